What follows belongs to an exercise in optimizing a design on an open flow for a short achievable clock period and few clock cycles; a production flow would make more cautious choices.
At most, simulation tests tie the RTL to the original design; equivalence was not proved.
Runs are listed by start time; runs that overlapped did not see each other's results, and the first one shown may already differ from the original design.
Some runs may be left out. An edit can pass the tests and still lose a function that they never use.
Only the layout flow was run in run 1; the RTL was not checked for function there.
Power is estimated from default activity; no workload was simulated.

File: flow/constraint.sdc
create_clock -name core_clock -period 18.0 [get_ports {clk}]
set_input_delay 3.6000 -clock core_clock [delete_from_list [all_inputs] [get_ports {clk}]]
set_output_delay 3.6000 -clock core_clock [all_outputs]
set_load 0.01 [all_outputs]
File: flow/config.mk
export PLATFORM = sky130hd
export DESIGN_NAME = riscv_core
export DESIGN_NICKNAME = riscv_core
export VERILOG_FILES = /design/flow/design.v
export SDC_FILE = /design/flow/constraint.sdc
export NUM_CORES = 4
export LEC_CHECK = 0
export ABC_CLOCK_PERIOD_IN_PS = 4000
export CAP_MARGIN = 20
export CORE_MARGIN = 2
export CORE_UTILIZATION = 30
export SLEW_MARGIN = 20
File: flow/design.v
module riscv_core (
    input clk,
    input reset,
    output [31:0] imem_addr,
    input  [31:0] imem_rdata,
    output [31:0] dmem_addr,
    output [31:0] dmem_wdata,
    output [1:0]  dmem_size,
    output        dmem_we,
    input  [31:0] dmem_rdata
);
    reg  [31:0] pc_f;
    assign imem_addr = pc_f;
    wire [31:0] in = imem_rdata;
    wire [4:0]  op = in[6:2];
    wire d_lui    = (op == 5'b01101);
    wire d_auipc  = (op == 5'b00101);
    wire d_jal    = (op == 5'b11011);
    wire d_jalr   = (op == 5'b11001);
    wire d_branch = (op == 5'b11000);
    wire d_load   = (op == 5'b00000);
    wire d_store  = (op == 5'b01000);
    wire d_opimm  = (op == 5'b00100);
    wire d_op     = (op == 5'b01100);
    wire [2:0] f3 = in[14:12];
    wire d_alu    = d_opimm | d_op;
    wire d_sub    = d_op & (f3 == 3'b000) & in[30];
    wire d_add    = (d_alu & (f3 == 3'b000) & ~d_sub) | d_load | d_store;
    wire d_sll    = d_alu & (f3 == 3'b001);
    wire d_slt    = d_alu & (f3 == 3'b010);
    wire d_sltu   = d_alu & (f3 == 3'b011);
    wire d_xor    = d_alu & (f3 == 3'b100);
    wire d_srl    = d_alu & (f3 == 3'b101) & ~in[30];
    wire d_sra    = d_alu & (f3 == 3'b101) & in[30];
    wire d_or     = d_alu & (f3 == 3'b110);
    wire d_and    = d_alu & (f3 == 3'b111);
    wire d_rdwe   = (d_lui | d_auipc | d_jal | d_jalr | d_load | d_opimm | d_op) & (in[11:7] != 5'd0);
    wire d_use1   = d_jalr | d_branch | d_load | d_store | d_opimm | d_op;
    wire d_use2   = d_branch | d_store | d_op;
    reg [31:0] d_imm;
    always @(*) begin
        if (d_lui | d_auipc)   d_imm = {in[31:12], 12'b0};
        else if (d_jal)        d_imm = {{12{in[31]}}, in[19:12], in[20], in[30:21], 1'b0};
        else if (d_branch)     d_imm = {{20{in[31]}}, in[7], in[30:25], in[11:8], 1'b0};
        else if (d_store)      d_imm = {{21{in[31]}}, in[30:25], in[11:7]};
        else                   d_imm = {{21{in[31]}}, in[30:20]};
    end
    reg        x_valid;
    reg [31:0] x_pc, x_imm;
    reg [4:0]  x_rs1, x_rs2, x_rd;
    reg [2:0]  x_f3;
    reg x_lui, x_auipc, x_jal, x_jalr, x_branch, x_load, x_store, x_bsel;
    reg x_add, x_sub, x_sll, x_slt, x_sltu, x_xor, x_srl, x_sra, x_or, x_and;
    reg x_rdwe, x_use1, x_use2;
    reg        m_we, m_ldwe;
    reg [31:0] m_addr, m_wdata;
    reg [1:0]  m_size;
    reg [4:0]  m_rd;
    reg [2:0]  m_f3;
    assign dmem_addr  = m_addr;
    assign dmem_wdata = m_wdata;
    assign dmem_size  = m_size;
    assign dmem_we    = m_we;
    reg [31:0] rf [1:31];
    wire [31:0] rs1v = (x_rs1 == 5'd0) ? 32'd0 : rf[x_rs1];
    wire [31:0] rs2v = (x_rs2 == 5'd0) ? 32'd0 : rf[x_rs2];
    wire stall = x_valid & m_ldwe &
                 ((x_use1 & (x_rs1 == m_rd)) | (x_use2 & (x_rs2 == m_rd)));
    wire x_go = x_valid & ~stall;
    wire [31:0] opb = x_bsel ? x_imm : rs2v;
    wire [31:0] sum = rs1v + opb;
    wire [31:0] dif = rs1v - rs2v;
    wire        lt  = $signed(rs1v) < $signed(opb);
    wire        ltu = rs1v < opb;
    wire [31:0] sl  = rs1v << opb[4:0];
    wire [31:0] sr  = $signed({x_sra & rs1v[31], rs1v}) >>> opb[4:0];
    wire [31:0] pc_imm = x_pc + x_imm;
    wire [31:0] pc_4   = pc_f;    
    wire [31:0] res =
          ({32{x_add}}  & sum)
        | ({32{x_sub}}  & dif)
        | ({32{x_sll}}  & sl)
        | ({32{x_slt}}  & {31'b0, lt})
        | ({32{x_sltu}} & {31'b0, ltu})
        | ({32{x_xor}}  & (rs1v ^ opb))
        | ({32{x_srl | x_sra}} & sr)
        | ({32{x_or}}   & (rs1v | opb))
        | ({32{x_and}}  & (rs1v & opb))
        | ({32{x_lui}}  & x_imm)
        | ({32{x_auipc}} & pc_imm)
        | ({32{x_jal | x_jalr}} & pc_4);
    wire beq  = (rs1v == rs2v);
    wire blt  = $signed(rs1v) < $signed(rs2v);
    wire bltu = rs1v < rs2v;
    reg  cond;
    always @(*) begin
        case (x_f3)
            3'b000: cond = beq;
            3'b001: cond = ~beq;
            3'b100: cond = blt;
            3'b101: cond = ~blt;
            3'b110: cond = bltu;
            default: cond = ~bltu;
        endcase
    end
    wire redirect = x_go & (x_jal | x_jalr | (x_branch & cond));
    wire [31:0] target = x_jalr ? {sum[31:1], 1'b0} : pc_imm;
    always @(posedge clk or posedge reset) begin
        if (reset) begin
            pc_f    <= 32'd0;
            x_valid <= 1'b0;
            m_we    <= 1'b0;
            m_ldwe  <= 1'b0;
        end else begin
            if (redirect)    pc_f <= target;
            else if (~stall) pc_f <= pc_f + 32'd4;
            if (~stall) x_valid <= ~redirect;
            m_we   <= x_go & x_store;
            m_ldwe <= x_go & x_load & x_rdwe;
        end
    end
    always @(posedge clk) begin
        if (~stall) begin
            x_pc   <= pc_f;
            x_imm  <= d_imm;
            x_rs1  <= in[19:15];
            x_rs2  <= in[24:20];
            x_rd   <= in[11:7];
            x_f3   <= f3;
            x_lui  <= d_lui;  x_auipc <= d_auipc; x_jal <= d_jal; x_jalr <= d_jalr;
            x_branch <= d_branch; x_load <= d_load; x_store <= d_store;
            x_bsel <= ~(d_op | d_branch);
            x_add <= d_add; x_sub <= d_sub; x_sll <= d_sll; x_slt <= d_slt; x_sltu <= d_sltu;
            x_xor <= d_xor; x_srl <= d_srl; x_sra <= d_sra; x_or <= d_or; x_and <= d_and;
            x_rdwe <= d_rdwe; x_use1 <= d_use1; x_use2 <= d_use2;
        end
        m_addr  <= sum;
        m_wdata <= rs2v;
        m_size  <= x_f3[1:0];
        m_rd    <= x_rd;
        m_f3    <= x_f3;
    end
    reg [31:0] ld;
    always @(*) begin
        case (m_f3)
            3'b000: ld = {{24{dmem_rdata[7]}}, dmem_rdata[7:0]};
            3'b001: ld = {{16{dmem_rdata[15]}}, dmem_rdata[15:0]};
            3'b100: ld = {24'b0, dmem_rdata[7:0]};
            3'b101: ld = {16'b0, dmem_rdata[15:0]};
            default: ld = dmem_rdata;
        endcase
    end
    wire x_rfwe = x_go & x_rdwe & ~x_load;
    integer i;
    always @(posedge clk or posedge reset) begin
        if (reset) begin
            for (i = 1; i < 32; i = i + 1) rf[i] <= 32'd0;
        end else begin
            for (i = 1; i < 32; i = i + 1) begin
                if (x_rfwe && x_rd == i) rf[i] <= res;
                else if (m_ldwe && m_rd == i) rf[i] <= ld;
            end
        end
    end
endmodule
File: flow/run.sh
#!/bin/bash
# synth_recipe.tcl (not shown) runs the flow's synth.tcl, then flattens the netlist and writes it again
# the make line also repeats each setting of config.mk as NAME=value (left out here)
make -C /OpenROAD-flow-scripts/flow DESIGN_CONFIG=/design/flow/config.mk WORK_HOME=/design/flow/orfs CLKGATE_MAP_FILE= SYNTH_SCRIPT=/design/flow/synth_recipe.tcl finish
==> run_results.csv, run 1 <==
group,metric,value,unit
run_status,status,"timing/DRC/antenna clean",
die,start_util,30.2,%
die,boundaryPins,165,
final_layout,area_growth,13.9,%
worst_setup_path,reg2reg_to,"rf[26][28]",
power_and_ir_drop,power,10300,µW
sta,final.period_utilization,55.2,%
synth,synth_flop_cell,"dfrtp_1",
global_routing,first_global_vias,84200,
cts,clock_sinks,1202,
sta,max_freq,0.101,GHz
sta,skew,0.0860,ns
worst_setup_path,reg2reg_from,"x_rs1[2]",
synth,synthCells,9677,
cts,cts-hold-fix-buffers,0,
global_routing,grt_max_degree,154,
cts,clock_latency,0.89,ns
routing,ant_nets,0,
routing,wl_per_cell,39.4,µm
run,max-cap-violations,0,
worst_setup_path,crit_arrival,10.61,ns
global_routing,grt_pass1_wl,696000,µm
worst_hold_path,holdCritPathClass,"flip-flop to flip-flop",
synth,yosysUniqueCellTypes,111,
power_and_ir_drop,powerDensity,114,nW/µm²
worst_setup_path,worst_setup_path_end_kind,"flip-flop",
routing,wirelength,515000,µm
global_routing,antenna_found_initial,75,
die,coreArea,263000,µm²
placed_design,dp_hpwl,320000,µm
die,die_w,519,µm
power_and_ir_drop,ir_drop,0.0896,mV
sta,max_slew_margin,10.2,%
worst_setup_path,startpoint,"x_rs1[2]",
cts,postCtsResizedCells,0,
synth,synth-edff-count,103,
final_layout,fill_cells,27200,
placed_design,place.gp.congestion,1.05,
sta,fin_setup_tns,0,ns
routing,vias,93700,
worst_setup_path,max_stage_delay,0.82,ns
synth,ys_seq_elements,1202,
worst_setup_path,crit_type,"flip-flop to flip-flop",
sta,rsz0062_at_grt,"no",
cts,cts_tree,"done",
routing,drt_iter0_markers,21000,
synth,async_flop_share,85.4,%
worst_setup_path,reg2reg_slack,8.07,ns
worst_setup_path,reg2regPathDepth,24,
global_routing,grtUsageTotal,36.5,%
cts,clk_path_buf_depth,3,
die,num_rows,188,
worst_setup_path,crit_slowest_cell,"nor2b_4",
placed_design,portBuffers,162,
routing,dr.pass1.iters,10,
sta,finalCriticalPeriod,9.93,ns
synth,syn_area_per_cell,8.21,µm²
final_layout,nets,9572,
die,die-area,269000,µm²
cts,cts_setup_buffers,0,
worst_setup_path,cpMostUsedCell,"buf_4",
sta,worst_slack,8.07,ns
cts,cts_max_level,4,
placed_design,dp_slack,8.55,ns
cts,root_buffer,"clkbuf_16",
power_and_ir_drop,leakage,0.0339,µW
worst_setup_path,critPathLaunchType,"flip-flop",
worst_setup_path,cp_max_fo,55,
sta,setup_viol,0,
sta,tightest_slew,1.35,ns
worst_setup_path,worstPathCellList,"buf_12 -> nor2b_4 -> buf_4 -> buf_4 -> nand2_1 -> o2111ai_1 -> nor4_1 -> a21oi_2 -> ha_1 -> inv_1 -> fa_1 -> nor2_1 -> o311a_1 -> o22ai_1 -> o21bai_1 -> o2bb2ai_1 -> o22a_1 -> nand2_1 -> o311ai_0 -> xnor2_1 -> a221oi_1 -> and4b_1 -> buf_4 -> o21ai_0",
global_routing,grt_overflow,0,
synth,ys_warn_count,34,
die,die_y,519,µm
routing,viasPerCell,7.17,
synth,syn-cell-area,79400,µm²
synth,synth_seq_area_share,38.1,%
sta,hold_violations,0,
routing,drcViolationCount,0,
worst_setup_path,cp.required,18.68,ns
cts,numCtsBuffers,144,
sta,finalMaxSlewViolations,0,
worst_setup_path,crit_path_end,"rf[26][28]",
cts,clk_pin_slew,0.06,ns
final_layout,drive_above_1_share,9.57,%
-- sequential cells by signal (all words and copies together), names as in the netlist, 3 cells and up --
signal and cells:
rf 992, m_f3 3, x_imm 32, x_pc 32, m_addr 32, pc_f 32
x_rs2 5, x_f3 3, m_rd 5, x_rs1 5, x_rd 5, m_wdata 32
-- how the worst min path moves through the flow --
stage	from	to	slack [ns]	cells after the start
after global routing	x_f3[2]	m_f3[2]	0.50	0
after floorplan	x_f3[2]	m_f3[2]	0.39	0
after detailed placement	x_f3[2]	m_f3[2]	0.45	0
final	x_f3[2]	m_f3[2]	0.47	0
after CTS	x_f3[2]	m_f3[2]	0.47	0
after global placement	x_f3[2]	m_f3[2]	0.45	0
-- routing by layer --
metal / track usage [%] / share of wire (%) / vias to the layer above
met2: 46.5 / 37 / 10100
li1: - / - / 35700
met1: 44.4 / 36 / 44900
met5: 1.51 / 0.13 / -
met4: 29.0 / 10 / 38
met3: 20.1 / 17 / 2930
-- kinds of logic after synthesis --
family                     after synthesis  share of synthesized area, %
AOI/OAI and AO/OA                     3586                          30.2
xor gates and xnor gates               116                          1.28
adders and majority gates              164                          2.61
buffers and inverters                 1208                          6.09
DFF                                   1202                          38.1
muxes                                   96                          1.35
and+or+nand+nor                       3305                          20.4
-- power breakdown --
group	internal, µW	switching, µW
clock	1700	1350
sequential	3330	620
combinational	1200	2120
total	6230	4090
-- Yosys cell counts, types with 32 or more instances --
cell	count	area share (%)
a2111oi_0	70	0.77
a211oi_1	321	3.0
a21boi_0	34	0.32
a21o_1	87	0.82
a21oi_1	580	3.7
a221o_1	36	0.45
a221oi_1	71	0.78
a222oi_1	32	0.40
a22o_1	45	0.50
a22oi_1	401	3.8
and2_1	40	0.32
and3_1	312	2.5
buf_1	47	0.22
buf_2	157	0.99
clkbuf_1	787	3.7
dfrtp_1	1027	32
dfxtp_1	72	1.8
edfxtp_1	103	3.9
ha_1	161	2.5
inv_1	178	0.84
mux2i_1	70	0.88
nand2_1	1165	5.5
nand2b_1	41	0.32
nand3_1	578	3.6
nand4_1	175	1.4
nor2_1	403	1.9
nor2b_1	260	2.0
nor3_1	96	0.60
nor4_1	77	0.61
o2111ai_1	35	0.39
o211ai_1	689	6.5
o21ai_0	795	5.0
o21ai_1	96	0.60
o22ai_1	46	0.36
xnor2_1	74	0.82
xor2_1	42	0.46
-- layout by cell type, fill, tap and decap left out, drive strengths merged, types with 87 or more instances in the layout --
master,netlist,layout
nor2b,260,260
nor3,99,99
nand2,1166,1166
o211ai,690,690
diode,0,103
clkbuf,795,209
buf,228,380
a21o,87,87
o21ai,893,893
nand3,578,578
a22oi,401,401
ha,161,161
inv,183,189
a211oi,323,323
dfrtp,1027,1027
a21oi,581,581
nor2,407,407
nand4,176,176
clkdlybuf4s50,0,160
and3,312,312
edfxtp,103,103
-- layout make-up --
cell class / count / area, µm² / share of cell area (%)
Multi-Input combinational cell: 7267 / 45600 / 50.4
Sequential cell: 1202 / 30200 / 33.4
Timing Repair Buffer: 542 / 4560 / 5.04
Tap cell: 3515 / 4400 / 4.86
Clock buffer: 207 / 4180 / 4.62
Inverter: 185 / 698 / 0.772
Clock inverter: 47 / 573 / 0.633
Antenna cell: 103 / 258 / 0.285
-- stage by stage --
step	hold slack (ns)	utilization, %	instance area [µm²]	std cells
final	0.471	34.4	90500	13100
after global routing	0.499	34.3	90300	13000
after CTS	0.469	34.3	90200	13000
after detailed placement	0.447	32.5	85400	12700
after global placement	0.446	32.5	85400	12700
after floorplan	0.393	-	79400	9677
-- worst max-delay path: cells and delay by family (launching register included) --
kind / cells / cell delay [ns]
AOI/OAI and AO/OA: 10 / 3.65
xor gates and xnor gates: 1 / 0.36
adders and majority gates: 2 / 0.80
buffers and inverters: 5 / 2.17
DFF: 1 / 0.37
and+or+nand+nor: 6 / 2.14
==> inputs of run 2 (changes only) <==
==> flow/design.v (replaced) <==
module riscv_core (
    input clk,
    input reset,
    output [31:0] imem_addr,
    input  [31:0] imem_rdata,
    output [31:0] dmem_addr,
    output [31:0] dmem_wdata,
    output [1:0]  dmem_size,
    output        dmem_we,
    input  [31:0] dmem_rdata
);
    reg  [31:0] pc_f;
    reg        x_valid;
    reg [31:0] x_pc, x_pc4, x_imm;
    reg [31:0] x_c1 [0:3];
    reg [31:0] x_c2 [0:3];
    reg [5:0]  x_s1, x_s2, x_sb;     
    reg [4:0]  x_rd;
    reg [31:1] x_rd_oh;
    reg [2:0]  x_f3;
    reg x_lui, x_auipc, x_jal, x_jalr, x_branch, x_load, x_store, x_bsel, x_predt;
    reg x_add, x_sub, x_sll, x_slt, x_sltu, x_xor, x_srl, x_sra, x_or, x_and;
    reg x_rdwe;
    reg [31:0] last_res, last_ld;
    reg        m_we, m_ldwe;
    reg [31:0] m_addr, m_wdata;
    reg [1:0]  m_size;
    reg [4:0]  m_rd;
    reg [31:1] m_rd_oh;
    reg [2:0]  m_f3;
    reg [31:0] rf [1:31];
    reg [31:1] wr;
    assign imem_addr  = pc_f;
    assign dmem_addr  = m_addr;
    assign dmem_wdata = m_wdata;
    assign dmem_size  = m_size;
    assign dmem_we    = m_we;
    wire [31:0] in = imem_rdata;
    wire [4:0]  op = in[6:2];
    wire d_lui    = (op == 5'b01101);
    wire d_auipc  = (op == 5'b00101);
    wire d_jal    = (op == 5'b11011);
    wire d_jalr   = (op == 5'b11001);
    wire d_branch = (op == 5'b11000);
    wire d_load   = (op == 5'b00000);
    wire d_store  = (op == 5'b01000);
    wire d_opimm  = (op == 5'b00100);
    wire d_op     = (op == 5'b01100);
    wire [2:0] f3 = in[14:12];
    wire d_alu    = d_opimm | d_op;
    wire d_sub    = d_op & (f3 == 3'b000) & in[30];
    wire d_add    = (d_alu & (f3 == 3'b000) & ~d_sub) | d_load | d_store;
    wire d_sll    = d_alu & (f3 == 3'b001);
    wire d_slt    = d_alu & (f3 == 3'b010);
    wire d_sltu   = d_alu & (f3 == 3'b011);
    wire d_xor    = d_alu & (f3 == 3'b100);
    wire d_srl    = d_alu & (f3 == 3'b101) & ~in[30];
    wire d_sra    = d_alu & (f3 == 3'b101) & in[30];
    wire d_or     = d_alu & (f3 == 3'b110);
    wire d_and    = d_alu & (f3 == 3'b111);
    wire d_rdwe   = (d_lui | d_auipc | d_jal | d_jalr | d_load | d_opimm | d_op) & (in[11:7] != 5'd0);
    wire d_use1   = d_jalr | d_branch | d_load | d_store | d_opimm | d_op;
    wire d_use2   = d_branch | d_store | d_op;
    wire d_bsel   = ~(d_op | d_branch);
    wire d_predt  = d_branch & in[31];
    reg [31:0] d_imm;
    always @(*) begin
        if (d_lui | d_auipc)   d_imm = {in[31:12], 12'b0};
        else if (d_jal)        d_imm = {{12{in[31]}}, in[19:12], in[20], in[30:21], 1'b0};
        else if (d_branch)     d_imm = {{20{in[31]}}, in[7], in[30:25], in[11:8], 1'b0};
        else if (d_store)      d_imm = {{21{in[31]}}, in[30:25], in[11:7]};
        else                   d_imm = {{21{in[31]}}, in[30:20]};
    end
    wire [4:0] rs1 = in[19:15];
    wire [4:0] rs2 = in[24:20];
    wire [7:0] lo1 = 8'd1 << rs1[2:0];
    wire [7:0] lo2 = 8'd1 << rs2[2:0];
    wire [31:0] rfm [0:31];
    assign rfm[0] = 32'd0;
    genvar gi;
    generate
        for (gi = 1; gi < 32; gi = gi + 1) begin : rfmask
            assign rfm[gi] = {32{wr[gi]}} & rf[gi];
        end
    endgenerate
    reg [31:0] c1 [0:3];
    reg [31:0] c2 [0:3];
    integer g, j;
    always @(*) begin
        for (g = 0; g < 4; g = g + 1) begin
            c1[g] = 32'd0;
            c2[g] = 32'd0;
            for (j = 0; j < 8; j = j + 1) begin
                c1[g] = c1[g] | ({32{lo1[j]}} & rfm[8*g+j]);
                c2[g] = c2[g] | ({32{lo2[j]}} & rfm[8*g+j]);
            end
        end
    end
    wire x_wres = x_valid & x_rdwe & ~x_load;
    wire f1_res = x_wres & (rs1 == x_rd);
    wire f2_res = x_wres & (rs2 == x_rd);
    wire f1_ld  = m_ldwe & (rs1 == m_rd);
    wire f2_ld  = m_ldwe & (rs2 == m_rd);
    wire [3:0] hi1 = 4'd1 << rs1[4:3];
    wire [3:0] hi2 = 4'd1 << rs2[4:3];
    wire [5:0] s1 = ~d_use1 ? 6'd0 : f1_res ? 6'b100000 : f1_ld ? 6'b010000 : {2'b00, hi1};
    wire [5:0] s2 = ~d_use2 ? 6'd0 : f2_res ? 6'b100000 : f2_ld ? 6'b010000 : {2'b00, hi2};
    wire x_lw = x_valid & x_load & x_rdwe;
    wire stall = x_lw & ((d_use1 & (rs1 == x_rd)) | (d_use2 & (rs2 == x_rd)));
    wire [31:0] pc_f4 = pc_f + 32'd4;
    wire [20:0] j_lo;
    wire        j_c;
    ks_add #(21, 5) add_j (.a(pc_f[20:0]), .b({in[31], in[19:12], in[20], in[30:21], 1'b0}), .ci(1'b0),
                        .s(j_lo), .co(j_c));
    wire [10:0] j_hi0 = pc_f[31:21];
    wire [10:0] j_hip = pc_f[31:21] + 11'd1;
    wire [10:0] j_him = pc_f[31:21] - 11'd1;
    wire [10:0] j_hi  = in[31] ? (j_c ? j_hi0 : j_him) : (j_c ? j_hip : j_hi0);
    wire [31:0] pc_j  = {j_hi, j_lo};
    wire [12:0] b_lo;
    wire        b_c;
    ks_add #(13, 4) add_b (.a(pc_f[12:0]), .b({in[31], in[7], in[30:25], in[11:8], 1'b0}), .ci(1'b0),
                        .s(b_lo), .co(b_c));
    wire [18:0] b_hi0 = pc_f[31:13];
    wire [18:0] b_hip = pc_f[31:13] + 19'd1;
    wire [18:0] b_him = pc_f[31:13] - 19'd1;
    wire [18:0] b_hi  = in[31] ? (b_c ? b_hi0 : b_him) : (b_c ? b_hip : b_hi0);
    wire [31:0] pc_b  = {b_hi, b_lo};
    wire [31:0] pc_pred = d_jal ? pc_j : d_predt ? pc_b : pc_f4;
    wire [31:0] rs1v = ({32{x_s1[5]}} & last_res) | ({32{x_s1[4]}} & last_ld)
                     | ({32{x_s1[3]}} & x_c1[3]) | ({32{x_s1[2]}} & x_c1[2])
                     | ({32{x_s1[1]}} & x_c1[1]) | ({32{x_s1[0]}} & x_c1[0]);
    wire [31:0] rs2v = ({32{x_s2[5]}} & last_res) | ({32{x_s2[4]}} & last_ld)
                     | ({32{x_s2[3]}} & x_c2[3]) | ({32{x_s2[2]}} & x_c2[2])
                     | ({32{x_s2[1]}} & x_c2[1]) | ({32{x_s2[0]}} & x_c2[0]);
    wire [31:0] opb  = ({32{x_sb[5]}} & last_res) | ({32{x_sb[4]}} & last_ld)
                     | ({32{x_sb[3]}} & x_c2[3]) | ({32{x_sb[2]}} & x_c2[2])
                     | ({32{x_sb[1]}} & x_c2[1]) | ({32{x_sb[0]}} & x_c2[0])
                     | ({32{x_bsel}} & x_imm);
    wire [31:0] sum, dif;
    wire        sum_c, dif_c;
    ks_add #(32, 6) add_s (.a(rs1v), .b(opb),  .ci(1'b0), .s(sum), .co(sum_c));
    ks_add #(32, 6) add_d (.a(rs1v), .b(~opb), .ci(1'b1), .s(dif), .co(dif_c));
    wire ltu = ~dif_c;
    wire lt  = (rs1v[31] ^ opb[31]) ? rs1v[31] : ltu;
    wire eq  = (rs1v == opb);
    wire [31:0] sl  = rs1v << opb[4:0];
    wire [31:0] sr  = $signed({x_sra & rs1v[31], rs1v}) >>> opb[4:0];
    wire [31:0] pc_imm = x_pc + x_imm;
    wire [31:0] res =
          ({32{x_add}}  & sum)
        | ({32{x_sub}}  & dif)
        | ({32{x_sll}}  & sl)
        | ({32{x_slt}}  & {31'b0, lt})
        | ({32{x_sltu}} & {31'b0, ltu})
        | ({32{x_xor}}  & (rs1v ^ opb))
        | ({32{x_srl | x_sra}} & sr)
        | ({32{x_or}}   & (rs1v | opb))
        | ({32{x_and}}  & (rs1v & opb))
        | ({32{x_lui}}  & x_imm)
        | ({32{x_auipc}} & pc_imm)
        | ({32{x_jal | x_jalr}} & x_pc4);
    reg  cond;
    always @(*) begin
        case (x_f3)
            3'b000: cond = eq;
            3'b001: cond = ~eq;
            3'b100: cond = lt;
            3'b101: cond = ~lt;
            3'b110: cond = ltu;
            default: cond = ~ltu;
        endcase
    end
    wire redirect = x_valid & (x_jalr | (x_branch & (cond ^ x_predt)));
    wire [31:0] target = x_jalr ? {sum[31:1], 1'b0} : x_predt ? x_pc4 : pc_imm;
    reg [31:0] ld;
    always @(*) begin
        case (m_f3)
            3'b000: ld = {{24{dmem_rdata[7]}}, dmem_rdata[7:0]};
            3'b001: ld = {{16{dmem_rdata[15]}}, dmem_rdata[15:0]};
            3'b100: ld = {24'b0, dmem_rdata[7:0]};
            3'b101: ld = {16'b0, dmem_rdata[15:0]};
            default: ld = dmem_rdata;
        endcase
    end
    always @(posedge clk or posedge reset) begin
        if (reset) begin
            pc_f    <= 32'd0;
            x_valid <= 1'b0;
            m_we    <= 1'b0;
            m_ldwe  <= 1'b0;
        end else begin
            if (redirect)    pc_f <= target;
            else if (~stall) pc_f <= pc_pred;
            x_valid <= ~redirect & ~stall;
            m_we   <= x_valid & x_store;
            m_ldwe <= x_lw;
        end
    end
    integer q;
    always @(posedge clk) begin
        x_pc     <= pc_f;
        x_pc4    <= pc_f4;
        x_imm    <= d_imm;
        for (q = 0; q < 4; q = q + 1) begin
            x_c1[q] <= c1[q];
            x_c2[q] <= c2[q];
        end
        x_s1     <= s1;
        x_s2     <= s2;
        x_sb     <= d_bsel ? 6'd0 : s2;
        x_rd     <= in[11:7];
        x_rd_oh  <= (32'd1 << in[11:7]) >> 1;
        x_f3     <= f3;
        x_lui  <= d_lui;  x_auipc <= d_auipc; x_jal <= d_jal; x_jalr <= d_jalr;
        x_branch <= d_branch; x_load <= d_load; x_store <= d_store;
        x_bsel <= d_bsel;
        x_predt <= d_predt;
        x_add <= d_add; x_sub <= d_sub; x_sll <= d_sll; x_slt <= d_slt; x_sltu <= d_sltu;
        x_xor <= d_xor; x_srl <= d_srl; x_sra <= d_sra; x_or <= d_or; x_and <= d_and;
        x_rdwe <= d_rdwe;
        last_res <= res;
        last_ld  <= ld;
        m_addr  <= sum;
        m_wdata <= rs2v;
        m_size  <= x_f3[1:0];
        m_rd    <= x_rd;
        m_rd_oh <= x_rd_oh;
        m_f3    <= x_f3;
    end
    wire [31:1] we_x = {31{x_wres}} & x_rd_oh;
    wire [31:1] we_m = {31{m_ldwe}} & m_rd_oh;
    integer i;
    always @(posedge clk) begin
        for (i = 1; i < 32; i = i + 1) begin
            if (we_x[i]) rf[i] <= res;
            else if (we_m[i]) rf[i] <= ld;
        end
    end
    always @(posedge clk or posedge reset) begin
        if (reset) wr <= 31'd0;
        else       wr <= wr | we_x | we_m;
    end
endmodule
module ks_add #(parameter W = 32, parameter L = 6) (
    input  [W-1:0] a,
    input  [W-1:0] b,
    input          ci,
    output [W-1:0] s,
    output         co
);
    wire [W:0] g0 = {a & b, ci};
    wire [W:0] p0 = {a ^ b, 1'b0};
    wire [W:0] g [0:L];
    wire [W:0] p [0:L];
    assign g[0] = g0;
    assign p[0] = p0;
    genvar l, j;
    generate
        for (l = 0; l < L; l = l + 1) begin : lvl
            for (j = 0; j <= W; j = j + 1) begin : bit_
                if (j >= (1 << l)) begin : comb
                    assign g[l+1][j] = g[l][j] | (p[l][j] & g[l][j - (1 << l)]);
                    assign p[l+1][j] = p[l][j] & p[l][j - (1 << l)];
                end else begin : pass
                    assign g[l+1][j] = g[l][j];
                    assign p[l+1][j] = p[l][j];
                end
            end
        end
    endgenerate
    assign s  = p0[W:1] ^ g[L][W-1:0];
    assign co = g[L][W];
endmodule
==> flow/flow/run.sh (new file) <==
#!/bin/bash
set -euo pipefail
bash standard.sh SETUP_SLACK_MARGIN=13 "BUFFER_PORTS_ARGS=-buffer_cell sky130_fd_sc_hd__buf_4" finish > flow_make.log 2>&1
==> flow/standard.sh (new file) <==
#!/bin/bash
# synth_recipe.tcl (not shown) runs the flow's synth.tcl, then flattens the netlist and writes it again
# the make line also repeats each setting of config.mk as NAME=value (left out here)
make -C /OpenROAD-flow-scripts/flow DESIGN_CONFIG=/design/flow/config.mk WORK_HOME=/design/flow/orfs CLKGATE_MAP_FILE= SYNTH_SCRIPT=/design/flow/synth_recipe.tcl "${@:-finish}"
--- a/flow/config.mk
+++ b/flow/config.mk
@@ -5,8 +5,9 @@
 export SDC_FILE = /design/flow/constraint.sdc
 export NUM_CORES = 4
 export LEC_CHECK = 0
-export ABC_CLOCK_PERIOD_IN_PS = 4000
+export ABC_CLOCK_PERIOD_IN_PS = 2000
 export CAP_MARGIN = 20
 export CORE_MARGIN = 2
 export CORE_UTILIZATION = 30
+export PLACE_DENSITY = 0.5
 export SLEW_MARGIN = 20
removed: flow/run.sh
==> run_results.csv, run 2 <==
group,metric,value,unit
run_status,status,"timing/DRC/antenna clean",
placed_design,portBuffers,162,
routing,drcViolationCount,0,
routing,dr.pass1.iters,10,
worst_setup_path,worst-path-buf-inv,4,
cts,cts-hold-fix-buffers,0,
worst_setup_path,cp.required,18.76,ns
final_layout,largest_reg_flops,992,
global_routing,grt_overflow,0,
synth,synth_area_leaders,"edfxtp_1, dfxtp_1, a21oi_1",
final_layout,drive_above_1_share,16.2,%
routing,ant_nets,0,
placed_design,place.gp.congestion,0.972,
final_layout,fill_cells,29500,
worst_setup_path,reg2reg_slack,12.79,ns
worst_setup_path,crit_arrival,6.25,ns
sta,max_slew_margin,9.54,%
synth,yosys.area.top_type,"edfxtp_1",
cts,clock_latency,0.93,ns
sta,finalMaxSlewViolations,0,
power_and_ir_drop,pwr-share-seq,38.4,%
routing,vias,90700,
power_and_ir_drop,leakage,0.0388,µW
die,die_y,548,µm
placed_design,dp_hpwl,307000,µm
final_layout,final_cell_mix,"nor2_1, nand2_1, edfxtp_1",
routing,wl_per_cell,38.0,µm
cts,root_buffer,"clkbuf_16",
synth,synth.most_common_cell,"nor2_1",
worst_hold_path,holdCritPathClass,"flip-flop to flip-flop",
power_and_ir_drop,p_int,7670,µW
cts,cts_max_level,4,
global_routing,first_global_vias,81800,
worst_setup_path,worst_setup_path_end_kind,"flip-flop",
synth,yosysUniqueCellTypes,95,
final_layout,largest_register,"rf",
cts,clk_pin_slew,0.06,ns
synth,async_flop_share,4.00,%
worst_setup_path,crit_family,"compound AO/OA/AOI/OAI gates",
worst_setup_path,critPathLaunchType,"input port",
routing,wirelength,532000,µm
worst_setup_path,crit_type,"input port to flip-flop",
die,die_w,548,µm
power_and_ir_drop,pwr-share-clk,33.1,%
cts,clock_sinks,1652,
worst_setup_path,worstPathCellList,"buf_16 -> ha_4 -> inv_2 -> fa_2 -> nor2b_2 -> o31a_1 -> o211ai_1 -> buf_4 -> a31oi_4 -> a311oi_4 -> mux2i_4 -> buf_6 -> o31ai_4 -> mux2_4",
sta,rsz0062_at_grt,"yes",
die,coreArea,294000,µm²
die,start_util,30.2,%
cts,numCtsBuffers,192,
sta,tightest_slew,1.36,ns
power_and_ir_drop,powerDensity,113,nW/µm²
synth,syn_area_per_cell,8.89,µm²
synth,synthCells,10000,
final_layout,layout_commonest_cell,"nor2_1",
final_layout,nets,10100,
power_and_ir_drop,ir_drop,0.0755,mV
global_routing,antenna_found_initial,61,
final_layout,largest_registers,"rf x992, x_c1 x128, x_c2 x128",
die,num_rows,199,
sta,hold_violations,0,
die,boundaryPins,165,
worst_setup_path,max_stage_delay,0.39,ns
synth,synth_seq_area_share,48.7,%
power_and_ir_drop,switching_share,36.6,%
power_and_ir_drop,p_switching,4420,µW
sta,fin_setup_tns,0,ns
global_routing,grt_max_degree,66,
cts,clk_path_buf_depth,4,
sta,final.period_utilization,30.5,%
sta,setup_viol,0,
synth,ys_warn_count,9,
worst_setup_path,cp_max_fo,6,
run,max-cap-violations,0,
sta,skew,0.0622,ns
synth,ys_top_cells_by_count,"nor2_1, nand2_1, a21oi_1",
synth,synth_flop_cell,"edfxtp_1",
synth,synth-edff-count,992,
global_routing,grtUsageTotal,33.1,%
synth,synth_top_area_share,33.5,%
sta,finalCriticalPeriod,5.48,ns
synth,ys_seq_elements,1652,
worst_setup_path,crit_slowest_cell,"a311oi_4",
routing,drt_iter0_markers,16100,
sta,timing.hold.ws,0.328,ns
synth,syn-cell-area,88900,µm²
final_layout,area_growth,20.3,%
cts,cts_tree,"done",
routing,viasPerCell,6.48,
global_routing,grt_pass1_wl,693000,µm
power_and_ir_drop,pwr-share-comb,28.5,%
sta,max_freq,0.182,GHz
die,die-area,301000,µm²
## run 2: cell count changes after synthesis, sizes merged, moves of 257 or more
| cell | before | now |
|---|---|---|
| nand3 | 578 | 321 |
| a21oi | 581 | 1089 |
| dfrtp | 1027 | 66 |
| dfxtp | 72 | 594 |
| nor2 | 407 | 1313 |
| o22ai | 46 | 790 |
| a211oi | 323 | 29 |
| o211ai | 690 | 53 |
| o21ai | 893 | 191 |
| edfxtp | 103 | 992 |
## run 2: worst paths after layout
kind                                      from           to  depth (start not counted)
worst max-delay path            imem_rdata[21]     pc_f[31]                         14
worst min-delay path               x_rd_oh[15]  m_rd_oh[15]                          0
worst max register to register         x_s1[1]    rf[9][28]                         21
worst min register to register     x_rd_oh[15]  m_rd_oh[15]                          0
max in group asynchronous                reset       wr[13]                          4
min in group asynchronous                reset     pc_f[10]                          3
## run 2: final cells by class
| class | instances | area [µm²] | area share, % |
|---|---|---|---|
| Inverter | 169 | 716 | 0.669 |
| Timing Repair Buffer | 713 | 7660 | 7.16 |
| Sequential cell | 1652 | 43400 | 40.6 |
| Antenna cell | 36 | 90.1 | 0.0842 |
| Multi-Input combinational cell | 7154 | 43900 | 41.0 |
| Clock inverter | 61 | 551 | 0.515 |
| Clock buffer | 293 | 5710 | 5.34 |
| Tap cell | 3919 | 4900 | 4.59 |
| Timing Repair inverter | 1 | 8.76 | 0.00819 |
## run 2: routing by layer
| metal | share of wire (%) | track usage, % | vias to the layer above |
|---|---|---|---|
| met3 | 15 | 13.0 | 1896 |
| met5 | 0.11 | 0 | - |
| met2 | 41 | 47.7 | 8147 |
| met1 | 36 | 40.8 | 44000 |
| li1 | - | - | 36700 |
| met4 | 7.6 | 21.5 | 30 |
## run 2: cells by family (layout without fill, tap and decap cells)
logic type	after synthesis	in the layout	synth area share [%]
multiplexers	243	243	2.78
XOR/XNOR	136	136	1.34
flip-flops	1652	1652	48.7
buffers and inverters	1215	1237	5.33
AO/OA/AOI/OAI	3095	3095	21.9
other	0	36	0
AND/OR/NAND/NOR	3485	3503	17.4
adder cells (fa/ha/maj)	177	177	2.54
## run 2: metrics by stage
stage                     util (%)  power (µW)  instances  setup WS (ns)  cell area [µm²]
after floorplan                  -        6220      10000          11.92            90000
after global placement        31.9        7560      13300          10.49            93900
after detailed placement      31.9        7580      13300          10.44            93900
after CTS                     35.4       11800      13800          12.59           104000
after global routing          36.3       12300      14000          12.47           107000
final                         36.3       12100      14000          12.52           107000
## run 2: power by group through the flow
stage / Combinational (µW) / Clock, µW / Sequential [µW]
global route: 3560 / 4140 / 4620
CTS: 3170 / 4000 / 4600
global placement: 2820 / 0 / 4740
floorplan: 1740 / 0 / 4480
finish: 3450 / 4000 / 4640
detailed placement: 2840 / 0 / 4740
## run 2: what timing repair did
| action | 4_1_cts | 5_1_grt |
|---|---|---|
| pin swaps | 74 | 103 |
| setup buffers | 137 | 100 |
| gates resized for setup | 508 | 309 |
| gates cloned | 34 | 21 |
| endpoints found under the setup margin | 1357 | 1045 |
Testbench counts for the RTL of run 2, summed over its fixed seeds: cycles 36,415.
==> inputs of run 3 (changes only) <==
--- a/flow/design.v
+++ b/flow/design.v
@@ -10,6 +10,7 @@
     input  [31:0] dmem_rdata
 );
     reg  [31:0] pc_f;
+    reg  [31:0] pc_out;      
     reg        x_valid;
     reg [31:0] x_pc, x_pc4, x_imm;
     reg [31:0] x_c1 [0:3];
@@ -18,7 +19,7 @@
     reg [4:0]  x_rd;
     reg [31:1] x_rd_oh;
     reg [2:0]  x_f3;
-    reg x_lui, x_auipc, x_jal, x_jalr, x_branch, x_load, x_store, x_bsel, x_predt;
+    reg x_lui, x_auipc, x_jal, x_jalr, x_branch, x_load, x_store, x_bsel, x_hz;
     reg x_add, x_sub, x_sll, x_slt, x_sltu, x_xor, x_srl, x_sra, x_or, x_and;
     reg x_rdwe;
     reg [31:0] last_res, last_ld;
@@ -30,7 +31,7 @@
     reg [2:0]  m_f3;
     reg [31:0] rf [1:31];
     reg [31:1] wr;
-    assign imem_addr  = pc_f;
+    assign imem_addr  = pc_out;
     assign dmem_addr  = m_addr;
     assign dmem_wdata = m_wdata;
     assign dmem_size  = m_size;
@@ -62,7 +63,6 @@
     wire d_use1   = d_jalr | d_branch | d_load | d_store | d_opimm | d_op;
     wire d_use2   = d_branch | d_store | d_op;
     wire d_bsel   = ~(d_op | d_branch);
-    wire d_predt  = d_branch & in[31];
     reg [31:0] d_imm;
     always @(*) begin
         if (d_lui | d_auipc)   d_imm = {in[31:12], 12'b0};
@@ -96,7 +96,7 @@
             end
         end
     end
-    wire x_wres = x_valid & x_rdwe & ~x_load;
+    wire x_wres = x_valid & ~x_hz & x_rdwe & ~x_load;
     wire f1_res = x_wres & (rs1 == x_rd);
     wire f2_res = x_wres & (rs2 == x_rd);
     wire f1_ld  = m_ldwe & (rs1 == m_rd);
@@ -106,27 +106,8 @@
     wire [5:0] s1 = ~d_use1 ? 6'd0 : f1_res ? 6'b100000 : f1_ld ? 6'b010000 : {2'b00, hi1};
     wire [5:0] s2 = ~d_use2 ? 6'd0 : f2_res ? 6'b100000 : f2_ld ? 6'b010000 : {2'b00, hi2};
     wire x_lw = x_valid & x_load & x_rdwe;
-    wire stall = x_lw & ((d_use1 & (rs1 == x_rd)) | (d_use2 & (rs2 == x_rd)));
+    wire d_hz = x_lw & ((d_use1 & (rs1 == x_rd)) | (d_use2 & (rs2 == x_rd)));
     wire [31:0] pc_f4 = pc_f + 32'd4;
-    wire [20:0] j_lo;
-    wire        j_c;
-    ks_add #(21, 5) add_j (.a(pc_f[20:0]), .b({in[31], in[19:12], in[20], in[30:21], 1'b0}), .ci(1'b0),
-                        .s(j_lo), .co(j_c));
-    wire [10:0] j_hi0 = pc_f[31:21];
-    wire [10:0] j_hip = pc_f[31:21] + 11'd1;
-    wire [10:0] j_him = pc_f[31:21] - 11'd1;
-    wire [10:0] j_hi  = in[31] ? (j_c ? j_hi0 : j_him) : (j_c ? j_hip : j_hi0);
-    wire [31:0] pc_j  = {j_hi, j_lo};
-    wire [12:0] b_lo;
-    wire        b_c;
-    ks_add #(13, 4) add_b (.a(pc_f[12:0]), .b({in[31], in[7], in[30:25], in[11:8], 1'b0}), .ci(1'b0),
-                        .s(b_lo), .co(b_c));
-    wire [18:0] b_hi0 = pc_f[31:13];
-    wire [18:0] b_hip = pc_f[31:13] + 19'd1;
-    wire [18:0] b_him = pc_f[31:13] - 19'd1;
-    wire [18:0] b_hi  = in[31] ? (b_c ? b_hi0 : b_him) : (b_c ? b_hip : b_hi0);
-    wire [31:0] pc_b  = {b_hi, b_lo};
-    wire [31:0] pc_pred = d_jal ? pc_j : d_predt ? pc_b : pc_f4;
     wire [31:0] rs1v = ({32{x_s1[5]}} & last_res) | ({32{x_s1[4]}} & last_ld)
                      | ({32{x_s1[3]}} & x_c1[3]) | ({32{x_s1[2]}} & x_c1[2])
                      | ({32{x_s1[1]}} & x_c1[1]) | ({32{x_s1[0]}} & x_c1[0]);
@@ -171,8 +152,10 @@
             default: cond = ~ltu;
         endcase
     end
-    wire redirect = x_valid & (x_jalr | (x_branch & (cond ^ x_predt)));
-    wire [31:0] target = x_jalr ? {sum[31:1], 1'b0} : x_predt ? x_pc4 : pc_imm;
+    wire x_go = x_valid & ~x_hz;
+    wire redirect = x_valid & (x_hz | x_jal | x_jalr | (x_branch & cond));
+    wire [31:0] target = x_hz ? x_pc : x_jalr ? {sum[31:1], 1'b0} : pc_imm;
+    wire [31:0] pc_next = redirect ? target : pc_f4;
     reg [31:0] ld;
     always @(*) begin
         case (m_f3)
@@ -190,12 +173,15 @@
             m_we    <= 1'b0;
             m_ldwe  <= 1'b0;
         end else begin
-            if (redirect)    pc_f <= target;
-            else if (~stall) pc_f <= pc_pred;
-            x_valid <= ~redirect & ~stall;
-            m_we   <= x_valid & x_store;
-            m_ldwe <= x_lw;
-        end
+            pc_f    <= pc_next;
+            x_valid <= ~redirect;
+            m_we    <= x_go & x_store;
+            m_ldwe  <= x_go & x_load & x_rdwe;
+        end
+    end
+    always @(posedge clk) begin
+        if (reset) pc_out <= 32'd0;
+        else       pc_out <= pc_next;
     end
     integer q;
     always @(posedge clk) begin
@@ -215,7 +201,7 @@
         x_lui  <= d_lui;  x_auipc <= d_auipc; x_jal <= d_jal; x_jalr <= d_jalr;
         x_branch <= d_branch; x_load <= d_load; x_store <= d_store;
         x_bsel <= d_bsel;
-        x_predt <= d_predt;
+        x_hz   <= d_hz;
         x_add <= d_add; x_sub <= d_sub; x_sll <= d_sll; x_slt <= d_slt; x_sltu <= d_sltu;
         x_xor <= d_xor; x_srl <= d_srl; x_sra <= d_sra; x_or <= d_or; x_and <= d_and;
         x_rdwe <= d_rdwe;
@@ -223,7 +209,7 @@
         last_ld  <= ld;
         m_addr  <= sum;
         m_wdata <= rs2v;
-        m_size  <= x_f3[1:0];
+        m_size  <= x_store ? x_f3[1:0] : 2'b10;
         m_rd    <= x_rd;
         m_rd_oh <= x_rd_oh;
         m_f3    <= x_f3;
==> run_results.csv, run 3 <==
group,metric,value,unit
cts,cts_max_level,4,
routing,ant_nets,0,
die,coreArea,287000,µm²
die,num_rows,197,
cts,clk_pin_slew,0.06,ns
final_layout,drive_above_1_share,14.7,%
global_routing,grt_overflow,0,
synth,yosysUniqueCellTypes,93,
final_layout,final_cell_mix,"nor2_1, nand2_1, a21oi_1",
power_and_ir_drop,leakage,0.0372,µW
cts,clk_path_buf_depth,4,
worst_setup_path,worstPathCellList,"buf_4 -> a22oi_2 -> nand3_1 -> buf_4 -> ha_1 -> inv_2 -> and3_4 -> nor4bb_4 -> xor2_1 -> a21oi_1 -> o31ai_1 -> nor3b_2 -> a311oi_4 -> buf_6 -> buf_12 -> mux2_4 -> and2_4",
synth,synth_compound_area_share,21.1,%
worst_hold_path,holdCritPathClass,"flip-flop to flip-flop",
final_layout,area_growth,18.7,%
routing,viasPerCell,6.41,
sta,rsz0062_at_grt,"yes",
cts,clock_sinks,1686,
global_routing,grtUsageTotal,32.3,%
die,die_y,541,µm
synth,synth_area_leaders,"edfxtp_1, dfxtp_1, a21oi_1",
synth,ys_top_cells_by_count,"nor2_1, nand2_1, a21oi_1",
sta,setup_viol,0,
routing,dr.pass1.iters,10,
worst_setup_path,reg2reg_from,"x_s1[3]",
synth,yosys.area.top_type,"edfxtp_1",
global_routing,antenna_found_initial,54,
synth,synth_top_family_by_area,"compound AO/OA/AOI/OAI gates",
routing,drt_iter0_markers,15000,
worst_setup_path,worst-path-buf-inv,5,
final_layout,final_cells,13400,
synth,muxShareOfSynthArea,2.31,%
final_layout,largest_reg_flops,992,
sta,finalMaxSlewViolations,0,
worst_setup_path,crit_arrival,6.01,ns
final_layout,stdcell_area,103000,µm²
synth,ys_seq_elements,1686,
routing,met2_length,203000,µm
sta,max_freq,0.190,GHz
placed_design,dp.cells,12800,
synth,synth_xor_area_share,1.27,%
final_layout,largest_register,"rf",
final_layout,nets,9630,
routing,wl_per_cell,37.6,µm
cts,cts-hold-fix-buffers,0,
synth,ys_warn_count,7,
worst_setup_path,critPathLaunchType,"flip-flop",
final_layout,largest_registers,"rf x992, x_c1 x128, x_c2 x128",
synth,synth_flop_cell,"edfxtp_1",
cts,clock_latency,0.94,ns
synth,async_flop_share,3.91,%
routing,vias,86100,
worst_setup_path,max_stage_delay,0.56,ns
synth,synth-edff-count,992,
synth,synth-simple-area-share,17.2,%
worst_setup_path,reg2reg_to,"pc_out[0]",
synth,syn-cell-area,86400,µm²
routing,drcViolationCount,0,
die,die-area,292000,µm²
worst_setup_path,cp_max_fo,13,
worst_setup_path,crit_path_end,"pc_out[0]",
cts,root_buffer,"clkbuf_16",
sta,tightest_slew,1.30,ns
global_routing,grt_pass1_wl,658000,µm
sta,fin_setup_tns,0,ns
die,boundaryPins,165,
worst_setup_path,reg2regPathDepth,17,
placed_design,place.gp.congestion,0.993,
worst_setup_path,crit_family,"simple AND/OR/NAND/NOR gates",
worst_setup_path,worst_setup_path_end_kind,"flip-flop",
worst_setup_path,startpoint,"x_s1[3]",
sta,finalCriticalPeriod,5.27,ns
cts,numCtsBuffers,195,
cts,cts_tree,"done",
synth,syn_area_per_cell,8.97,µm²
die,start_util,30.1,%
sta,max_slew_margin,13.5,%
routing,highest_layer,"met5",
worst_setup_path,crit_type,"flip-flop to flip-flop",
placed_design,portBuffers,162,
sta,final.period_utilization,29.3,%
worst_hold_path,whs_path_depth,0,
run,max-cap-violations,0,
worst_setup_path,cp.depth,17,
worst_setup_path,cp.required,18.75,ns
sta,skew,0.0871,ns
routing,dr_wl_met3,75500,µm
synth,synth_top_area_share,34.5,%
power_and_ir_drop,ir_drop,0.0808,mV
worst_setup_path,reg2reg_slack,12.73,ns
synth,synth_seq_area_share,50.9,%
synth,synthAdderAreaFrac,1.91,%
power_and_ir_drop,powerDensity,112,nW/µm²
global_routing,first_global_vias,78200,
final_layout,layout_commonest_cell,"nor2_1",
worst_setup_path,cpMostUsedCell,"buf_4",
synth,synth.most_common_cell,"nor2_1",
routing,wirelength,504000,µm
die,die_w,541,µm
worst_setup_path,crit_slowest_cell,"nor4bb_4",
synth,synthCells,9638,
sta,hold_violations,0,
routing,drt-met1-wl,179000,µm
placed_design,dpl_cell_area,91000,µm²
placed_design,dp_hpwl,291000,µm
run_status,status,"timing/DRC/antenna clean",
global_routing,grt_max_degree,66,
==> run 3: per-stage QoR <==
step | setup WS, ns | utilization (%) | total power [µW] | hold slack, ns
after floorplan | 12.85 | - | 5920 | 0.323
after global placement | 10.55 | 31.7 | 6950 | 0.325
after detailed placement | 10.54 | 31.7 | 6970 | 0.328
after CTS | 12.91 | 35.0 | 11200 | 0.342
after global routing | 12.85 | 35.7 | 11700 | 0.346
final | 12.73 | 35.7 | 11500 | 0.341
==> run 3: how the worst min path moves through the flow <==
stage | from | endpoint
finish | x_rd_oh[11] | m_rd_oh[11]
floorplan | x_rd_oh[10] | m_rd_oh[10]
detailed placement | x_rd_oh[6] | m_rd_oh[6]
global placement | x_rd_oh[27] | m_rd_oh[27]
global route | x_rd_oh[5] | m_rd_oh[5]
CTS | x_rd_oh[6] | m_rd_oh[6]
==> run 3: cells by family (layout without fill, tap and decap cells) <==
group,Yosys count,count (layout)
buf+inv,1184,1129
flops,1686,1686
xor+xnor,125,125
simple gates,3365,3380
mux,194,194
fa+ha+maj,131,131
other cells,0,49
compound gates,2953,2953
==> run 3: layout make-up <==
type                            instances  area [µm²]
Multi-Input combinational cell       6783       40200
Antenna cell                           49         123
Sequential cell                      1686       44100
Fill cell                           29000      185000
Timing Repair Buffer                  592        6260
Tap cell                             3781        4730
Inverter                              175         679
Clock buffer                          275        5580
Clock inverter                         87         958
==> run 3: report_power, final <==
group / leakage, µW / switching [µW] / internal, µW
sequential: 0.0150 / 355 / 4360
clock: 0.00322 / 1780 / 2410
combinational: 0.0190 / 1790 / 808
==> run 3: timing repair <==
action | 4_1_cts | 5_1_grt
gates cloned | 24 | 19
resized for setup | 404 | 207
setup endpoints to repair | 1351 | 810
pin swaps | 66 | 76
buffers inserted | 76 | 67
==> run 3: per-layer routing <==
metal,vias to the layer above,GRT usage (%)
met3,2019,11.7
met1,41400,39.7
li1,34900,-
met4,30,24.3
met2,7678,46.2
met5,-,0.0164
Testbench counts for the RTL of run 3, summed over its fixed seeds: cycles 37,241.
==> inputs of run 4 (changes only) <==
--- a/flow/design.v
+++ b/flow/design.v
@@ -22,8 +22,8 @@
     reg x_lui, x_auipc, x_jal, x_jalr, x_branch, x_load, x_store, x_bsel, x_hz;
     reg x_add, x_sub, x_sll, x_slt, x_sltu, x_xor, x_srl, x_sra, x_or, x_and;
     reg x_rdwe;
-    reg [31:0] last_res, last_ld;
-    reg        m_we, m_ldwe;
+    reg [31:0] last_res, last_wb;
+    reg        m_we, m_ldwe, m_wres;
     reg [31:0] m_addr, m_wdata;
     reg [1:0]  m_size;
     reg [4:0]  m_rd;
@@ -97,10 +97,11 @@
         end
     end
     wire x_wres = x_valid & ~x_hz & x_rdwe & ~x_load;
+    wire m_wb   = m_wres | m_ldwe;
     wire f1_res = x_wres & (rs1 == x_rd);
     wire f2_res = x_wres & (rs2 == x_rd);
-    wire f1_ld  = m_ldwe & (rs1 == m_rd);
-    wire f2_ld  = m_ldwe & (rs2 == m_rd);
+    wire f1_ld  = m_wb & (rs1 == m_rd);
+    wire f2_ld  = m_wb & (rs2 == m_rd);
     wire [3:0] hi1 = 4'd1 << rs1[4:3];
     wire [3:0] hi2 = 4'd1 << rs2[4:3];
     wire [5:0] s1 = ~d_use1 ? 6'd0 : f1_res ? 6'b100000 : f1_ld ? 6'b010000 : {2'b00, hi1};
@@ -108,13 +109,13 @@
     wire x_lw = x_valid & x_load & x_rdwe;
     wire d_hz = x_lw & ((d_use1 & (rs1 == x_rd)) | (d_use2 & (rs2 == x_rd)));
     wire [31:0] pc_f4 = pc_f + 32'd4;
-    wire [31:0] rs1v = ({32{x_s1[5]}} & last_res) | ({32{x_s1[4]}} & last_ld)
+    wire [31:0] rs1v = ({32{x_s1[5]}} & last_res) | ({32{x_s1[4]}} & last_wb)
                      | ({32{x_s1[3]}} & x_c1[3]) | ({32{x_s1[2]}} & x_c1[2])
                      | ({32{x_s1[1]}} & x_c1[1]) | ({32{x_s1[0]}} & x_c1[0]);
-    wire [31:0] rs2v = ({32{x_s2[5]}} & last_res) | ({32{x_s2[4]}} & last_ld)
+    wire [31:0] rs2v = ({32{x_s2[5]}} & last_res) | ({32{x_s2[4]}} & last_wb)
                      | ({32{x_s2[3]}} & x_c2[3]) | ({32{x_s2[2]}} & x_c2[2])
                      | ({32{x_s2[1]}} & x_c2[1]) | ({32{x_s2[0]}} & x_c2[0]);
-    wire [31:0] opb  = ({32{x_sb[5]}} & last_res) | ({32{x_sb[4]}} & last_ld)
+    wire [31:0] opb  = ({32{x_sb[5]}} & last_res) | ({32{x_sb[4]}} & last_wb)
                      | ({32{x_sb[3]}} & x_c2[3]) | ({32{x_sb[2]}} & x_c2[2])
                      | ({32{x_sb[1]}} & x_c2[1]) | ({32{x_sb[0]}} & x_c2[0])
                      | ({32{x_bsel}} & x_imm);
@@ -172,11 +173,13 @@
             x_valid <= 1'b0;
             m_we    <= 1'b0;
             m_ldwe  <= 1'b0;
+            m_wres  <= 1'b0;
         end else begin
             pc_f    <= pc_next;
             x_valid <= ~redirect;
             m_we    <= x_go & x_store;
             m_ldwe  <= x_go & x_load & x_rdwe;
+            m_wres  <= x_wres;
         end
     end
     always @(posedge clk) begin
@@ -206,7 +209,7 @@
         x_xor <= d_xor; x_srl <= d_srl; x_sra <= d_sra; x_or <= d_or; x_and <= d_and;
         x_rdwe <= d_rdwe;
         last_res <= res;
-        last_ld  <= ld;
+        last_wb  <= wbv;
         m_addr  <= sum;
         m_wdata <= rs2v;
         m_size  <= x_store ? x_f3[1:0] : 2'b10;
@@ -214,18 +217,16 @@
         m_rd_oh <= x_rd_oh;
         m_f3    <= x_f3;
     end
-    wire [31:1] we_x = {31{x_wres}} & x_rd_oh;
-    wire [31:1] we_m = {31{m_ldwe}} & m_rd_oh;
+    wire [31:0] wbv = m_ldwe ? ld : last_res;
+    wire [31:1] we  = {31{m_wb}} & m_rd_oh;
     integer i;
     always @(posedge clk) begin
-        for (i = 1; i < 32; i = i + 1) begin
-            if (we_x[i]) rf[i] <= res;
-            else if (we_m[i]) rf[i] <= ld;
-        end
+        for (i = 1; i < 32; i = i + 1)
+            if (we[i]) rf[i] <= wbv;
     end
     always @(posedge clk or posedge reset) begin
         if (reset) wr <= 31'd0;
-        else       wr <= wr | we_x | we_m;
+        else       wr <= wr | we;
     end
 endmodule
 module ks_add #(parameter W = 32, parameter L = 6) (
==> run_results.csv, run 4 <==
group,metric,value,unit
run_status,status,"timing/DRC/antenna clean",
sta,max_freq,0.196,GHz
synth,ys_warn_count,7,
sta,fin_setup_tns,0,ns
run,max-cap-violations,0,
routing,ant_nets,0,
power_and_ir_drop,powerDensity,119,nW/µm²
synth,ys_seq_elements,1687,
routing,drt_iter0_markers,10200,
placed_design,place.gp.congestion,1.01,
worst_setup_path,worst_setup_path_end_kind,"flip-flop",
sta,max_slew_margin,19.9,%
die,start_util,30.1,%
sta,finalCriticalPeriod,5.11,ns
final_layout,largest_reg_flops,992,
sta,finalMaxSlewViolations,0,
worst_setup_path,cp_max_fo,52,
routing,wirelength,372000,µm
final_layout,layout_commonest_cell,"nand2_1",
die,die_y,506,µm
routing,met2_length,158000,µm
die,num_rows,184,
sta,final.period_utilization,28.4,%
power_and_ir_drop,p_int,7240,µW
cts,cts_tree,"done",
synth,ys_top_cells_by_count,"nand2_1, edfxtp_1, o22ai_1",
routing,dr.pass1.iters,10,
worst_setup_path,critPathLaunchType,"input port",
synth,async_flop_share,3.97,%
sta,skew,0.0859,ns
power_and_ir_drop,power,10600,µW
synth,synth_top_area_share,39.4,%
synth,yosys.area.top_type,"edfxtp_1",
cts,clk_path_buf_depth,3,
final_layout,final_cell_mix,"nand2_1, edfxtp_1, o22ai_1",
synth,synthCells,7180,
cts,clock_latency,0.89,ns
routing,dr_wl_met3,46500,µm
routing,highest_layer,"met5",
final_layout,largest_register,"rf",
final_layout,nets,7368,
routing,wl_per_cell,34.7,µm
power_and_ir_drop,switching_share,31.8,%
power_and_ir_drop,leakage,0.0315,µW
die,die-area,256000,µm²
routing,viasPerCell,6.15,
worst_setup_path,crit_type,"input port to flip-flop",
placed_design,dp_slack,10.82,ns
power_and_ir_drop,pwr-share-comb,18.2,%
worst_setup_path,startpoint,"imem_rdata[20]",
sta,setup_viol,0,
global_routing,grt_max_degree,121,
synth,syn_area_per_cell,10.5,µm²
power_and_ir_drop,ir_drop,0.102,mV
worst_setup_path,reg2reg_from,"x_s1[0]",
worst_setup_path,reg2reg_slack,12.97,ns
die,boundaryPins,165,
sta,worst_slack,12.89,ns
worst_hold_path,holdCritPathClass,"flip-flop to flip-flop",
routing,drcViolationCount,0,
synth,synth_area_leaders,"edfxtp_1, dfxtp_1, o22ai_1",
synth,synth_flop_cell,"edfxtp_1",
cts,clk_pin_slew,0.06,ns
power_and_ir_drop,pwr-share-clk,37.2,%
routing,drt-met1-wl,143000,µm
global_routing,first_global_vias,61700,
synth,synth-edff-count,992,
placed_design,portBuffers,162,
final_layout,final_cells,10700,
synth,synth_seq_area_share,58.2,%
worst_setup_path,reg2regPathDepth,13,
worst_setup_path,reg2reg_to,"last_res[27]",
cts,numCtsBuffers,184,
global_routing,grt_pass1_wl,499000,µm
global_routing,antenna_found_initial,30,
synth,syn-cell-area,75700,µm²
synth,yosysUniqueCellTypes,98,
synth,synth.most_common_cell,"nand2_1",
placed_design,dp.cells,10300,
worst_setup_path,crit_path_end,"x_c2[3][9]",
sta,rsz0062_at_grt,"yes",
placed_design,dp_hpwl,230000,µm
sta,hold_violations,0,
worst_hold_path,hold_path.startpoint,"x_rd_oh[31]",
final_layout,drive_above_1_share,13.9,%
cts,clock_sinks,1687,
die,coreArea,251000,µm²
cts,cts-hold-fix-buffers,0,
power_and_ir_drop,p_switching,3380,µW
sta,tightest_slew,1.19,ns
worst_setup_path,cp.required,18.71,ns
cts,root_buffer,"clkbuf_16",
worst_setup_path,crit_arrival,5.82,ns
global_routing,grtUsageTotal,27.5,%
routing,vias,65900,
die,die_w,506,µm
final_layout,largest_registers,"rf x992, x_c1 x128, x_c2 x128",
cts,cts_max_level,4,
power_and_ir_drop,pwr-share-seq,44.5,%
global_routing,grt_overflow,0,
final_layout,area_growth,17.8,%
run 4: layout make-up:
class	count	area (µm²)
timing repair buffer	381	3810
clock buffer	251	5260
multi-input combinational	4785	30000
tap	3348	4190
inverter	130	497
antenna	40	100
sequential	1687	44100
fill	24900	162000
clock inverter	98	1170
run 4: logic make-up after synthesis:
group | count (synthesis) | share of synthesized area, %
mux | 174 | 2.36
buf+inv | 715 | 3.65
xor+xnor | 126 | 1.46
compound gates | 1948 | 17.4
fa+ha+maj | 133 | 2.22
flops | 1687 | 58.2
simple gates | 2397 | 14.8
run 4: power by group through the flow:
| stage | sequential, µW | combinational (µW) | clock, µW |
|---|---|---|---|
| floorplan | 4600 | 1140 | 0 |
| global placement | 4780 | 1790 | 0 |
| detailed placement | 4770 | 1800 | 0 |
| CTS | 4700 | 1850 | 4000 |
| global route | 4740 | 2040 | 4150 |
| finish | 4730 | 1940 | 3950 |
run 4: worst min-delay path by stage:
stage                   to  cells after the start
3_3_place_gp   m_rd_oh[24]                      0
5_1_grt        m_rd_oh[30]                      0
6_report       m_rd_oh[31]                      0
3_5_place_dp   m_rd_oh[18]                      0
4_1_cts        m_rd_oh[18]                      0
2_1_floorplan  m_rd_oh[10]                      0
run 4: through the flow:
stage          area (µm²)  hold WS, ns  utilization (%)
2_1_floorplan       76400        0.310                -
3_3_place_gp        80700        0.311             32.1
3_5_place_dp        80700        0.312             32.1
4_1_cts             88300        0.326             35.2
5_1_grt             89100        0.331             35.5
6_report            89100        0.328             35.5
run 4: layer usage:
metal / vias up / track usage [%]
li1: 27300 / -
met2: 4893 / 40.6
met1: 32600 / 36.0
met3: 1114 / 7.59
met4: 10 / 15.7
met5: - / 0
run 4: worst max-delay path, cell delays in order:
cell and delay (ns):
buf_6 0.21, nand3_4 0.39, buf_12 0.43, buf_12 0.39, o22ai_1 0.11, or4_1 0.57
run 4: repair_timing:
action                                 in CTS  in global routing
resized for setup                         231                 70
pin swaps                                  11                 21
endpoints found under the hold margin       0                  0
setup endpoints to repair                 351                163
setup buffers                               8                 16
gates cloned                               11                  9
Testbench counts for the RTL of run 4, summed over its fixed seeds: cycles 37,241.
==> inputs of run 5 (changes only) <==
--- a/flow/design.v
+++ b/flow/design.v
@@ -19,7 +19,7 @@
     reg [4:0]  x_rd;
     reg [31:1] x_rd_oh;
     reg [2:0]  x_f3;
-    reg x_lui, x_auipc, x_jal, x_jalr, x_branch, x_load, x_store, x_bsel, x_hz;
+    reg x_lui, x_auipc, x_jal, x_jalr, x_branch, x_load, x_store, x_bsel, x_hz, x_pj, x_pb;
     reg x_add, x_sub, x_sll, x_slt, x_sltu, x_xor, x_srl, x_sra, x_or, x_and;
     reg x_rdwe;
     reg [31:0] last_res, last_wb;
@@ -109,6 +109,20 @@
     wire x_lw = x_valid & x_load & x_rdwe;
     wire d_hz = x_lw & ((d_use1 & (rs1 == x_rd)) | (d_use2 & (rs2 == x_rd)));
     wire [31:0] pc_f4 = pc_f + 32'd4;
+    wire [9:0] jimm_lo = {in[29:21], 1'b0};
+    wire [9:0] bimm_lo = {in[29:25], in[11:8], 1'b0};
+    wire d_pj = d_jal & (in[31] ? (&{in[19:12], in[20], in[30:29]}) : ~(|{in[19:12], in[20], in[30:29]}))
+                      & ~in[21];
+    wire d_pb = d_branch & in[31] & in[7] & in[30] & in[29] & ~in[8];
+    wire [8:0] j_lo = {1'b0, pc_f[9:2]} + {1'b0, jimm_lo[9:2]};
+    wire [8:0] b_lo = {1'b0, pc_f[9:2]} + {1'b0, bimm_lo[9:2]};
+    wire [21:0] hi0 = pc_f[31:10];
+    wire [21:0] hip, him;
+    inc_dec #(22) pc_hi_pm (.a(pc_f[31:10]), .inc(hip), .dec(him));
+    wire [21:0] j_hi = in[31] ? (j_lo[8] ? hi0 : him) : (j_lo[8] ? hip : hi0);
+    wire [21:0] b_hi = b_lo[8] ? hi0 : him;
+    wire [31:0] pc_j = {j_hi, j_lo[7:0], pc_f[1:0]};
+    wire [31:0] pc_b = {b_hi, b_lo[7:0], pc_f[1:0]};
     wire [31:0] rs1v = ({32{x_s1[5]}} & last_res) | ({32{x_s1[4]}} & last_wb)
                      | ({32{x_s1[3]}} & x_c1[3]) | ({32{x_s1[2]}} & x_c1[2])
                      | ({32{x_s1[1]}} & x_c1[1]) | ({32{x_s1[0]}} & x_c1[0]);
@@ -154,9 +168,17 @@
         endcase
     end
     wire x_go = x_valid & ~x_hz;
-    wire redirect = x_valid & (x_hz | x_jal | x_jalr | (x_branch & cond));
-    wire [31:0] target = x_hz ? x_pc : x_jalr ? {sum[31:1], 1'b0} : pc_imm;
-    wire [31:0] pc_next = redirect ? target : pc_f4;
+    wire redirect = x_valid & (x_hz | (x_jal & ~x_pj) | x_jalr | (x_branch & (cond ^ x_pb)));
+    wire [31:0] target = x_hz ? x_pc : x_jalr ? {sum[31:1], 1'b0} : x_pb ? x_pc4 : pc_imm;
+    wire sel_t = redirect;
+    wire sel_j = ~redirect & d_pj;
+    wire sel_b = ~redirect & d_pb;
+    wire sel_4 = ~redirect & ~d_pj & ~d_pb;
+    wire [31:0] pc_next = ({32{sel_t}} & target) | ({32{sel_j}} & pc_j)
+                        | ({32{sel_b}} & pc_b) | ({32{sel_4}} & pc_f4);
+    wire [3:0] so = {sel_t, sel_j, sel_b, sel_4} & {4{~reset}};
+    wire [31:0] pc_next_o = ({32{so[3]}} & target) | ({32{so[2]}} & pc_j)
+                          | ({32{so[1]}} & pc_b) | ({32{so[0]}} & pc_f4);
     reg [31:0] ld;
     always @(*) begin
         case (m_f3)
@@ -183,8 +205,7 @@
         end
     end
     always @(posedge clk) begin
-        if (reset) pc_out <= 32'd0;
-        else       pc_out <= pc_next;
+        pc_out <= pc_next_o;
     end
     integer q;
     always @(posedge clk) begin
@@ -205,6 +226,8 @@
         x_branch <= d_branch; x_load <= d_load; x_store <= d_store;
         x_bsel <= d_bsel;
         x_hz   <= d_hz;
+        x_pj   <= d_pj;
+        x_pb   <= d_pb;
         x_add <= d_add; x_sub <= d_sub; x_sll <= d_sll; x_slt <= d_slt; x_sltu <= d_sltu;
         x_xor <= d_xor; x_srl <= d_srl; x_sra <= d_sra; x_or <= d_or; x_and <= d_and;
         x_rdwe <= d_rdwe;
@@ -259,3 +282,11 @@
     assign s  = p0[W:1] ^ g[L][W-1:0];
     assign co = g[L][W];
 endmodule
+module inc_dec #(parameter W = 22) (
+    input  [W-1:0] a,
+    output [W-1:0] inc,
+    output [W-1:0] dec
+);
+    assign inc = a + 1'b1;
+    assign dec = a - 1'b1;
+endmodule
--- a/flow/config.mk
+++ b/flow/config.mk
@@ -11,3 +11,4 @@
 export CORE_UTILIZATION = 30
 export PLACE_DENSITY = 0.5
 export SLEW_MARGIN = 20
+export SYNTH_HIERARCHICAL = 1
==> run_results.csv, run 5 <==
group,metric,value,unit
power_and_ir_drop,leakage,0.0339,µW
placed_design,place.gp.congestion,1.02,
worst_setup_path,startpoint,"x_s1[0]",
worst_setup_path,crit_type,"flip-flop to flip-flop",
final_layout,fill_cells,25900,
final_layout,drive_above_1_share,17.2,%
worst_setup_path,max_stage_delay,0.48,ns
worst_setup_path,reg2reg_from,"x_s1[0]",
sta,setup_viol,0,
routing,drcViolationCount,0,
global_routing,grt_pass1_wl,572000,µm
die,die-area,267000,µm²
run_status,status,"timing/DRC/antenna clean",
worst_setup_path,cp_max_fo,8,
global_routing,grt_max_degree,61,
routing,vias,73100,
run,max-cap-violations,0,
worst_setup_path,worst_setup_path_end_kind,"flip-flop",
routing,drt_iter0_markers,12100,
worst_setup_path,worstPathCellList,"buf_12 -> buf_16 -> a22oi_2 -> and3_4 -> buf_8 -> clkinvlp_4 -> ha_4 -> nand2_4 -> nor4_4 -> a31oi_2 -> a31oi_2 -> o211a_1 -> o21ai_4 -> a21oi_4 -> buf_12 -> xor2_1 -> o2bb2ai_1 -> a221oi_2 -> o21ai_1 -> a211o_4 -> buf_12 -> inv_16 -> a311oi_4 -> a211oi_2",
cts,clk_path_buf_depth,3,
final_layout,final_util,36.4,%
synth,ys_warn_count,13,
cts,numCtsBuffers,186,
cts,cts_max_level,4,
worst_setup_path,crit_arrival,6.22,ns
routing,ant_nets,0,
sta,finalMaxSlewViolations,0,
die,coreArea,262000,µm²
placed_design,dp.cells,10800,
power_and_ir_drop,powerDensity,121,nW/µm²
global_routing,antenna_found_initial,55,
sta,max_freq,0.182,GHz
final_layout,final_cell_mix,"nand2_1, edfxtp_1, o22ai_1",
die,boundaryPins,165,
final_layout,area_growth,21.0,%
routing,dr_wl_met3,59600,µm
sta,max_slew_margin,16.5,%
die,die_y,517,µm
synth,synthCells,7567,
final_layout,final_cells,11400,
cts,cts_tree,"done",
sta,rsz0062_at_grt,"yes",
routing,dr.pass1.iters,10,
placed_design,portBuffers,162,
final_layout,nets,7955,
die,num_rows,188,
die,die_w,517,µm
final_layout,largest_reg_flops,992,
worst_hold_path,holdCritPathClass,"flip-flop to flip-flop",
sta,tightest_slew,1.25,ns
synth,syn-cell-area,78900,µm²
power_and_ir_drop,ir_drop,0.102,mV
cts,clock_latency,0.90,ns
final_layout,layout_commonest_cell,"nand2_1",
sta,skew,0.0818,ns
routing,highest_layer,"met5",
final_layout,largest_register,"rf",
cts,clk_pin_slew,0.06,ns
sta,fin_setup_tns,0,ns
worst_setup_path,crit_slowest_cell,"a211oi_2",
worst_setup_path,worst-path-buf-inv,7,
routing,met2_length,183000,µm
worst_hold_path,hold_path.startpoint,"x_rd_oh[25]",
cts,root_buffer,"clkbuf_16",
worst_setup_path,cp.required,18.74,ns
global_routing,first_global_vias,65500,
sta,hold_violations,0,
global_routing,grtUsageTotal,31.1,%
synth,syn_area_per_cell,10.4,µm²
worst_setup_path,critPathLaunchType,"flip-flop",
cts,clock_sinks,1689,
final_layout,largest_registers,"rf x992, x_c1 x128, x_c2 x128",
worst_setup_path,crit_family,"compound AO/OA/AOI/OAI gates",
power_and_ir_drop,power,11600,µW
sta,finalCriticalPeriod,5.48,ns
routing,viasPerCell,6.39,
routing,wirelength,435000,µm
worst_setup_path,cpMostUsedCell,"buf_12",
placed_design,dp_hpwl,271000,µm
routing,drt-met1-wl,154000,µm
global_routing,grt_overflow,0,
die,start_util,30.1,%
routing,wl_per_cell,38.0,µm
sta,final.period_utilization,30.5,%
-- run 5: metrics by stage --
stage / setup WS [ns] / instance area [µm²] / hold WS (ns)
6_report: 12.52 / 95500 / 0.321
2_1_floorplan: 12.46 / 80000 / 0.310
4_1_cts: 12.82 / 94300 / 0.322
3_3_place_gp: 10.34 / 84500 / 0.310
3_5_place_dp: 10.38 / 84500 / 0.312
5_1_grt: 12.52 / 95400 / 0.329
-- run 5: report_power, final --
| part | switching (µW) | internal, µW |
|---|---|---|
| clock | 1710 | 2220 |
| sequential | 514 | 4410 |
| combinational | 1880 | 846 |
| total | 4100 | 7470 |
-- run 5: timing repair --
item	in CTS	in global routing
setup buffers	108	46
cloned	30	7
pin swaps	124	81
hold buffers	0	0
resized for setup	418	116
endpoints found under the setup margin	363	181
-- run 5: worst paths after layout --
check                         endpoint  slack (ns)  depth (start not counted)
hold reg to reg            m_rd_oh[25]        0.32                          0
min in group asynchronous     pc_f[27]        3.03                          2
max in group asynchronous        wr[7]       13.40                          3
setup / recovery            pc_out[13]       12.52                         24
setup reg to reg            pc_out[13]       12.52                         24
hold / removal             m_rd_oh[25]        0.32                          0
-- run 5: worst register-to-register path, delay by kind of cell, from the launching register on --
| kind | cells | cell delay (ns) |
|---|---|---|
| AO/OA/AOI/OAI | 12 | 2.74 |
| XOR/XNOR | 1 | 0.16 |
| flip-flops | 1 | 0.39 |
| buffers and inverters | 7 | 1.12 |
| AND/OR/NAND/NOR | 3 | 0.66 |
| adder cells (fa/ha/maj) | 1 | 0.30 |
-- run 5: routing by layer --
layer  global-route usage, %  vias up
li1                        -    29300
met1                    38.2    36100
met2                    46.4     6161
met3                    10.1     1469
met4                    20.6       18
met5                       0        -
-- run 5: layout make-up --
type	instances	area [µm²]	area share [%]
Clock inverter	101	1150	1.21
Timing Repair Buffer	560	5670	5.94
Antenna cell	45	113	0.118
Clock buffer	251	5100	5.34
Sequential cell	1689	44100	46.2
Timing Repair inverter	3	56.3	0.0590
Inverter	124	542	0.567
Multi-Input combinational cell	5146	34400	36.0
Tap cell	3515	4400	4.61
Testbench counts for the RTL of run 5, summed over its fixed seeds: cycles 36,521.
==> inputs of run 6 (changes only) <==
--- a/flow/design.v
+++ b/flow/design.v
@@ -13,13 +13,12 @@
     reg  [31:0] pc_out;      
     reg        x_valid;
     reg [31:0] x_pc, x_pc4, x_imm;
-    reg [31:0] x_c1 [0:3];
-    reg [31:0] x_c2 [0:3];
-    reg [5:0]  x_s1, x_s2, x_sb;     
+    reg [31:0] x_c1, x_c2;           
+    reg [2:0]  x_s1, x_s2, x_sb;     
     reg [4:0]  x_rd;
     reg [31:1] x_rd_oh;
     reg [2:0]  x_f3;
-    reg x_lui, x_auipc, x_jal, x_jalr, x_branch, x_load, x_store, x_bsel, x_hz, x_pj, x_pb;
+    reg x_lui, x_auipc, x_jal, x_jalr, x_branch, x_load, x_store, x_bsel, x_hz;
     reg x_add, x_sub, x_sll, x_slt, x_sltu, x_xor, x_srl, x_sra, x_or, x_and;
     reg x_rdwe;
     reg [31:0] last_res, last_wb;
@@ -73,27 +72,16 @@
     end
     wire [4:0] rs1 = in[19:15];
     wire [4:0] rs2 = in[24:20];
-    wire [7:0] lo1 = 8'd1 << rs1[2:0];
-    wire [7:0] lo2 = 8'd1 << rs2[2:0];
-    wire [31:0] rfm [0:31];
-    assign rfm[0] = 32'd0;
-    genvar gi;
-    generate
-        for (gi = 1; gi < 32; gi = gi + 1) begin : rfmask
-            assign rfm[gi] = {32{wr[gi]}} & rf[gi];
-        end
-    endgenerate
-    reg [31:0] c1 [0:3];
-    reg [31:0] c2 [0:3];
-    integer g, j;
-    always @(*) begin
-        for (g = 0; g < 4; g = g + 1) begin
-            c1[g] = 32'd0;
-            c2[g] = 32'd0;
-            for (j = 0; j < 8; j = j + 1) begin
-                c1[g] = c1[g] | ({32{lo1[j]}} & rfm[8*g+j]);
-                c2[g] = c2[g] | ({32{lo2[j]}} & rfm[8*g+j]);
-            end
+    wire [31:0] sel1 = 32'd1 << rs1;
+    wire [31:0] sel2 = 32'd1 << rs2;
+    reg [31:0] c1, c2;
+    integer j;
+    always @(*) begin
+        c1 = 32'd0;
+        c2 = 32'd0;
+        for (j = 1; j < 32; j = j + 1) begin
+            c1 = c1 | ({32{sel1[j] & wr[j]}} & rf[j]);
+            c2 = c2 | ({32{sel2[j] & wr[j]}} & rf[j]);
         end
     end
     wire x_wres = x_valid & ~x_hz & x_rdwe & ~x_load;
@@ -102,37 +90,17 @@
     wire f2_res = x_wres & (rs2 == x_rd);
     wire f1_ld  = m_wb & (rs1 == m_rd);
     wire f2_ld  = m_wb & (rs2 == m_rd);
-    wire [3:0] hi1 = 4'd1 << rs1[4:3];
-    wire [3:0] hi2 = 4'd1 << rs2[4:3];
-    wire [5:0] s1 = ~d_use1 ? 6'd0 : f1_res ? 6'b100000 : f1_ld ? 6'b010000 : {2'b00, hi1};
-    wire [5:0] s2 = ~d_use2 ? 6'd0 : f2_res ? 6'b100000 : f2_ld ? 6'b010000 : {2'b00, hi2};
+    wire [2:0] s1 = ~d_use1 ? 3'd0 : f1_res ? 3'b100 : f1_ld ? 3'b010 : 3'b001;
+    wire [2:0] s2 = ~d_use2 ? 3'd0 : f2_res ? 3'b100 : f2_ld ? 3'b010 : 3'b001;
     wire x_lw = x_valid & x_load & x_rdwe;
     wire d_hz = x_lw & ((d_use1 & (rs1 == x_rd)) | (d_use2 & (rs2 == x_rd)));
     wire [31:0] pc_f4 = pc_f + 32'd4;
-    wire [9:0] jimm_lo = {in[29:21], 1'b0};
-    wire [9:0] bimm_lo = {in[29:25], in[11:8], 1'b0};
-    wire d_pj = d_jal & (in[31] ? (&{in[19:12], in[20], in[30:29]}) : ~(|{in[19:12], in[20], in[30:29]}))
-                      & ~in[21];
-    wire d_pb = d_branch & in[31] & in[7] & in[30] & in[29] & ~in[8];
-    wire [8:0] j_lo = {1'b0, pc_f[9:2]} + {1'b0, jimm_lo[9:2]};
-    wire [8:0] b_lo = {1'b0, pc_f[9:2]} + {1'b0, bimm_lo[9:2]};
-    wire [21:0] hi0 = pc_f[31:10];
-    wire [21:0] hip, him;
-    inc_dec #(22) pc_hi_pm (.a(pc_f[31:10]), .inc(hip), .dec(him));
-    wire [21:0] j_hi = in[31] ? (j_lo[8] ? hi0 : him) : (j_lo[8] ? hip : hi0);
-    wire [21:0] b_hi = b_lo[8] ? hi0 : him;
-    wire [31:0] pc_j = {j_hi, j_lo[7:0], pc_f[1:0]};
-    wire [31:0] pc_b = {b_hi, b_lo[7:0], pc_f[1:0]};
-    wire [31:0] rs1v = ({32{x_s1[5]}} & last_res) | ({32{x_s1[4]}} & last_wb)
-                     | ({32{x_s1[3]}} & x_c1[3]) | ({32{x_s1[2]}} & x_c1[2])
-                     | ({32{x_s1[1]}} & x_c1[1]) | ({32{x_s1[0]}} & x_c1[0]);
-    wire [31:0] rs2v = ({32{x_s2[5]}} & last_res) | ({32{x_s2[4]}} & last_wb)
-                     | ({32{x_s2[3]}} & x_c2[3]) | ({32{x_s2[2]}} & x_c2[2])
-                     | ({32{x_s2[1]}} & x_c2[1]) | ({32{x_s2[0]}} & x_c2[0]);
-    wire [31:0] opb  = ({32{x_sb[5]}} & last_res) | ({32{x_sb[4]}} & last_wb)
-                     | ({32{x_sb[3]}} & x_c2[3]) | ({32{x_sb[2]}} & x_c2[2])
-                     | ({32{x_sb[1]}} & x_c2[1]) | ({32{x_sb[0]}} & x_c2[0])
-                     | ({32{x_bsel}} & x_imm);
+    wire [31:0] rs1v = ({32{x_s1[2]}} & last_res) | ({32{x_s1[1]}} & last_wb)
+                     | ({32{x_s1[0]}} & x_c1);
+    wire [31:0] rs2v = ({32{x_s2[2]}} & last_res) | ({32{x_s2[1]}} & last_wb)
+                     | ({32{x_s2[0]}} & x_c2);
+    wire [31:0] opb  = ({32{x_sb[2]}} & last_res) | ({32{x_sb[1]}} & last_wb)
+                     | ({32{x_sb[0]}} & x_c2) | ({32{x_bsel}} & x_imm);
     wire [31:0] sum, dif;
     wire        sum_c, dif_c;
     ks_add #(32, 6) add_s (.a(rs1v), .b(opb),  .ci(1'b0), .s(sum), .co(sum_c));
@@ -168,17 +136,9 @@
         endcase
     end
     wire x_go = x_valid & ~x_hz;
-    wire redirect = x_valid & (x_hz | (x_jal & ~x_pj) | x_jalr | (x_branch & (cond ^ x_pb)));
-    wire [31:0] target = x_hz ? x_pc : x_jalr ? {sum[31:1], 1'b0} : x_pb ? x_pc4 : pc_imm;
-    wire sel_t = redirect;
-    wire sel_j = ~redirect & d_pj;
-    wire sel_b = ~redirect & d_pb;
-    wire sel_4 = ~redirect & ~d_pj & ~d_pb;
-    wire [31:0] pc_next = ({32{sel_t}} & target) | ({32{sel_j}} & pc_j)
-                        | ({32{sel_b}} & pc_b) | ({32{sel_4}} & pc_f4);
-    wire [3:0] so = {sel_t, sel_j, sel_b, sel_4} & {4{~reset}};
-    wire [31:0] pc_next_o = ({32{so[3]}} & target) | ({32{so[2]}} & pc_j)
-                          | ({32{so[1]}} & pc_b) | ({32{so[0]}} & pc_f4);
+    wire redirect = x_valid & (x_hz | x_jal | x_jalr | (x_branch & cond));
+    wire [31:0] target = x_hz ? x_pc : x_jalr ? {sum[31:1], 1'b0} : pc_imm;
+    wire [31:0] pc_next = redirect ? target : pc_f4;
     reg [31:0] ld;
     always @(*) begin
         case (m_f3)
@@ -205,20 +165,18 @@
         end
     end
     always @(posedge clk) begin
-        pc_out <= pc_next_o;
-    end
-    integer q;
+        if (reset) pc_out <= 32'd0;
+        else       pc_out <= pc_next;
+    end
     always @(posedge clk) begin
         x_pc     <= pc_f;
         x_pc4    <= pc_f4;
         x_imm    <= d_imm;
-        for (q = 0; q < 4; q = q + 1) begin
-            x_c1[q] <= c1[q];
-            x_c2[q] <= c2[q];
-        end
+        x_c1     <= c1;
+        x_c2     <= c2;
         x_s1     <= s1;
         x_s2     <= s2;
-        x_sb     <= d_bsel ? 6'd0 : s2;
+        x_sb     <= d_bsel ? 3'd0 : s2;
         x_rd     <= in[11:7];
         x_rd_oh  <= (32'd1 << in[11:7]) >> 1;
         x_f3     <= f3;
@@ -226,8 +184,6 @@
         x_branch <= d_branch; x_load <= d_load; x_store <= d_store;
         x_bsel <= d_bsel;
         x_hz   <= d_hz;
-        x_pj   <= d_pj;
-        x_pb   <= d_pb;
         x_add <= d_add; x_sub <= d_sub; x_sll <= d_sll; x_slt <= d_slt; x_sltu <= d_sltu;
         x_xor <= d_xor; x_srl <= d_srl; x_sra <= d_sra; x_or <= d_or; x_and <= d_and;
         x_rdwe <= d_rdwe;
@@ -282,11 +238,3 @@
     assign s  = p0[W:1] ^ g[L][W-1:0];
     assign co = g[L][W];
 endmodule
-module inc_dec #(parameter W = 22) (
-    input  [W-1:0] a,
-    output [W-1:0] inc,
-    output [W-1:0] dec
-);
-    assign inc = a + 1'b1;
-    assign dec = a - 1'b1;
-endmodule
--- a/flow/config.mk
+++ b/flow/config.mk
@@ -11,4 +11,3 @@
 export CORE_UTILIZATION = 30
 export PLACE_DENSITY = 0.5
 export SLEW_MARGIN = 20
-export SYNTH_HIERARCHICAL = 1
==> run_results.csv, run 6 <==
group,metric,value,unit
run_status,status,"timing/DRC/antenna clean",
synth,async_flop_share,4.51,%
sta,final.period_utilization,28.3,%
routing,wirelength,379000,µm
final_layout,fill_cells,21400,
synth,synth_seq_area_share,59.6,%
power_and_ir_drop,power,9280,µW
final_layout,nets,6157,
placed_design,dpl_cell_area,73300,µm²
placed_design,dp_slack,11.40,ns
final_layout,largest_register,"rf",
sta,max_slew_margin,16.1,%
synth,yosysUniqueCellTypes,87,
placed_design,portBuffers,162,
cts,numCtsBuffers,161,
global_routing,grt_max_degree,70,
cts,root_buffer,"clkbuf_16",
synth,ys_seq_elements,1486,
worst_hold_path,holdCritPathClass,"flip-flop to flip-flop",
die,die-area,228000,µm²
global_routing,grt_overflow,0,
worst_setup_path,cp_max_fo,11,
die,num_rows,173,
worst_setup_path,critPathLaunchType,"input port",
placed_design,place.gp.congestion,1.01,
cts,clk_path_buf_depth,3,
cts,clock_latency,0.87,ns
routing,viasPerCell,6.61,
global_routing,grtUsageTotal,31.3,%
synth,ys_warn_count,3,
die,die_w,477,µm
sta,fin_setup_tns,0,ns
synth,synth_flop_cell,"edfxtp_1",
power_and_ir_drop,powerDensity,111,nW/µm²
cts,clock_sinks,1486,
global_routing,antenna_found_initial,36,
routing,vias,60100,
final_layout,stdcell_area,83500,µm²
routing,dr.pass1.iters,10,
die,coreArea,222000,µm²
routing,wl_per_cell,41.6,µm
final_layout,area_growth,24.4,%
global_routing,grt_pass1_wl,491000,µm
sta,max_freq,0.196,GHz
sta,worst_slack,12.91,ns
routing,drcViolationCount,0,
sta,skew,0.0791,ns
sta,hold_violations,0,
synth,yosys.area.top_type,"edfxtp_1",
synth,ys_top_cells_by_count,"edfxtp_1, a22oi_1, dfxtp_1",
cts,cts_max_level,4,
final_layout,final_cell_mix,"edfxtp_1, a22oi_1, dfxtp_1",
global_routing,first_global_vias,55600,
cts,clk_pin_slew,0.06,ns
synth,synth_area_leaders,"edfxtp_1, dfxtp_1, a22oi_1",
sta,tightest_slew,1.26,ns
worst_setup_path,worst_setup_path_end_kind,"flip-flop",
routing,ant_nets,0,
worst_setup_path,cp.required,18.65,ns
die,boundaryPins,165,
synth,synth.most_common_cell,"edfxtp_1",
worst_setup_path,crit_arrival,5.74,ns
sta,rsz0062_at_grt,"yes",
final_layout,layout_commonest_cell,"edfxtp_1",
sta,timing.hold.ws,0.322,ns
synth,syn-cell-area,67200,µm²
synth,synth-edff-count,992,
worst_setup_path,startpoint,"imem_rdata[16]",
run,max-cap-violations,0,
sta,finalCriticalPeriod,5.09,ns
final_layout,largest_reg_flops,992,
sta,finalMaxSlewViolations,0,
sta,setup_viol,0,
power_and_ir_drop,leakage,0.0305,µW
routing,drt_iter0_markers,12700,
synth,syn_area_per_cell,11.8,µm²
synth,synthCells,5696,
cts,cts_tree,"done",
worst_setup_path,crit_type,"input port to flip-flop",
placed_design,dp_hpwl,220000,µm
worst_setup_path,reg2reg_from,"x_sb[0]",
die,start_util,30.2,%
final_layout,drive_above_1_share,21.9,%
power_and_ir_drop,ir_drop,0.0816,mV
worst_hold_path,hold_path.startpoint,"x_rd_oh[20]",
synth,synth_top_area_share,44.4,%
die,die_y,477,µm
==> run 6: cell families after synthesis <==
group / count (synthesis) / share of synthesized area [%]
compound gates: 1858 / 20.8
xor+xnor: 126 / 1.64
fa+ha+maj: 131 / 2.46
buf+inv: 623 / 3.50
flops: 1486 / 59.6
mux: 122 / 1.89
simple gates: 1350 / 10.1
==> run 6: path summary, 6_finish.rpt <==
check	cells after the start	endpoint	slack, ns
max reg2reg	14	pc_out[29]	12.96
max	9	x_c1[27]	12.91
max in group asynchronous	3	m_ldwe	13.82
min reg2reg	0	m_rd_oh[20]	0.32
min	0	m_rd_oh[20]	0.32
min in group asynchronous	2	pc_f[27]	2.87
==> run 6: cell type report <==
type	count	area, µm²	share of cell area, %
antenna	23	57.6	0.0689
clock buffer	212	4410	5.27
clock inverter	90	1220	1.46
inverter	170	646	0.773
multi-input combinational	3587	27100	32.5
sequential	1486	40000	47.9
tap	2975	3720	4.46
timing repair buffer	554	6340	7.59
==> run 6: power breakdown <==
part           internal, µW  switching, µW  leakage [µW]  total [µW]
registers              3920            237        0.0135        4150
logic                   517           1060        0.0143        1580
clock network          2050           1500       0.00271        3550
total                  6480           2800        0.0305        9280
==> run 6: stage by stage <==
| stage | util (%) | std cells |
|---|---|---|
| after floorplan | - | 5696 |
| after global placement | 33.0 | 8576 |
| after detailed placement | 33.0 | 8578 |
| after CTS | 36.8 | 8980 |
| after global routing | 37.6 | 9078 |
| final | 37.6 | 9097 |
==> run 6: what timing repair did <==
item	4_1_cts	5_1_grt
gates resized for setup	355	127
setup endpoints to repair	149	94
buffers inserted	84	78
endpoints found under the hold margin	0	0
pin swaps	42	57
hold buffers	0	0
cloned	16	15
==> run 6: per-layer routing <==
layer / vias to the layer above / track usage [%] / wire (µm) / share of wire (%)
li1: 23100 / - / - / -
met1: 30000 / 38.8 / 136000 / 36
met2: 5544 / 46.1 / 158000 / 42
met3: 1470 / 11.3 / 53200 / 14
met4: 16 / 19.8 / 31100 / 8.2
met5: - / 0.588 / 337 / 0.089
==> run 6: worst max-delay path, stage by stage <==
cell and delay, ns:
buf_4 0.17, nor2b_4 0.16, nor2b_4 0.14, and3_4 0.22, buf_12 0.16, bufbuf_16 0.33, a22oi_1 0.18, nand3_1 0.10
or4_4 0.63
Testbench counts for the RTL of run 6, summed over its fixed seeds: cycles 37,241.
==> inputs of run 7 (changes only) <==
--- a/flow/design.v
+++ b/flow/design.v
@@ -18,7 +18,7 @@
     reg [4:0]  x_rd;
     reg [31:1] x_rd_oh;
     reg [2:0]  x_f3;
-    reg x_lui, x_auipc, x_jal, x_jalr, x_branch, x_load, x_store, x_bsel, x_hz;
+    reg x_lui, x_auipc, x_jal, x_jalr, x_branch, x_load, x_store, x_bsel, x_hz, x_pb, x_pr, x_stat;
     reg x_add, x_sub, x_sll, x_slt, x_sltu, x_xor, x_srl, x_sra, x_or, x_and;
     reg x_rdwe;
     reg [31:0] last_res, last_wb;
@@ -95,6 +95,29 @@
     wire x_lw = x_valid & x_load & x_rdwe;
     wire d_hz = x_lw & ((d_use1 & (rs1 == x_rd)) | (d_use2 & (rs2 == x_rd)));
     wire [31:0] pc_f4 = pc_f + 32'd4;
+    wire [9:0] jimm_lo = {in[29:21], 1'b0};
+    wire [9:0] bimm_lo = {in[29:25], in[11:8], 1'b0};
+    wire d_pj = d_jal & (in[31] ? (&{in[19:12], in[20], in[30:29]}) : ~(|{in[19:12], in[20], in[30:29]}))
+                      & ~in[21];
+    wire d_pb = d_branch & in[31] & in[7] & in[30] & in[29] & ~in[8];
+    wire [8:0] j_lo = {1'b0, pc_f[9:2]} + {1'b0, jimm_lo[9:2]};
+    wire [8:0] b_lo = {1'b0, pc_f[9:2]} + {1'b0, bimm_lo[9:2]};
+    wire [21:0] hi0 = pc_f[31:10];
+    wire [21:0] hip, him;
+    inc_dec #(22) pc_hi_pm (.a(pc_f[31:10]), .inc(hip), .dec(him));
+    wire [21:0] j_hi = in[31] ? (j_lo[8] ? hi0 : him) : (j_lo[8] ? hip : hi0);
+    wire [21:0] b_hi = b_lo[8] ? hi0 : him;
+    wire [31:0] pc_j = {j_hi, j_lo[7:0], pc_f[1:0]};
+    wire [31:0] pc_b = {b_hi, b_lo[7:0], pc_f[1:0]};
+    wire [31:0] pc_imm = x_pc + x_imm;
+    wire d_pr = d_jalr & x_valid & x_auipc & x_rdwe & (rs1 == x_rd) & (pc_imm[1:0] == 2'b00)
+                       & (in[31] ? (in[30] & in[29]) : ~(in[30] | in[29])) & ~in[21];
+    wire [8:0] r_lo = {1'b0, pc_imm[9:2]} + {1'b0, in[29:22]};
+    wire [21:0] r_hi0 = pc_imm[31:10];
+    wire [21:0] r_hip, r_him;
+    inc_dec #(22) auipc_hi_pm (.a(pc_imm[31:10]), .inc(r_hip), .dec(r_him));
+    wire [21:0] r_hi = in[31] ? (r_lo[8] ? r_hi0 : r_him) : (r_lo[8] ? r_hip : r_hi0);
+    wire [31:0] pc_r = {r_hi, r_lo[7:0], 2'b00};
     wire [31:0] rs1v = ({32{x_s1[2]}} & last_res) | ({32{x_s1[1]}} & last_wb)
                      | ({32{x_s1[0]}} & x_c1);
     wire [31:0] rs2v = ({32{x_s2[2]}} & last_res) | ({32{x_s2[1]}} & last_wb)
@@ -110,7 +133,6 @@
     wire eq  = (rs1v == opb);
     wire [31:0] sl  = rs1v << opb[4:0];
     wire [31:0] sr  = $signed({x_sra & rs1v[31], rs1v}) >>> opb[4:0];
-    wire [31:0] pc_imm = x_pc + x_imm;
     wire [31:0] res =
           ({32{x_add}}  & sum)
         | ({32{x_sub}}  & dif)
@@ -136,9 +158,16 @@
         endcase
     end
     wire x_go = x_valid & ~x_hz;
-    wire redirect = x_valid & (x_hz | x_jal | x_jalr | (x_branch & cond));
-    wire [31:0] target = x_hz ? x_pc : x_jalr ? {sum[31:1], 1'b0} : pc_imm;
-    wire [31:0] pc_next = redirect ? target : pc_f4;
+    wire redirect = x_valid & (x_stat | (x_branch & (cond ^ x_pb)));
+    wire [31:0] target = x_hz ? x_pc : x_jalr ? {sum[31:1], 1'b0} : x_pb ? x_pc4 : pc_imm;
+    wire d_p4 = ~(d_pj | d_pb | d_pr);
+    wire [31:0] pc_pred = ({32{d_pj}} & pc_j) | ({32{d_pb}} & pc_b)
+                        | ({32{d_pr}} & pc_r) | ({32{d_p4}} & pc_f4);
+    wire [31:0] pc_next = redirect ? target : pc_pred;
+    wire [3:0] so = {d_pj, d_pb, d_pr, d_p4} & {4{~reset}};
+    wire [31:0] pc_pred_o = ({32{so[3]}} & pc_j) | ({32{so[2]}} & pc_b)
+                          | ({32{so[1]}} & pc_r) | ({32{so[0]}} & pc_f4);
+    wire [31:0] pc_next_o = (redirect & ~reset) ? target : pc_pred_o;
     reg [31:0] ld;
     always @(*) begin
         case (m_f3)
@@ -165,8 +194,7 @@
         end
     end
     always @(posedge clk) begin
-        if (reset) pc_out <= 32'd0;
-        else       pc_out <= pc_next;
+        pc_out <= pc_next_o;
     end
     always @(posedge clk) begin
         x_pc     <= pc_f;
@@ -184,6 +212,9 @@
         x_branch <= d_branch; x_load <= d_load; x_store <= d_store;
         x_bsel <= d_bsel;
         x_hz   <= d_hz;
+        x_pb   <= d_pb;
+        x_pr   <= d_pr;
+        x_stat <= d_hz | (d_jal & ~d_pj) | (d_jalr & ~d_pr);
         x_add <= d_add; x_sub <= d_sub; x_sll <= d_sll; x_slt <= d_slt; x_sltu <= d_sltu;
         x_xor <= d_xor; x_srl <= d_srl; x_sra <= d_sra; x_or <= d_or; x_and <= d_and;
         x_rdwe <= d_rdwe;
@@ -238,3 +269,11 @@
     assign s  = p0[W:1] ^ g[L][W-1:0];
     assign co = g[L][W];
 endmodule
+module inc_dec #(parameter W = 22) (
+    input  [W-1:0] a,
+    output [W-1:0] inc,
+    output [W-1:0] dec
+);
+    assign inc = a + 1'b1;
+    assign dec = a - 1'b1;
+endmodule
--- a/flow/config.mk
+++ b/flow/config.mk
@@ -11,3 +11,4 @@
 export CORE_UTILIZATION = 30
 export PLACE_DENSITY = 0.5
 export SLEW_MARGIN = 20
+export SYNTH_HIERARCHICAL = 1
==> run_results.csv, run 7 <==
group,metric,value,unit
sta,final.period_utilization,30.4,%
placed_design,portBuffers,162,
final_layout,final_cell_mix,"edfxtp_1, buf_4, a22oi_1",
routing,wirelength,424000,µm
sta,fin_setup_tns,0,ns
global_routing,first_global_vias,62300,
run_status,status,"timing/DRC/antenna clean",
placed_design,place.gp.congestion,1.04,
die,boundaryPins,165,
routing,drcViolationCount,0,
worst_setup_path,crit_arrival,6.18,ns
worst_setup_path,reg2reg_from,"x_imm[6]",
cts,clk_path_buf_depth,3,
die,num_rows,180,
sta,timing.hold.ws,0.325,ns
worst_setup_path,worstPathCellList,"ha_1 -> a21o_1 -> or3_1 -> o211ai_1 -> a211oi_2 -> nand2b_1 -> a21boi_0 -> xnor2_1 -> buf_4 -> nand3_1 -> nor4_4 -> nand4_1 -> xnor2_1 -> nand3_1 -> o22ai_2 -> nor2_1 -> o21ai_0 -> a31oi_1 -> a311oi_1",
routing,ant_nets,0,
global_routing,grtUsageTotal,32.2,%
cts,numCtsBuffers,164,
cts,clock_latency,0.85,ns
worst_setup_path,max_stage_delay,0.64,ns
final_layout,final_cells,10200,
sta,setup_viol,0,
routing,drt_iter0_markers,13100,
sta,rsz0062_at_grt,"yes",
placed_design,dp.cells,9456,
power_and_ir_drop,powerDensity,119,nW/µm²
sta,worst_slack,12.53,ns
worst_hold_path,holdCritPathClass,"flip-flop to flip-flop",
final_layout,nets,7159,
die,start_util,30.1,%
synth,synthCells,6415,
cts,cts_tree,"done",
routing,vias,68800,
die,die-area,245000,µm²
worst_hold_path,hold_path.startpoint,"x_rd_oh[24]",
worst_setup_path,crit_family,"compound AO/OA/AOI/OAI gates",
synth,ys_warn_count,9,
global_routing,antenna_found_initial,63,
cts,root_buffer,"clkbuf_16",
worst_setup_path,startpoint,"x_imm[6]",
routing,dr.pass1.iters,10,
final_layout,largest_reg_flops,992,
worst_setup_path,worst-path-buf-inv,1,
die,coreArea,240000,µm²
sta,skew,0.0520,ns
worst_setup_path,crit_type,"flip-flop to flip-flop",
final_layout,largest_register,"rf",
sta,finalMaxSlewViolations,0,
power_and_ir_drop,leakage,0.0343,µW
cts,cts-hold-fix-buffers,0,
sta,hold_violations,0,
die,die_y,495,µm
final_layout,layout_commonest_cell,"edfxtp_1",
sta,max_freq,0.183,GHz
die,die_w,495,µm
global_routing,grt_max_degree,67,
final_layout,fill_cells,22900,
routing,viasPerCell,6.72,
placed_design,dp_hpwl,243000,µm
worst_setup_path,cp_max_fo,9,
cts,clock_sinks,1488,
sta,finalCriticalPeriod,5.47,ns
synth,syn_area_per_cell,11.3,µm²
worst_setup_path,crit_slowest_cell,"dfxtp_1",
placed_design,dp_slack,10.89,ns
run,max-cap-violations,0,
final_layout,drive_above_1_share,27.1,%
sta,max_slew_margin,5.97,%
worst_setup_path,critPathLaunchType,"flip-flop",
final_layout,final_util,38.8,%
cts,clk_pin_slew,0.06,ns
power_and_ir_drop,ir_drop,0.105,mV
worst_setup_path,cp.required,18.71,ns
synth,syn-cell-area,72400,µm²
global_routing,grt_pass1_wl,543000,µm
sta,tightest_slew,1.41,ns
cts,cts_max_level,4,
final_layout,area_growth,28.6,%
worst_setup_path,worst_setup_path_end_kind,"flip-flop",
routing,wl_per_cell,41.4,µm
global_routing,grt_overflow,0,
==> run 7: final timing paths <==
| check | to | slack, ns | cells past startpoint |
|---|---|---|---|
| min in group asynchronous | pc_f[21] | 2.97 | 2 |
| max | pc_out[29] | 12.53 | 19 |
| max reg2reg | pc_out[29] | 12.53 | 19 |
| max in group asynchronous | m_ldwe | 13.70 | 3 |
| min | m_rd_oh[24] | 0.32 | 0 |
| min reg2reg | m_rd_oh[24] | 0.32 | 0 |
==> run 7: area by class of cell <==
class | instances | area (µm²) | area share, %
timing repair buffer | 830 | 9040 | 9.71
multi-input combinational | 4259 | 33700 | 36.2
inverter | 160 | 691 | 0.742
clock buffer | 223 | 4600 | 4.94
tap | 3185 | 3990 | 4.28
clock inverter | 79 | 947 | 1.02
antenna | 20 | 50.0 | 0.0537
sequential | 1488 | 40100 | 43.0
==> run 7: where the power goes <==
part	internal, µW	switching, µW
Clock	1990	1520
Combinational	1270	2050
Sequential	3910	332
==> run 7: repair_timing <==
item / 4_1_cts / 5_1_grt
pin swaps: 121 / 196
gates cloned: 20 / 30
gates resized for setup: 511 / 317
endpoints found under the setup margin: 151 / 131
buffers inserted: 207 / 207
==> run 7: per-stage QoR <==
step / power [µW] / area [µm²]
floorplan: 5820 / 75600
global placement: 6830 / 78900
detailed placement: 6830 / 79000
CTS: 10700 / 89100
global route: 11400 / 93100
finish: 11100 / 93100
==> run 7: layer usage <==
| layer | routed length [µm] | vias to the layer above | global-route usage [%] |
|---|---|---|---|
| li1 | - | 26500 | - |
| met1 | 150000 | 33900 | 39.9 |
| met4 | 38600 | 26 | 22.9 |
| met5 | 224 | - | 0.274 |
| met2 | 174000 | 6650 | 46.6 |
| met3 | 60600 | 1760 | 10.9 |
Testbench counts for the RTL of run 7, summed over its fixed seeds: cycles 35,994.
==> inputs of run 8 (changes only) <==
==> flow/design.v: back to that of run 4 <==
==> flow/flow/run.sh (replaced) <==
#!/bin/bash
set -euo pipefail
bash standard.sh SETUP_SLACK_MARGIN=13.3 "BUFFER_PORTS_ARGS=-buffer_cell sky130_fd_sc_hd__buf_4" finish > flow_make.log 2>&1
--- a/flow/config.mk
+++ b/flow/config.mk
@@ -11,4 +11,3 @@
 export CORE_UTILIZATION = 30
 export PLACE_DENSITY = 0.5
 export SLEW_MARGIN = 20
-export SYNTH_HIERARCHICAL = 1
==> run_results.csv, run 8 <==
group,metric,value,unit
cts,clock_latency,0.93,ns
power_and_ir_drop,powerDensity,118,nW/µm²
final_layout,final_cells,10900,
final_layout,largest_reg_flops,992,
sta,rsz0062_at_grt,"yes",
synth,synth_area_leaders,"edfxtp_1, dfxtp_1, o22ai_1",
synth,synthCells,7180,
global_routing,grt_max_degree,66,
sta,finalCriticalPeriod,5.07,ns
sta,timing.hold.ws,0.325,ns
worst_setup_path,critPathLaunchType,"input port",
worst_setup_path,startpoint,"dmem_rdata[7]",
synth,yosys.area.top_type,"edfxtp_1",
routing,ant_nets,0,
synth,ys_top_cells_by_count,"nand2_1, edfxtp_1, o22ai_1",
routing,wirelength,427000,µm
sta,setup_viol,0,
run_status,status,"complete, but fails checks",
placed_design,dp_hpwl,235000,µm
die,boundaryPins,165,
die,coreArea,251000,µm²
final_layout,final_cell_mix,"nand2_1, edfxtp_1, o22ai_1",
routing,drcViolationCount,0,
worst_hold_path,holdCritPathClass,"flip-flop to flip-flop",
power_and_ir_drop,ir_drop,0.114,mV
die,die-area,256000,µm²
cts,cts_tree,"done",
cts,numCtsBuffers,184,
sta,tightest_slew,1.69,ns
routing,dr.pass1.iters,7,
synth,ys_seq_elements,1687,
worst_setup_path,cp_max_fo,32,
global_routing,grt_overflow,0,
worst_hold_path,hold_path.startpoint,"x_rd_oh[21]",
final_layout,nets,7514,
final_layout,stdcell_area,92800,µm²
final_layout,drive_above_1_share,17.7,%
final_layout,largest_registers,"rf x992, x_c1 x128, x_c2 x128",
worst_setup_path,crit_family,"compound AO/OA/AOI/OAI gates",
synth,async_flop_share,3.97,%
sta,hold_violations,0,
worst_setup_path,crit_type,"input port to flip-flop",
sta,skew,0.143,ns
synth,synth_seq_area_share,58.2,%
power_and_ir_drop,leakage,0.0330,µW
placed_design,dp.cells,10300,
final_layout,area_growth,22.6,%
synth,synth.most_common_cell,"nand2_1",
synth,synth_top_area_share,39.4,%
placed_design,place.gp.congestion,0.980,
worst_setup_path,reg2reg_slack,13.14,ns
run_status,violations,"capacitance limit, slew limit",
final_layout,fill_cells,24500,
worst_setup_path,worst-path-buf-inv,1,
cts,clk_path_buf_depth,3,
placed_design,dpl_cell_area,80700,µm²
global_routing,grtUsageTotal,31.3,%
final_layout,layout_commonest_cell,"nand2_1",
sta,max_slew_margin,-13.5,%
cts,cts_max_level,4,
die,num_rows,184,
sta,max_freq,0.197,GHz
synth,yosysUniqueCellTypes,98,
synth,syn_area_per_cell,10.5,µm²
placed_design,portBuffers,162,
die,start_util,30.1,%
cts,clk_pin_slew,0.06,ns
sta,finalMaxSlewViolations,3,
routing,drt_iter0_markers,12000,
worst_setup_path,worstPathCellList,"buf_4 -> or4b_4 -> a31oi_4",
worst_setup_path,max_stage_delay,0.94,ns
worst_setup_path,worst_setup_path_end_kind,"flip-flop",
die,die_w,506,µm
synth,syn-cell-area,75700,µm²
cts,clock_sinks,1687,
synth,synth_flop_cell,"edfxtp_1",
routing,vias,70100,
synth,synth-edff-count,992,
cts,root_buffer,"clkbuf_16",
sta,final.period_utilization,28.2,%
synth,ys_warn_count,7,
sta,fin_setup_tns,0,ns
global_routing,grt_pass1_wl,555000,µm
cts,cts-hold-fix-buffers,0,
die,die_y,506,µm
worst_setup_path,reg2reg_from,"x_s1[0]",
worst_setup_path,cp.required,18.49,ns
global_routing,antenna_found_initial,40,
routing,viasPerCell,6.45,
global_routing,first_global_vias,64200,
routing,wl_per_cell,39.3,µm
worst_setup_path,crit_arrival,5.56,ns
worst_setup_path,crit_slowest_cell,"a31oi_4",
final_layout,largest_register,"rf",
run,max-cap-violations,1,
==> run 8: where the power goes <==
group	switching (µW)	leakage [µW]	internal, µW
clock network	1710	0.00308	2230
registers	320	0.0151	4410
logic	1560	0.0148	678
total	3590	0.0330	7320
==> run 8: timing repair <==
item,in CTS,in global routing
pin swaps,68,64
gates resized for setup,510,164
setup endpoints to repair,1153,575
buffers inserted,73,57
cloned,59,16
==> run 8: final cells by class <==
type	instances	area (µm²)	share of cell area, %
tap	3348	4190	4.51
multi-input combinational	4810	31200	33.6
clock inverter	86	1110	1.19
clock buffer	262	5240	5.65
antenna	45	113	0.121
inverter	130	497	0.535
timing repair buffer	502	6290	6.78
sequential	1687	44200	47.6
==> run 8: path summary, 6_finish.rpt <==
kind | endpoint | depth (start not counted)
setup / recovery | rf[15][10] | 3
hold / removal | m_rd_oh[21] | 0
setup reg to reg | last_res[20] | 15
hold reg to reg | m_rd_oh[21] | 0
max in group asynchronous | wr[10] | 3
min in group asynchronous | pc_f[19] | 2
==> run 8: cell families (layout without fill, tap and decap cells) <==
| kind of cell | count (synthesis) | in the layout | share of synthesized area [%] |
|---|---|---|---|
| AND/OR/NAND/NOR | 2397 | 2410 | 14.8 |
| AO/OA/AOI/OAI | 1948 | 1967 | 17.4 |
| flip-flops | 1687 | 1687 | 58.2 |
| buffers and inverters | 715 | 980 | 3.65 |
| multiplexers | 174 | 174 | 2.36 |
| adder cells (fa/ha/maj) | 133 | 133 | 2.22 |
| XOR/XNOR | 126 | 126 | 1.46 |
| other | 0 | 45 | 0 |
==> run 8: worst register-to-register path, stage by stage (launching register included) <==
cell	delay (ns)
dfxtp_2	0.33
buf_12	0.16
buf_16	0.17
buf_4	0.17
a22oi_2	0.54
nand3_2	0.22
ha_2	0.25
fa_1	0.48
nand2b_1	0.16
a211oi_4	0.11
o211ai_4	0.27
a31oi_4	0.16
a21oi_4	0.29
xnor2_2	0.15
a222oi_1	0.89
nand3_2	0.35
==> run 8: layer usage <==
metal	vias up	GRT usage, %	routed length (µm)
li1	27700	-	-
met3	1674	12.3	62400
met2	6030	45.4	177000
met4	20	20.7	35600
met1	34700	38.4	152000
met5	-	0	132
==> run 8: metrics by stage <==
stage,setup slack [ns],util (%),total power (µW)
global route,12.98,36.9,11100
global placement,10.78,32.1,6630
finish,12.93,36.9,10900
CTS,13.00,36.2,10700
floorplan,12.63,-,5760
detailed placement,10.77,32.1,6640
Testbench counts for the RTL of run 8, summed over its fixed seeds: cycles 37,241.
==> inputs of run 9 (changes only) <==
==> flow/design.v: back to that of run 6 <==
==> run_results.csv, run 9 <==
group,metric,value,unit
synth,ys_warn_count,3,
cts,clk_pin_slew,0.06,ns
synth,ys_top_cells_by_count,"edfxtp_1, a22oi_1, dfxtp_1",
cts,root_buffer,"clkbuf_16",
worst_setup_path,worst-path-buf-inv,3,
synth,synth-edff-count,992,
worst_hold_path,whs_path_depth,0,
sta,setup_viol,0,
run_status,status,"complete, but fails checks",
placed_design,portBuffers,162,
worst_hold_path,holdPathEnd,"m_rd_oh[14]",
global_routing,first_global_vias,59500,
power_and_ir_drop,leakage,0.0340,µW
sta,skew,0.0894,ns
routing,dr_wl_met3,73100,µm
routing,drt_iter0_markers,15000,
final_layout,stdcell_area,92000,µm²
final_layout,area_growth,37.0,%
sta,hold_violations,0,
global_routing,grt_overflow,0,
routing,viasPerCell,7.01,
routing,wl_per_cell,47.6,µm
placed_design,dpl_cell_area,73500,µm²
global_routing,grt_pass1_wl,567000,µm
sta,max_slew_margin,-6.77,%
synth,synth_flop_cell,"edfxtp_1",
power_and_ir_drop,ir_drop,0.0792,mV
placed_design,dp_hpwl,232000,µm
cts,numCtsBuffers,165,
synth,synthCells,5696,
die,coreArea,222000,µm²
die,boundaryPins,165,
sta,worst_slack,12.94,ns
routing,ant_nets,0,
die,die_w,477,µm
worst_setup_path,crit_arrival,5.73,ns
synth,syn_area_per_cell,11.8,µm²
sta,fin_setup_tns,0,ns
synth,synth_seq_area_share,59.6,%
cts,cts_tree,"done",
routing,wirelength,456000,µm
worst_setup_path,crit_type,"input port to flip-flop",
die,die-area,228000,µm²
routing,drcViolationCount,0,
sta,finalCriticalPeriod,5.06,ns
placed_design,place.gp.congestion,1.04,
run,max-cap-violations,2,
worst_hold_path,holdCritPathClass,"flip-flop to flip-flop",
cts,clock_latency,0.89,ns
routing,dr.pass1.iters,12,
routing,met2_length,178000,µm
cts,clock_sinks,1486,
worst_setup_path,cp.required,18.67,ns
die,die_y,477,µm
synth,synth_top_area_share,44.4,%
routing,highest_layer,"met5",
synth,syn-cell-area,67200,µm²
worst_setup_path,worstPathCellList,"buf_12 -> nor2b_4 -> and2_4 -> and3_4 -> buf_4 -> buf_16 -> a22oi_2 -> nand3_1 -> or4_4",
synth,synth_area_leaders,"edfxtp_1, dfxtp_1, a22oi_1",
placed_design,dp_slack,11.36,ns
final_layout,largest_reg_flops,992,
sta,finalMaxSlewViolations,4,
die,num_rows,173,
sta,rsz0062_at_grt,"yes",
die,start_util,30.2,%
sta,tightest_slew,1.58,ns
global_routing,grt_max_degree,69,
final_layout,largest_register,"rf",
cts,cts_max_level,4,
synth,yosysUniqueCellTypes,87,
sta,final.period_utilization,28.1,%
worst_setup_path,cp.depth,9,
worst_hold_path,hold_path.startpoint,"x_rd_oh[14]",
worst_setup_path,crit_family,"simple AND/OR/NAND/NOR gates",
final_layout,drive_above_1_share,31.6,%
routing,vias,67200,
final_layout,layout_commonest_cell,"edfxtp_1",
cts,clk_path_buf_depth,3,
final_layout,nets,6608,
final_layout,final_cell_mix,"edfxtp_1, a22oi_1, buf_4",
sta,max_freq,0.197,GHz
cts,cts-hold-fix-buffers,0,
synth,ys_seq_elements,1486,
worst_setup_path,worst_setup_path_end_kind,"flip-flop",
global_routing,grtUsageTotal,37.0,%
run_status,violations,"capacitance limit, slew limit",
worst_setup_path,critPathLaunchType,"input port",
worst_setup_path,reg2reg_to,"pc_out[29]",
worst_setup_path,reg2reg_from,"x_s1[2]",
worst_setup_path,reg2reg_slack,13.19,ns
worst_setup_path,cp_max_fo,11,
synth,yosys.area.top_type,"edfxtp_1",
synth,synth.most_common_cell,"edfxtp_1",
power_and_ir_drop,powerDensity,104,nW/µm²
worst_setup_path,reg2regPathDepth,17,
global_routing,antenna_found_initial,66,
synth,async_flop_share,4.51,%
routing,drt-met1-wl,153000,µm
worst_setup_path,crit_slowest_cell,"or4_4",
worst_setup_path,max_stage_delay,0.65,ns
==> run 9: cell types whose count changed in the layout (fill, tap and decap cells not counted), sizes merged, moves of 53 or more <==
cell	before	now
a22oi	284	682
buf	471	933
mux2i	139	86
a22o	7	170
o22ai	823	6
nor2	328	225
a221oi	34	193
a222oi	35	121
a31oi	112	36
and3	42	96
dfxtp	628	427
nand2	1177	327
or4	188	68
==> run 9: through the flow <==
stage	hold slack [ns]	utilization, %	total power [µW]	instances
finish	0.303	41.4	9600	9580
floorplan	0.310	-	4930	5696
global placement	0.311	33.0	5660	8586
global route	0.324	41.3	9780	9545
detailed placement	0.312	33.1	5660	8588
CTS	0.322	39.9	9390	9352
==> run 9: cells by family after synthesis <==
group           after synthesis  share of synthesized area [%]
fa+ha+maj                   131                           2.46
compound gates             1858                           20.8
mux                         122                           1.89
buf+inv                     623                           3.50
xor+xnor                    126                           1.64
flops                      1486                           59.6
simple gates               1350                           10.1
==> run 9: area by class of cell <==
| type | count | area [µm²] |
|---|---|---|
| Fill cell | 20300 | 130000 |
| Sequential cell | 1486 | 40200 |
| Multi-Input combinational cell | 3612 | 28800 |
| Timing Repair Buffer | 976 | 12800 |
| Clock buffer | 223 | 4640 |
| Tap cell | 2975 | 3720 |
| Clock inverter | 84 | 1120 |
| Inverter | 170 | 644 |
| Antenna cell | 54 | 135 |
==> run 9: routing by layer <==
layer	up-vias	GRT usage (%)
met5	-	1.79
met1	33000	42.1
met2	7431	51.3
met4	52	31.4
met3	2468	18.4
li1	24200	-
==> run 9: worst max path at each step <==
stage,startpoint,to,slack [ns]
floorplan,imem_rdata[18],x_c1[14],12.54
global placement,imem_rdata[16],x_c1[23],11.35
detailed placement,imem_rdata[16],x_c1[23],11.36
CTS,m_we,dmem_we,13.03
global route,imem_rdata[19],x_c1[8],12.99
finish,imem_rdata[19],x_c1[28],12.94
==> run 9: where the power goes <==
group,internal [µW],switching (µW)
Combinational,607,1180
Clock,2090,1550
Sequential,3920,250
==> run 9: worst register-to-register path, stage by stage, from the launching register on <==
cell and delay [ns]:
dfxtp_4 0.40, clkbuf_16 0.22, a222oi_1 0.34, buf_4 0.19, inv_1 0.08, ha_4 0.27
or4_4 0.58, nor4b_4 0.34, nor2b_4 0.22, a2111oi_4 0.08, buf_6 0.17, o2111a_1 0.27
o211a_1 0.14, a221oi_4 0.36, buf_12 0.18, inv_4 0.07, or4_4 0.55, a21oi_4 0.23
==> run 9: what timing repair did <==
item,4_1_cts,5_1_grt
pin swaps,261,231
endpoints found under the setup margin,546,690
setup buffers,380,136
gates cloned,77,30
resized for setup,921,285
Testbench counts for the RTL of run 9, summed over its fixed seeds: cycles 37,241.
==> inputs of run 10 (changes only) <==
==> flow/flow/run.sh (replaced) <==
#!/bin/bash
set -euo pipefail
bash standard.sh SETUP_SLACK_MARGIN=13 "BUFFER_PORTS_ARGS=-buffer_cell sky130_fd_sc_hd__buf_4" finish > flow_make.log 2>&1
--- a/flow/config.mk
+++ b/flow/config.mk
@@ -8,6 +8,6 @@
 export ABC_CLOCK_PERIOD_IN_PS = 2000
 export CAP_MARGIN = 20
 export CORE_MARGIN = 2
-export CORE_UTILIZATION = 30
-export PLACE_DENSITY = 0.5
+export CORE_UTILIZATION = 40
+export PLACE_DENSITY = 0.6
 export SLEW_MARGIN = 20
==> run_results.csv, run 10 <==
group,metric,value,unit
final_layout,drive_above_1_share,21.1,%
synth,ys_warn_count,3,
die,num_rows,150,
worst_setup_path,reg2regPathDepth,15,
worst_hold_path,whs_path_depth,0,
worst_setup_path,crit_family,"simple AND/OR/NAND/NOR gates",
worst_setup_path,cp.required,18.65,ns
cts,clk_path_buf_depth,3,
global_routing,first_global_vias,56100,
sta,finalMaxSlewViolations,0,
worst_setup_path,critPathLaunchType,"input port",
synth,async_flop_share,4.51,%
synth,syn_area_per_cell,11.8,µm²
cts,clock_sinks,1486,
final_layout,fill_cells,14600,
routing,wirelength,363000,µm
sta,final.period_utilization,28.9,%
power_and_ir_drop,leakage,0.0300,µW
final_layout,nets,6125,
synth,muxShareOfSynthArea,1.89,%
worst_setup_path,crit_slowest_cell,"or4_4",
worst_setup_path,cp.depth,8,
sta,tightest_slew,1.24,ns
final_layout,largest_register,"rf",
synth,synthAdderAreaFrac,2.46,%
cts,numCtsBuffers,157,
worst_hold_path,holdPathEnd,"m_rd_oh[8]",
cts,cts_tree,"done",
synth,yosysUniqueCellTypes,87,
synth,synth_flop_cell,"edfxtp_1",
synth,synth-simple-area-share,10.1,%
global_routing,grt_pass1_wl,475000,µm
placed_design,dp_hpwl,199000,µm
power_and_ir_drop,ir_drop,0.0894,mV
sta,finalCriticalPeriod,5.21,ns
global_routing,grt_overflow,0,
final_layout,final_util,48.9,%
cts,clock_latency,0.85,ns
die,coreArea,167000,µm²
run,max-cap-violations,0,
sta,fin_setup_tns,0,ns
routing,vias,61600,
worst_hold_path,hold_path.startpoint,"x_rd_oh[8]",
final_layout,area_growth,21.7,%
die,start_util,40.2,%
routing,drcViolationCount,0,
worst_hold_path,holdCritPathClass,"flip-flop to flip-flop",
synth,yosys.area.top_type,"edfxtp_1",
cts,root_buffer,"clkbuf_16",
global_routing,grt_max_degree,61,
routing,viasPerCell,7.42,
synth,synth_area_leaders,"edfxtp_1, dfxtp_1, a22oi_1",
die,die-area,171000,µm²
final_layout,stdcell_area,81700,µm²
final_layout,seqCellArea,40000,µm²
synth,ys_seq_elements,1486,
sta,max_freq,0.192,GHz
die,die_y,414,µm
synth,ys_top_cells_by_count,"edfxtp_1, a22oi_1, dfxtp_1",
synth,synth-edff-count,992,
worst_setup_path,worst-path-buf-inv,2,
cts,clk_pin_slew,0.06,ns
placed_design,dpl_cell_area,72200,µm²
cts,cts_max_level,4,
sta,setup_viol,0,
routing,dr.pass1.iters,11,
global_routing,antenna_found_initial,41,
synth,synthCells,5696,
die,die_w,414,µm
worst_setup_path,crit_arrival,5.86,ns
final_layout,largest_reg_flops,992,
cts,cts-hold-fix-buffers,0,
synth,synth_compound_area_share,20.8,%
worst_setup_path,cp_max_fo,25,
worst_setup_path,startpoint,"imem_rdata[21]",
sta,skew,0.0821,ns
synth,synth_top_family_by_area,"compound AO/OA/AOI/OAI gates",
worst_setup_path,reg2reg_from,"x_c2[2]",
final_layout,layout_commonest_cell,"edfxtp_1",
routing,wl_per_cell,43.7,µm
sta,rsz0062_at_grt,"yes",
worst_setup_path,crit_type,"input port to flip-flop",
final_layout,final_cell_mix,"edfxtp_1, a22oi_1, dfxtp_1",
placed_design,place.gp.congestion,1.02,
run_status,status,"timing/DRC/antenna clean",
worst_setup_path,max_stage_delay,0.66,ns
final_layout,multi_input_area,27100,µm²
power_and_ir_drop,powerDensity,111,nW/µm²
worst_setup_path,worstPathCellList,"buf_4 -> nor2b_4 -> and3_4 -> buf_12 -> a22o_1 -> a221oi_2 -> nand3_1 -> or4_4",
worst_setup_path,reg2reg_slack,13.09,ns
synth,synth_top_area_share,44.4,%
sta,hold_violations,0,
synth,syn-cell-area,67200,µm²
global_routing,grtUsageTotal,40.7,%
synth,synth_seq_area_share,59.6,%
routing,ant_nets,0,
synth,synth_xor_area_share,1.64,%
sta,max_slew_margin,17.3,%
worst_setup_path,reg2reg_to,"pc_out[31]",
routing,drt_iter0_markers,13600,
die,boundaryPins,165,
placed_design,portBuffers,162,
worst_setup_path,worst_setup_path_end_kind,"flip-flop",
synth,synth.most_common_cell,"edfxtp_1",
[run 10: cell counts after synthesis]
No cell type changed its count.
[run 10: kinds of logic after synthesis]
| family | count (synthesis) |
|---|---|
| flip-flops | 1486 |
| XOR/XNOR | 126 |
| buffers and inverters | 623 |
| AO/OA/AOI/OAI | 1858 |
| adder cells (fa/ha/maj) | 131 |
| AND/OR/NAND/NOR | 1350 |
| multiplexers | 122 |
[run 10: how the worst max path moves through the flow]
stage / to / slack, ns
4_1_cts: x_c1[23] / 12.94
6_report: x_c2[20] / 12.79
5_1_grt: x_c2[20] / 12.89
2_1_floorplan: rf[10][21] / 12.53
3_5_place_dp: x_c2[20] / 11.47
3_3_place_gp: x_c2[20] / 11.46
[run 10: power by group]
group	total [µW]	internal [µW]	switching, µW
Sequential	4150	3910	236
Clock	3370	1900	1470
Combinational	1510	507	1000
[run 10: cell type report]
type	count	area share (%)
clock buffer	209	5.18
inverter	170	0.793
timing repair buffer	520	7.01
clock inverter	83	1.30
antenna	44	0.135
multi-input combinational	3593	33.2
sequential	1486	49.0
tap	2204	3.38
[run 10: per-stage QoR]
step | hold slack, ns | setup WS [ns] | std cells | total power, µW
6_report | 0.327 | 12.79 | 8309 | 9030
5_1_grt | 0.327 | 12.89 | 8269 | 9230
4_1_cts | 0.326 | 12.94 | 8177 | 8930
3_5_place_dp | 0.312 | 11.47 | 7781 | 5580
3_3_place_gp | 0.311 | 11.46 | 7780 | 5580
2_1_floorplan | 0.310 | 12.53 | 5696 | 4930
[run 10: routing by layer]
layer  GRT usage (%)  wire (µm)  up-vias
li1                -          -    23100
met1            46.4     118000    29800
met2            58.9     150000     6621
met3            17.1      55700     2090
met4            34.3      39000       24
met5           0.904        368        -
[run 10: what timing repair did]
action / in CTS / in global routing
pin swaps: 33 / 62
endpoints found under the setup margin: 154 / 102
endpoints found under the hold margin: 0 / 0
cloned: 24 / 5
setup buffers: 80 / 83
resized for setup: 298 / 116
[run 10: worst register-to-register path: stages, from the launching register on]
cell and delay (ns):
dfxtp_1 0.59, a22oi_1 0.16, and2_2 0.21, buf_4 0.31
inv_1 0.19, buf_6 0.38, ha_1 0.34, inv_1 0.10
o2111ai_1 0.26, nand4_1 0.35, a31oi_2 0.45, a41oi_1 0.24
xnor2_2 0.50, a21o_1 0.20, a221oi_1 0.10, a211oi_1 0.38

-- what the ideal ports hide --
In the flow no input, the clock included, has a driving cell. The finished layouts below were timed again as built, in two steps.
Step 1 assumes that a clkbuf_16 drives the clock port and a buf_2 every other input.
Step 2 moves the port delays by t, midway between the first and last clock arrival at a register: inputs arrive t later, outputs are due t later. That takes back most of the time a late clock gives input paths.
a / b / c = no drivers / after step 1 / after step 2; a / b = the first two.
run	t, ns	slack for setup (ns)	hold WS [ns]	worst slew at a driven data input, ns
run 1	0.946	8.069 / 8.069 / 8.069	0.471 / 0.471 / 0.471	0.16
run 2	1.001	12.518 / 12.382 / 11.381	0.328 / 0.328 / 0.328	0.28
run 3	0.994	12.734 / 12.734 / 11.897	0.341 / 0.341 / 0.341	0.13
run 4	0.942	12.892 / 12.912 / 12.007	0.328 / 0.328 / 0.328	0.06
run 5	0.962	12.518 / 12.518 / 11.667	0.321 / 0.321 / 0.321	0.35
run 6	0.919	12.908 / 12.818 / 11.899	0.322 / 0.322 / 0.322	0.23
run 7	0.925	12.532 / 12.532 / 11.626	0.325 / 0.325 / 0.325	0.22
run 8	0.955	12.933 / 12.936 / 12.044	0.325 / 0.325 / 0.325	0.29
run 9	0.944	12.936 / 12.912 / 11.968	0.303 / 0.303 / 0.303	0.22
run 10	0.913	12.790 / 12.874 / 11.961	0.327 / 0.327 / 0.327	0.09
For run 2, which loses most, drivers alone change the setup slack by -0.136 ns; drivers and shift together by -1.137 ns.
